What follows belongs to an exercise in optimizing a design on an open flow for small area; a production flow would make more cautious choices.
In this exercise RTL edits were held to simulation tests only and were not proved equivalent to the original.
Order is by start time. A run may have started before the one above it ended, and the first run may already hold edits.
Some runs may be left out. An edit can pass the tests and still lose a function that they never use.

File: flow/config.mk
export PLATFORM = sky130hd
export DESIGN_NAME = top
export DESIGN_NICKNAME = top
export VERILOG_FILES = /design/flow/design.v
export SDC_FILE = /design/flow/constraint.sdc
export NUM_CORES = 4
export LEC_CHECK = 0
export CAP_MARGIN = 20
export CORE_MARGIN = 2
export CORE_UTILIZATION = 40
export SLEW_MARGIN = 20
File: flow/constraint.sdc
create_clock -name core_clock -period 10.0 [get_ports {clk}]
set_input_delay 2.0000 -clock core_clock [delete_from_list [all_inputs] [get_ports {clk}]]
set_output_delay 2.0000 -clock core_clock [all_outputs]
set_load 0.01 [all_outputs]
File: flow/design.v
module my74LS161(input wire clk,
                 input wire rst,
                 input wire ce,
                 input wire C_R,
                 input wire clear,
                 input wire L_D,
                 input wire CT_P,
                 input wire CT_T,
                 input wire [3:0] D,
                 output reg [3:0] Q,
                 output reg Co
	);
	always @(posedge clk)
	begin
		if (rst)
		begin
			Q <= 4'b0;
			Co <= 1'b0;
		end
		else if (ce)
		begin
			if (C_R==1&&CT_P==1&&CT_T==1&&L_D==1)
			begin
				Q[3:0] <= Q[3:0]+4'b0001;    
				if (Q[3:0]==4'b1000)
					Co <= 1'b1;              
				else
					Co <= 1'b0;
			end
			if (C_R==0)                      
			begin
				Q <= 0;
				Co <= 1'b0;
			end
			if (clear==1)                    
			begin
				Q <= 0;
				Co <= 1'b0;
			end
		end
	end
endmodule
module Score(
	input wire clk,
	input wire rst,
	input wire ce,           
	input wire L_D,          
	input wire clear,        
	output wire [15:0] Q     
	);
	wire [3:0] Co;
	wire INV1_OUT = ~Co[0];
	wire AND1_IN = ~(Co[0] & Co[1]);
	wire AND2_IN = ~(Co[1] & Co[2] & Co[0]);
	wire AND3_IN = ~(Co[0] & Co[3] & Co[1] & Co[2]);
	wire AND4_IN = Co[0] & Co[1];
	wire AND5_IN = Co[2] & AND4_IN;
	my74LS161 m1(.clk(clk),.rst(rst),.ce(ce),.clear(clear),.C_R(INV1_OUT),.L_D(1'b1),.CT_T(1'b1),.CT_P(L_D),.D(4'b0000),.Q(Q[3:0]),.Co(Co[0]));
	my74LS161 m2(.clk(clk),.rst(rst),.ce(ce),.clear(clear),.C_R(AND1_IN),.L_D(1'b1),.CT_T(Co[0]),.CT_P(L_D),.D(4'b0000),.Q(Q[7:4]),.Co(Co[1]));
	my74LS161 m3(.clk(clk),.rst(rst),.ce(ce),.clear(clear),.C_R(AND2_IN),.L_D(1'b1),.CT_T(AND4_IN),.CT_P(L_D),.D(4'b0000),.Q(Q[11:8]),.Co(Co[2]));
	my74LS161 m4(.clk(clk),.rst(rst),.ce(ce),.clear(clear),.C_R(AND3_IN),.L_D(1'b1),.CT_T(AND5_IN),.CT_P(L_D),.D(4'b0000),.Q(Q[15:12]),.Co(Co[3]));
endmodule
module Game(
    input wire clk,
    input wire rst,                                  
    input wire ce,                                   
    input wire jump,                                 
    input wire start,                                
    output reg night,                                
    output reg [11:0] dino_y,                        
    output reg signed [11:0] obstacle_x,             
    output reg game_over,                            
    output reg [1:0] dino_state                      
);
    localparam DINO_SCREEN_X = 12'd20;
    localparam DINO_HEAD_OFFSET_X = 12'd12;
    localparam DINO_HEAD_OFFSET_Y = -12'd20;
    localparam GROUND_SCREEN_Y = 12'd100;
    localparam OBSTACLE_BITMAP_SIZE_X = 12'd17;
    localparam OBSTACLE_BITMAP_SIZE_Y = 12'd28;
    localparam OBSTACLE_BITMAP_CENTER_X = 12'd9;
    localparam OBSTACLE_BITMAP_CENTER_Y = 12'd28;
    localparam
        DINO_STATE_RUNNING_1 = 2'b00,
        DINO_STATE_RUNNING_2 = 2'b01,
        DINO_STATE_JUMP = 2'b10,
        DINO_STATE_COLLIDED = 2'b11;
    localparam DINO_INIT_V = 12'd10;                 
    localparam DINO_G = 12'd1;                       
    localparam OBSTACLE_INIT_X = 12'd400;            
    reg signed [11:0] speed;
    reg is_going;                                    
    reg [1:0] state_counter;                         
    reg running_img;                                 
    reg [11:0] obs_speed;                            
    reg [11:0] frame_count;                          
    always @ (posedge clk)
    if (rst)
    begin
        is_going <= 0;
        dino_state <= DINO_STATE_RUNNING_1;
        state_counter <= 2'b0;
        running_img <= 1'b0;
        night <= 0;
        dino_y <= 0;
        obstacle_x <= 0;
        game_over <= 0;
        speed <= 0;
        obs_speed <= 0;
        frame_count <= 0;
    end
    else if (ce)
    begin
        if (is_going == 0 && start == 1)
        begin
            dino_y <= GROUND_SCREEN_Y;
            obstacle_x <= OBSTACLE_INIT_X;
            game_over <= 0;
            speed <= 0;
            is_going <= 1;
            frame_count <= 11'b0;
            obs_speed <= 3'd3;
            night <= 0;
        end
        if ((
                DINO_SCREEN_X >= obstacle_x - OBSTACLE_BITMAP_CENTER_X
                && DINO_SCREEN_X <= obstacle_x - OBSTACLE_BITMAP_CENTER_X + OBSTACLE_BITMAP_SIZE_X
                && dino_y >= GROUND_SCREEN_Y - OBSTACLE_BITMAP_CENTER_Y
                && dino_y <= GROUND_SCREEN_Y - OBSTACLE_BITMAP_CENTER_Y + OBSTACLE_BITMAP_SIZE_Y
            )
            ||(
                DINO_SCREEN_X + DINO_HEAD_OFFSET_X >= obstacle_x - OBSTACLE_BITMAP_CENTER_X
                && DINO_SCREEN_X + DINO_HEAD_OFFSET_X <= obstacle_x - OBSTACLE_BITMAP_CENTER_X + OBSTACLE_BITMAP_SIZE_X
                && dino_y + DINO_HEAD_OFFSET_Y >= GROUND_SCREEN_Y - OBSTACLE_BITMAP_CENTER_Y
                && dino_y + DINO_HEAD_OFFSET_Y <= GROUND_SCREEN_Y - OBSTACLE_BITMAP_CENTER_Y + OBSTACLE_BITMAP_SIZE_Y
            ))
        begin
            is_going <= 1'b0;
            game_over <= 1'b1;
            dino_state <= DINO_STATE_COLLIDED;
        end
        if (is_going == 1'b1)
        begin
            if (jump == 1'b1 && speed == 1'b0 && dino_y == GROUND_SCREEN_Y)
            begin
                speed <= DINO_INIT_V;
                dino_state <= DINO_STATE_JUMP;
            end
            else
            begin
                if (dino_y - speed >= GROUND_SCREEN_Y)
                begin
                    dino_y <= GROUND_SCREEN_Y;
                    speed <= 1'b0;
                    dino_state <= {1'b0, running_img};
                end
                else
                begin
                    dino_y <= dino_y - speed;
                    speed <= speed - DINO_G;
                end
            end
            if (obstacle_x > 0)
            begin
                obstacle_x <= obstacle_x - obs_speed;
            end
            else
            begin
                obstacle_x <= OBSTACLE_INIT_X;
            end
            state_counter <= state_counter + 1'b1;
            if (state_counter == 2'b11)
            begin
                running_img <= !running_img;
                state_counter <= 2'b00;
            end
            frame_count <= frame_count + 11'b1;
            if (frame_count == 11'b1_0_000_000) begin
                frame_count <= 11'b0;
                if (obs_speed < 12'd20)
                begin
                    obs_speed <= obs_speed + 3'd2;
                end
                night <= ~night;
            end
        end
    end
endmodule
module Renderer(
    input wire clk,
    input wire rst,
    input wire [11:0] dino_y,
    input wire [1:0] dino_state,
    input wire [11:0] obstacle_x,
    input wire night,
    input [11:0] vga_x,      
    input [11:0] vga_y,      
    output reg pixel         
);
    localparam DINO_SCREEN_X = 12'd20;
    localparam DINO_BITMAP_SIZE_X = 12'd28;
    localparam DINO_BITMAP_SIZE_Y = 12'd28;
    localparam DINO_BITMAP_CENTER_X = 12'd12;
    localparam DINO_BITMAP_CENTER_Y = 12'd28;
    localparam GROUND_SCREEN_Y = 12'd100;
    localparam OBSTACLE_BITMAP_SIZE_X = 12'd17;
    localparam OBSTACLE_BITMAP_SIZE_Y = 12'd28;
    localparam OBSTACLE_BITMAP_CENTER_X = 12'd9;
    localparam OBSTACLE_BITMAP_CENTER_Y = 12'd28;
    localparam [0:DINO_BITMAP_SIZE_X*DINO_BITMAP_SIZE_Y*4-1] DINO_IMG = {
    28'b0000000000000000000000000000,
    28'b0000000000000000000000000000,
    28'b0000000000000000000000000000,
    28'b0000000000000111111111000000,
    28'b0000000000001111111111100000,
    28'b0000000000001101111111100000,
    28'b0000000000001111111111100000,
    28'b0000000000001111111111100000,
    28'b0000000000001111111111100000,
    28'b0000000000001111100000000000,
    28'b0000000000001111111110000000,
    28'b0000000000001111111110000000,
    28'b1000000000011111000000000000,
    28'b1000000001111111000000000000,
    28'b1110000111111111111000000000,
    28'b1111001111111111001000000000,
    28'b1111111111111111000000000000,
    28'b1111111111111111000000000000,
    28'b0111111111111111000000000000,
    28'b0111111111111110000000000000,
    28'b0001111111111110000000000000,
    28'b0000111111111100000000000000,
    28'b0000011111111000000000000000,
    28'b0000001111001110000000000000,
    28'b0000001100000000000000000000,
    28'b0000001000000000000000000000,
    28'b0000001000000000000000000000,
    28'b0000001100000000000000000000,
    28'b0000000000000000000000000000,
    28'b0000000000000000000000000000,
    28'b0000000000000000000000000000,
    28'b0000000000000111111111000000,
    28'b0000000000001111111111100000,
    28'b0000000000001101111111100000,
    28'b0000000000001111111111100000,
    28'b0000000000001111111111100000,
    28'b0000000000001111111111100000,
    28'b0000000000001111100000000000,
    28'b0000000000001111111110000000,
    28'b0000000000001111111110000000,
    28'b1000000000011111000000000000,
    28'b1000000001111111000000000000,
    28'b1110000111111111111000000000,
    28'b1111001111111111001000000000,
    28'b1111111111111111000000000000,
    28'b1111111111111111000000000000,
    28'b0111111111111111000000000000,
    28'b0111111111111110000000000000,
    28'b0001111111111110000000000000,
    28'b0000111111111100000000000000,
    28'b0000011111111000000000000000,
    28'b0000001100011000000000000000,
    28'b0000000111001000000000000000,
    28'b0000000000001000000000000000,
    28'b0000000000001000000000000000,
    28'b0000000000001100000000000000,
    28'b0000000000000000000000000000,
    28'b0000000000000000000000000000,
    28'b0000000000000000000000000000,
    28'b0000000000000111111111000000,
    28'b0000000000001111111111100000,
    28'b0000000000001101111111100000,
    28'b0000000000001111111111100000,
    28'b0000000000001111111111100000,
    28'b0000000000001111111111100000,
    28'b0000000000001111100000000000,
    28'b0000000000001111111110000000,
    28'b0000000000001111111110000000,
    28'b1000000000011111000000000000,
    28'b1000000001111111000000000000,
    28'b1110000111111111111000000000,
    28'b1111001111111111001000000000,
    28'b1111111111111111000000000000,
    28'b1111111111111111000000000000,
    28'b0111111111111111000000000000,
    28'b0111111111111110000000000000,
    28'b0001111111111110000000000000,
    28'b0000111111111100000000000000,
    28'b0000011111111000000000000000,
    28'b0000001111011000000000000000,
    28'b0000001100001000000000000000,
    28'b0000001000001000000000000000,
    28'b0000001000001000000000000000,
    28'b0000001100001100000000000000,
    28'b0000000000000000000000000000,
    28'b0000000000000000000000000000,
    28'b0000000000000000000000000000,
    28'b0000000000000111111111000000,
    28'b0000000000001111111111100000,
    28'b0000000000001100011111100000,
    28'b0000000000001101011111100000,
    28'b0000000000001100011111100000,
    28'b0000000000001111111111100000,
    28'b0000000000001111111111000000,
    28'b0000000000001111111111000000,
    28'b0000000000001111111110000000,
    28'b1000000000011111000000000000,
    28'b1000000001111111000000000000,
    28'b1110000111111111111000000000,
    28'b1111001111111111001000000000,
    28'b1111111111111111000000000000,
    28'b1111111111111111000000000000,
    28'b0111111111111111000000000000,
    28'b0111111111111110000000000000,
    28'b0001111111111110000000000000,
    28'b0000111111111100000000000000,
    28'b0000011111111000000000000000,
    28'b0000001111011000000000000000,
    28'b0000001100001000000000000000,
    28'b0000001000001000000000000000,
    28'b0000001000001000000000000000,
    28'b0000001100001100000000000000
    };
    localparam [0:OBSTACLE_BITMAP_SIZE_X*OBSTACLE_BITMAP_SIZE_Y-1] OBSTACLE_IMG = {
    17'b00000001110000000,
    17'b00000011111000000,
    17'b00000011111000000,
    17'b00000011111000000,
    17'b01100011111000000,
    17'b11110011111000000,
    17'b11110011111000000,
    17'b11110011111000110,
    17'b11110011111001111,
    17'b11110011111001111,
    17'b11110011111001111,
    17'b11110011111001111,
    17'b11110011111001111,
    17'b11110011111001111,
    17'b11111111111001111,
    17'b01111111111001111,
    17'b00111111111001111,
    17'b00011111111001111,
    17'b00000011111001111,
    17'b00000011111111100,
    17'b00000011111111100,
    17'b00000011111000000,
    17'b00000011111000000,
    17'b00000011111000000,
    17'b00000011111000000,
    17'b00000011111000000,
    17'b00000011111000000,
    17'b00000011111000000
    };
    wire [11:0] screen_x = vga_x >> 1;
    wire [11:0] screen_y = vga_y >> 1;
    wire dino_in_rect;
    wire [11:0] dino_rel_x;
    wire [11:0] dino_rel_y;
    wire [11:0] dino_pixel_pos;
    wire is_dino;
    wire obs_in_rect;
    wire [11:0] obs_rel_x;
    wire [11:0] obs_rel_y;
    wire [11:0] obs_pixel_pos;
    wire is_obstacle;
    InRect obs_rect(
        .cur_x(screen_x),
        .cur_y(screen_y),
        .rect_pos_x(obstacle_x - OBSTACLE_BITMAP_CENTER_X),
        .rect_pos_y(GROUND_SCREEN_Y - OBSTACLE_BITMAP_CENTER_Y),
        .rect_size_x(OBSTACLE_BITMAP_SIZE_X),
        .rect_size_y(OBSTACLE_BITMAP_SIZE_Y),
        .in_rect(obs_in_rect),
        .rel_x(obs_rel_x),
        .rel_y(obs_rel_y)
    );
    InRect dino_rect(
        .cur_x(screen_x),
        .cur_y(screen_y),
        .rect_pos_x(DINO_SCREEN_X - DINO_BITMAP_CENTER_X),
        .rect_pos_y(dino_y - DINO_BITMAP_CENTER_Y),
        .rect_size_x(DINO_BITMAP_SIZE_X),
        .rect_size_y(DINO_BITMAP_SIZE_Y),
        .in_rect(dino_in_rect),
        .rel_x(dino_rel_x),
        .rel_y(dino_rel_y)
    );
    assign dino_pixel_pos =
        dino_state * DINO_BITMAP_SIZE_X * DINO_BITMAP_CENTER_Y +
        dino_rel_y * DINO_BITMAP_SIZE_X +
        dino_rel_x;
    assign is_dino = dino_in_rect ? DINO_IMG[dino_pixel_pos] : 1'b0;
    assign obs_pixel_pos =
        obs_rel_y * OBSTACLE_BITMAP_SIZE_X +
        obs_rel_x;
    assign is_obstacle = obs_in_rect ? OBSTACLE_IMG[obs_pixel_pos] : 1'b0;
    wire is_ground = screen_y == GROUND_SCREEN_Y;
    always @(posedge clk) begin
        if (rst)
            pixel <= 1'b0;
        else
            pixel <= night != (is_dino || is_obstacle || is_ground);  
    end
endmodule
module InRect(
    input wire [11:0] cur_x, cur_y,
    input wire [11:0] rect_pos_x, rect_pos_y,
    input wire [11:0] rect_size_x, rect_size_y,
    output wire in_rect,
    output wire [11:0] rel_x, rel_y  
);
    assign in_rect =
        cur_x >= rect_pos_x &&
        cur_y >= rect_pos_y &&
        cur_x < rect_pos_x + rect_size_x &&
        cur_y < rect_pos_y + rect_size_y;
    assign rel_x = cur_x - rect_pos_x;
    assign rel_y = cur_y - rect_pos_y;
endmodule
module vgac (vga_clk,clrn,d_in,row_addr,col_addr,rdn,r,g,b,hs,vs);
   input     [11:0] d_in;      
   input            vga_clk;   
   input            clrn;      
   output reg [8:0] row_addr;  
   output reg [9:0] col_addr;  
   output reg [3:0] r,g,b;     
   output reg       rdn;       
   output reg       hs,vs;     
   reg [9:0] h_count;
   always @ (posedge vga_clk) begin
       if (!clrn) begin
           h_count <= 10'h0;
       end else if (h_count == 10'd799) begin
           h_count <= 10'h0;
       end else begin
           h_count <= h_count + 10'h1;
       end
   end
   reg [9:0] v_count;
   always @ (posedge vga_clk) begin
       if (!clrn) begin
           v_count <= 10'h0;
       end else if (h_count == 10'd799) begin
           if (v_count == 10'd524) begin
               v_count <= 10'h0;
           end else begin
               v_count <= v_count + 10'h1;
           end
       end
   end
    wire  [9:0] row    =  v_count - 10'd35;      
    wire  [9:0] col    =  h_count - 10'd143;     
    wire        h_sync = (h_count > 10'd95);     
    wire        v_sync = (v_count > 10'd1);      
    wire        read   = (h_count > 10'd142) &&  
                         (h_count < 10'd783) &&  
                         (v_count > 10'd34)  &&  
                         (v_count < 10'd515);    
    always @ (posedge vga_clk) begin
        if (!clrn) begin
            row_addr <= 9'b0;
            col_addr <= 10'b0;
            rdn      <= 1'b0;
            hs       <= 1'b0;
            vs       <= 1'b0;
            r        <= 4'h0;
            g        <= 4'h0;
            b        <= 4'h0;
        end else begin
            row_addr <=  row[8:0];
            col_addr <=  col;
            rdn      <= ~read;
            hs       <=  h_sync;
            vs       <=  v_sync;
            r        <=  rdn ? 4'h0 : d_in[3:0];
            g        <=  rdn ? 4'h0 : d_in[7:4];
            b        <=  rdn ? 4'h0 : d_in[11:8];
        end
    end
endmodule
module top(
	input clk,                   
	input rst,                   
	input tick,                  
	input start,                 
	input BTN,                   
	output [7:0] LED,            
	output hs,                   
	output vs,                   
	output [3:0] r,              
	output [3:0] g,              
	output [3:0] b,              
	output [15:0] score          
	);
	reg [1:0] tick_div;
	always @(posedge clk) begin
		if (rst)
			tick_div <= 2'b0;
		else if (tick)
			tick_div <= tick_div + 1'b1;
	end
	wire score_tick = tick && (tick_div == 2'd2);
	wire [11:0] dino_y;
	wire [11:0] obstacle_x;
	wire night;
	wire game_over;
	wire [1:0] dino_state;
	wire [9:0] col_addr;
	wire [8:0] row_addr;
	wire [11:0] vga_x = {2'b0, col_addr};
	wire [11:0] vga_y = {3'b0, row_addr};
	wire pixel;
	assign LED = {8{game_over}};
	Score score0(
		.clk(clk),
		.rst(rst),
		.ce(score_tick),
		.clear(start),
		.L_D(!game_over),
		.Q(score));
	Game game0(
		.clk(clk),
		.rst(rst),
		.ce(tick),
		.jump(~BTN),
		.start(start),
		.dino_y(dino_y),
		.night(night),
		.obstacle_x(obstacle_x),
		.game_over(game_over),
		.dino_state(dino_state));
	Renderer renderer0(
		.clk(clk),
		.rst(rst),
		.dino_y(dino_y),
		.dino_state(dino_state),
		.obstacle_x(obstacle_x),
		.night(night),
		.vga_x(vga_x),
		.vga_y(vga_y),
		.pixel(pixel));
	vgac v0 (
		.vga_clk(clk),
		.clrn(!rst),
		.d_in(pixel ? 12'hFFF : 12'h000),
		.row_addr(row_addr),
		.col_addr(col_addr),
		.rdn(),
		.r(r),
		.g(g),
		.b(b),
		.hs(hs),
		.vs(vs)
	);
endmodule
File: flow/run.sh
#!/bin/bash
# synth_recipe.tcl (not shown) runs the flow's synth.tcl, then flattens the netlist and writes it again
# the make line also repeats each setting of config.mk as NAME=value (left out here)
make -C /OpenROAD-flow-scripts/flow DESIGN_CONFIG=/design/flow/config.mk WORK_HOME=/design/flow/orfs CLKGATE_MAP_FILE= SYNTH_SCRIPT=/design/flow/synth_recipe.tcl finish
==> run notes, run 1 <==
| Stage | Item | Reported |
|---|---|---|
| sta | Relative slew slack | 0.354 |
| routing | Residual DRC count | 0 |
| sta | Clock period minus worst slack | 7.90 ns |
| logic synthesis | Number of register bits inferred by synthesis | 132 |
| grt | Number of global-route vias before repair | 12700 |
| worst setup path | Worst Path Class, Setup | register to register |
| floorplan | Area of the core region | 34500 µm² |
| worst setup path | Maximum single-stage delay on the critical path | 0.87 ns |
| clock tree | Clk sinks | 132 |
| sta | Number of pins exceeding their max-slew limit in the final report | 0 |
| routing | Wire length per cell | 16.8 µm |
| grt | Antenna violations before repair | 0 |
| grt | Met1 track demand over resource | 0.256 |
| placed design | Port buffer count | 42 |
| clock tree | Clk Tree Root Cell | sky130_fd_sc_hd__clkbuf_16 |
| logic synthesis | Cell area after technology mapping | 14000 µm² |
| worst setup path | Critical path data required time | 10.32 ns |
| sta | Tightest Pin Transition | 0.964 ns |
| finish | Final-stage net count | 2027 |
| routing | First-pass iteration count of the detailed router | 9 |
| sta | Final period utilization | 0.790 |
| routing | Post-DR vias/cell | 5.81 |
| clock tree | Post-CTS setup-driven buffer insertion count | 0 |
| worst setup path | Crit-path leading delay family | adder cells |
| clock tree | Clk pin slew, worst setup/hold paths | 0.07 ns |
| floorplan | IO Count | 43 |
| sta | Final setup fails | 0 |
| worst setup path | Crit start category | register |
| grt | GR peak layer | met2 |
| logic synthesis | Average cell area after synthesis | 7.39 µm² |
| logic synthesis | Number of distinct standard cells referenced by the synthesized netlist | 94 |
| grt | Wire length of the first global-routing pass | 63400 µm |
| run status | Run status | finished clean |
| clock tree | Max Root-Sink Buffers | 2 |
| logic synthesis | Post-Syn Instances | 1898 |
| clock tree | TritonCTS clock tree | yes |
| floorplan | Number of placement rows | 68 |
| grt | Global Route met2 Usage | 0.378 |
| routing | Wire length reported by the detailed router | 38900 µm |
| finish | Share of cells above drive strength 1 | 0.0420 |
| logic synthesis | Number of flops mapped to enable cells by yosys | 0 |
| routing | Vias | 13400 |
| worst setup path | CP bufs+invs | 4 |
| sta | Setup repair after global routing missed its margin | false |
| placed design | Post-detailed-placement half-perimeter wirelength | 29100 µm |
| grt | All-layer global routing usage | 0.213 |
| logic synthesis | Main flop type after synthesis | sky130_fd_sc_hd__dfxtp_1 |
| logic synthesis | Number of warnings reported in the yosys synthesis log | 5 |
| logic synthesis | Portion of the post-synthesis area used by sequential elements | 0.188 |
| sta | Setup slack of the critical path after layout | 2.10 ns |
| placed design | GPL Wtd Cong | 0.941 |
| placed design | Setup slack at placement | 2.29 ns |
| floorplan | Effective utilization at floorplan | 0.406 |
| hold path | Hold Crit Class | register to register |
| sta | Setup skew after layout | 0.0146 ns |
| worst setup path | Type of destination of the critical path | register |
| finish | Synth-to-Final Area Change | 8.09% |
| finish | Filler cell count | 3518 |
| logic synthesis | Proportion of register bits with asynchronous set or reset after synthesis | 0 |
| clock tree | Post-cts resize count | 0 |
| clock tree | Clock H-tree levels | 4 |
| routing | Detailed Route Iter0 Violations | 1097 |
| routing | Number of nets with antenna violations after detailed routing | 0 |
| worst setup path | CP Max Fanout | 26 |
| worst setup path | Most common cell type on the critical path | sky130_fd_sc_hd__ha_1 |
| sta | Maximum operating frequency | 127 MHz |
| flow run | Max-cap violation count | 0 |
| clock tree | Number of buffers added to fix hold violations after cts | 0 |
| clock tree | Number of buffers created by CTS | 17 |
| sta | Post-route worst hold slack | 0.463 ns |
| floorplan | Die H | 191 µm |
| logic synthesis | Syn_nets | 2078 |
| floorplan | Full die area | 36600 µm² |
| clock tree | Insertion delay of the later-clocked pin in the worst-skew pair | 0.43 ns |
| worst setup path | Arr. time, crit path | 8.22 ns |
| worst setup path | Max stage delay cell, worst path | sky130_fd_sc_hd__ha_1 |
| finish | Register cell area after layout | 2640 µm² |
| floorplan | Die span in x | 191 µm |
| sta | Sum of negative setup slack | 0 ns |
| grt | Met3 track demand over resource | 0.0228 |
| grt | Pin count of the biggest net entering global routing | 75 |
| grt | Global route overflow | 0 |
| finish | Multi-input gate area | 10300 µm² |
| finish | Diode count | 0 |
| sta | Number of hold violations in the final report | 0 |
==> metal layers <==
layer / wire [µm] / vias to the layer above
met5: 0 / -
met2: 18900 / 405
li1: - / 6608
met1: 16800 / 6324
met3: 1630 / 99
met4: 1500 / 0
==> tightest hold or removal path, delay by kind of cell (launching register included) <==
| family | cells | cell delay (ns) |
|---|---|---|
| flops | 1 | 0.31 |
| buf+inv | 1 | 0.07 |
| simple gates | 1 | 0.04 |
==> area by class of cell <==
class | instances | share of cell area
sequential | 132 | 0.174
timing repair buffer | 56 | 0.0343
clock inverter | 9 | 0.00850
tap | 455 | 0.0375
multi-input combinational | 1487 | 0.677
inverter | 153 | 0.0379
clock buffer | 22 | 0.0306
==> cell families after synthesis <==
| logic type | count (synthesis) | synth area share |
|---|---|---|
| AOI/OAI and AO/OA | 516 | 0.238 |
| xor gates and xnor gates | 145 | 0.0941 |
| adders and majority gates | 176 | 0.173 |
| buffers and inverters | 279 | 0.0820 |
| DFF | 132 | 0.188 |
| muxes | 12 | 0.00874 |
| and+or+nand+nor | 638 | 0.215 |
==> worst paths after layout <==
path / end / from / slack [ns] / cells past startpoint
worst max-delay path: renderer0.pixel / game0.dino_y[2] / 2.10 / 25
worst min-delay path: game0.obs_speed[6] / game0.obs_speed[6] / 0.46 / 2
worst max register to register: renderer0.pixel / game0.dino_y[2] / 2.10 / 25
worst min register to register: game0.obs_speed[6] / game0.obs_speed[6] / 0.46 / 2
==> stage by stage <==
step | util | cells | instance area, µm²
after floorplan | - | 1898 | 14000
after global placement | 0.422 | 2283 | 14600
after detailed placement | 0.422 | 2283 | 14600
after CTS | 0.439 | 2314 | 15200
after global routing | 0.439 | 2314 | 15200
final | 0.439 | 2314 | 15200
==> synthesized netlist by cell type (24+ instances only) <==
cell / n / area (µm²)
sky130_fd_sc_hd__a21oi_1: 143 / 716
sky130_fd_sc_hd__o21ai_0: 97 / 485
sky130_fd_sc_hd__a211oi_1: 24 / 180
sky130_fd_sc_hd__fa_1: 31 / 621
sky130_fd_sc_hd__ha_1: 144 / 1800
sky130_fd_sc_hd__xnor2_1: 83 / 727
sky130_fd_sc_hd__nand3_1: 54 / 270
sky130_fd_sc_hd__dfxtp_1: 132 / 2640
sky130_fd_sc_hd__nor3_1: 59 / 295
sky130_fd_sc_hd__nand2_1: 156 / 586
sky130_fd_sc_hd__a31oi_1: 28 / 175
sky130_fd_sc_hd__inv_1: 150 / 563
sky130_fd_sc_hd__clkbuf_1: 89 / 334
sky130_fd_sc_hd__nor2_1: 209 / 785
sky130_fd_sc_hd__xor2_1: 57 / 499
==> flip-flops by register name, indices dropped and copies added, names as in the netlist, 2 cells and up <==
signal / cells
game0.dino_state: 2
game0.dino_y: 12
game0.frame_count: 12
game0.obs_speed: 12
game0.obstacle_x: 12
game0.speed: 12
game0.state_counter: 2
score0.m1.Q: 4
score0.m2.Q: 4
score0.m3.Q: 4
score0.m4.Q: 4
tick_div: 2
v0.col_addr: 9
v0.h_count: 10
v0.row_addr: 8
v0.v_count: 10
==> placed cells by master (no fill, tap or decap), types with 10 or more instances in the layout <==
cell                                n
sky130_fd_sc_hd__inv_1            150
sky130_fd_sc_hd__mux2i_1           10
sky130_fd_sc_hd__o21ai_1           15
sky130_fd_sc_hd__clkdlybuf4s50_1   41
sky130_fd_sc_hd__a31oi_1           28
sky130_fd_sc_hd__o21a_1            20
sky130_fd_sc_hd__nand2b_1          12
sky130_fd_sc_hd__clkbuf_16         17
sky130_fd_sc_hd__dfxtp_1          132
sky130_fd_sc_hd__nor2_1           209
sky130_fd_sc_hd__nand2_1          156
sky130_fd_sc_hd__xnor2_1           81
sky130_fd_sc_hd__o211ai_1          13
sky130_fd_sc_hd__buf_4             14
sky130_fd_sc_hd__a21o_1            21
sky130_fd_sc_hd__o31ai_1           13
sky130_fd_sc_hd__nor3_1            59
sky130_fd_sc_hd__a211oi_1          24
sky130_fd_sc_hd__nor2b_1           14
sky130_fd_sc_hd__or3_1             15
sky130_fd_sc_hd__a21oi_1          143
sky130_fd_sc_hd__nor4_1            18
sky130_fd_sc_hd__ha_1             144
sky130_fd_sc_hd__nand3_1           54
sky130_fd_sc_hd__fa_1              31
sky130_fd_sc_hd__and3_1            18
sky130_fd_sc_hd__a311oi_1          18
sky130_fd_sc_hd__a22oi_1           20
sky130_fd_sc_hd__or2_2             10
sky130_fd_sc_hd__o22ai_1           12
sky130_fd_sc_hd__xor2_1            56
sky130_fd_sc_hd__nand4_1           22
sky130_fd_sc_hd__o21ai_0           96
Power of run 1 is not shown: the default activity estimate is doubtful for this run.
==> inputs of run 2 (changes only) <==
==> flow/design.v (replaced) <==
module Score(
	input wire clk,
	input wire rst,
	input wire ce,           
	input wire run,          
	input wire clear,        
	output reg [15:0] Q      
	);
	wire n0 = Q[3] & Q[0];
	wire n1 = Q[7] & Q[4];
	wire n2 = Q[11] & Q[8];
	wire n3 = Q[15] & Q[12];
	wire c1 = n0;
	wire c2 = n0 & n1;
	wire c3 = c2 & n2;
	always @(posedge clk) begin
		if (rst || (ce && clear))
			Q <= 16'b0;
		else if (ce) begin
			Q[3:0]   <= n0 ? 4'd0 : Q[3:0] + run;
			Q[7:4]   <= c2 ? 4'd0 : Q[7:4] + (run & c1);
			Q[11:8]  <= c3 ? 4'd0 : Q[11:8] + (run & c2);
			Q[15:12] <= (c3 & n3) ? 4'd0 : Q[15:12] + (run & c3);
		end
	end
endmodule
module Game(
    input wire clk,
    input wire rst,
    input wire ce,
    input wire jump,
    input wire start,
    output wire idle,
    output reg night,
    output reg [3:0] dino_h,
    output reg [8:0] obstacle_x,
    output reg game_over,
    output reg [1:0] dino_state
);
    reg is_going;
    reg up;
    reg [2:0] anim;              
    reg [3:0] spd;
    reg [7:0] frame_count;
    assign idle = !is_going && !game_over;
    wire foot_x = obstacle_x >= 9'd12 && obstacle_x <= 9'd29;
    wire head_x = obstacle_x >= 9'd24 && obstacle_x <= 9'd41;
    wire collide = !idle && ((dino_h <= 4'd3 && foot_x) || (dino_h == 4'd0 && head_x));
    wire [9:0] ox_sub = {1'b0, obstacle_x} - {5'b0, spd, 1'b1};
    wire on_ground = !up && dino_h == 4'd0;
    always @(posedge clk)
    if (rst)
    begin
        is_going <= 1'b0;
        game_over <= 1'b0;
        dino_state <= 2'b00;
        anim <= 3'b0;
        night <= 1'b0;
    end
    else if (ce)
    begin
        if (!is_going && start)
        begin
            dino_h <= 4'd0;
            up <= 1'b0;
            obstacle_x <= 9'd400;
            game_over <= 1'b0;
            is_going <= 1'b1;
            frame_count <= 8'd0;
            spd <= 4'd1;
            night <= 1'b0;
        end
        if (collide)
        begin
            is_going <= 1'b0;
            game_over <= 1'b1;
            dino_state <= 2'b11;
        end
        if (is_going)
        begin
            if (on_ground && jump)
            begin
                up <= 1'b1;
                dino_state <= 2'b10;
            end
            else if (up)
            begin
                if (dino_h == 4'd10)
                    up <= 1'b0;
                else
                    dino_h <= dino_h + 4'd1;
            end
            else
            begin
                if (dino_h <= 4'd1)
                    dino_state <= {1'b0, anim[2]};      
                if (dino_h != 4'd0)
                    dino_h <= dino_h - 4'd1;
            end
            if (obstacle_x == 9'd0)
                obstacle_x <= 9'd400;
            else if (ox_sub[9] || ox_sub == 10'd0)
                obstacle_x <= 9'd0;
            else
                obstacle_x <= ox_sub[8:0];
            anim <= anim + 3'd1;
            if (frame_count[7])
            begin
                frame_count <= 8'd0;
                if (spd != 4'd10)
                    spd <= spd + 4'd1;
                night <= ~night;
            end
            else
                frame_count <= frame_count + 8'd1;
        end
    end
endmodule
module Renderer(
    input wire clk,
    input wire rst,
    input wire idle,
    input wire [3:0] dino_h,
    input wire [1:0] dino_state,
    input wire [8:0] obstacle_x,
    input wire night,
    input wire [9:0] col,
    input wire [9:0] row,
    input wire read,
    output reg rgb
);
    wire [8:0] sx = col[9:1];
    wire [7:0] sy = row[8:1];
    reg [6:0] ytop;
    always @(*) case (dino_h)
        4'd0: ytop = 7'd72;
        4'd1: ytop = 7'd62;
        4'd2: ytop = 7'd53;
        4'd3: ytop = 7'd45;
        4'd4: ytop = 7'd38;
        4'd5: ytop = 7'd32;
        4'd6: ytop = 7'd27;
        4'd7: ytop = 7'd23;
        4'd8: ytop = 7'd20;
        4'd9: ytop = 7'd18;
        4'd10: ytop = 7'd17;
        default: ytop = 7'd0;
    endcase
    wire [8:0] dy = {1'b0, sy} - {2'b0, ytop};
    wire [4:0] dx = sx[4:0] - 5'd8;
    wire dino_in = !idle && dy <= 9'd27 && sx >= 9'd8 && sx <= 9'd35;
    reg dino_bit;
    always @(*) case ({dino_state, dy[4:0], dx})
        12'd109: dino_bit = 1'b1;
        12'd110: dino_bit = 1'b1;
        12'd111: dino_bit = 1'b1;
        12'd112: dino_bit = 1'b1;
        12'd113: dino_bit = 1'b1;
        12'd114: dino_bit = 1'b1;
        12'd115: dino_bit = 1'b1;
        12'd116: dino_bit = 1'b1;
        12'd117: dino_bit = 1'b1;
        12'd140: dino_bit = 1'b1;
        12'd141: dino_bit = 1'b1;
        12'd142: dino_bit = 1'b1;
        12'd143: dino_bit = 1'b1;
        12'd144: dino_bit = 1'b1;
        12'd145: dino_bit = 1'b1;
        12'd146: dino_bit = 1'b1;
        12'd147: dino_bit = 1'b1;
        12'd148: dino_bit = 1'b1;
        12'd149: dino_bit = 1'b1;
        12'd150: dino_bit = 1'b1;
        12'd172: dino_bit = 1'b1;
        12'd173: dino_bit = 1'b1;
        12'd175: dino_bit = 1'b1;
        12'd176: dino_bit = 1'b1;
        12'd177: dino_bit = 1'b1;
        12'd178: dino_bit = 1'b1;
        12'd179: dino_bit = 1'b1;
        12'd180: dino_bit = 1'b1;
        12'd181: dino_bit = 1'b1;
        12'd182: dino_bit = 1'b1;
        12'd204: dino_bit = 1'b1;
        12'd205: dino_bit = 1'b1;
        12'd206: dino_bit = 1'b1;
        12'd207: dino_bit = 1'b1;
        12'd208: dino_bit = 1'b1;
        12'd209: dino_bit = 1'b1;
        12'd210: dino_bit = 1'b1;
        12'd211: dino_bit = 1'b1;
        12'd212: dino_bit = 1'b1;
        12'd213: dino_bit = 1'b1;
        12'd214: dino_bit = 1'b1;
        12'd236: dino_bit = 1'b1;
        12'd237: dino_bit = 1'b1;
        12'd238: dino_bit = 1'b1;
        12'd239: dino_bit = 1'b1;
        12'd240: dino_bit = 1'b1;
        12'd241: dino_bit = 1'b1;
        12'd242: dino_bit = 1'b1;
        12'd243: dino_bit = 1'b1;
        12'd244: dino_bit = 1'b1;
        12'd245: dino_bit = 1'b1;
        12'd246: dino_bit = 1'b1;
        12'd268: dino_bit = 1'b1;
        12'd269: dino_bit = 1'b1;
        12'd270: dino_bit = 1'b1;
        12'd271: dino_bit = 1'b1;
        12'd272: dino_bit = 1'b1;
        12'd273: dino_bit = 1'b1;
        12'd274: dino_bit = 1'b1;
        12'd275: dino_bit = 1'b1;
        12'd276: dino_bit = 1'b1;
        12'd277: dino_bit = 1'b1;
        12'd278: dino_bit = 1'b1;
        12'd300: dino_bit = 1'b1;
        12'd301: dino_bit = 1'b1;
        12'd302: dino_bit = 1'b1;
        12'd303: dino_bit = 1'b1;
        12'd304: dino_bit = 1'b1;
        12'd332: dino_bit = 1'b1;
        12'd333: dino_bit = 1'b1;
        12'd334: dino_bit = 1'b1;
        12'd335: dino_bit = 1'b1;
        12'd336: dino_bit = 1'b1;
        12'd337: dino_bit = 1'b1;
        12'd338: dino_bit = 1'b1;
        12'd339: dino_bit = 1'b1;
        12'd340: dino_bit = 1'b1;
        12'd364: dino_bit = 1'b1;
        12'd365: dino_bit = 1'b1;
        12'd366: dino_bit = 1'b1;
        12'd367: dino_bit = 1'b1;
        12'd368: dino_bit = 1'b1;
        12'd369: dino_bit = 1'b1;
        12'd370: dino_bit = 1'b1;
        12'd371: dino_bit = 1'b1;
        12'd372: dino_bit = 1'b1;
        12'd384: dino_bit = 1'b1;
        12'd395: dino_bit = 1'b1;
        12'd396: dino_bit = 1'b1;
        12'd397: dino_bit = 1'b1;
        12'd398: dino_bit = 1'b1;
        12'd399: dino_bit = 1'b1;
        12'd416: dino_bit = 1'b1;
        12'd425: dino_bit = 1'b1;
        12'd426: dino_bit = 1'b1;
        12'd427: dino_bit = 1'b1;
        12'd428: dino_bit = 1'b1;
        12'd429: dino_bit = 1'b1;
        12'd430: dino_bit = 1'b1;
        12'd431: dino_bit = 1'b1;
        12'd448: dino_bit = 1'b1;
        12'd449: dino_bit = 1'b1;
        12'd450: dino_bit = 1'b1;
        12'd455: dino_bit = 1'b1;
        12'd456: dino_bit = 1'b1;
        12'd457: dino_bit = 1'b1;
        12'd458: dino_bit = 1'b1;
        12'd459: dino_bit = 1'b1;
        12'd460: dino_bit = 1'b1;
        12'd461: dino_bit = 1'b1;
        12'd462: dino_bit = 1'b1;
        12'd463: dino_bit = 1'b1;
        12'd464: dino_bit = 1'b1;
        12'd465: dino_bit = 1'b1;
        12'd466: dino_bit = 1'b1;
        12'd480: dino_bit = 1'b1;
        12'd481: dino_bit = 1'b1;
        12'd482: dino_bit = 1'b1;
        12'd483: dino_bit = 1'b1;
        12'd486: dino_bit = 1'b1;
        12'd487: dino_bit = 1'b1;
        12'd488: dino_bit = 1'b1;
        12'd489: dino_bit = 1'b1;
        12'd490: dino_bit = 1'b1;
        12'd491: dino_bit = 1'b1;
        12'd492: dino_bit = 1'b1;
        12'd493: dino_bit = 1'b1;
        12'd494: dino_bit = 1'b1;
        12'd495: dino_bit = 1'b1;
        12'd498: dino_bit = 1'b1;
        12'd512: dino_bit = 1'b1;
        12'd513: dino_bit = 1'b1;
        12'd514: dino_bit = 1'b1;
        12'd515: dino_bit = 1'b1;
        12'd516: dino_bit = 1'b1;
        12'd517: dino_bit = 1'b1;
        12'd518: dino_bit = 1'b1;
        12'd519: dino_bit = 1'b1;
        12'd520: dino_bit = 1'b1;
        12'd521: dino_bit = 1'b1;
        12'd522: dino_bit = 1'b1;
        12'd523: dino_bit = 1'b1;
        12'd524: dino_bit = 1'b1;
        12'd525: dino_bit = 1'b1;
        12'd526: dino_bit = 1'b1;
        12'd527: dino_bit = 1'b1;
        12'd544: dino_bit = 1'b1;
        12'd545: dino_bit = 1'b1;
        12'd546: dino_bit = 1'b1;
        12'd547: dino_bit = 1'b1;
        12'd548: dino_bit = 1'b1;
        12'd549: dino_bit = 1'b1;
        12'd550: dino_bit = 1'b1;
        12'd551: dino_bit = 1'b1;
        12'd552: dino_bit = 1'b1;
        12'd553: dino_bit = 1'b1;
        12'd554: dino_bit = 1'b1;
        12'd555: dino_bit = 1'b1;
        12'd556: dino_bit = 1'b1;
        12'd557: dino_bit = 1'b1;
        12'd558: dino_bit = 1'b1;
        12'd559: dino_bit = 1'b1;
        12'd577: dino_bit = 1'b1;
        12'd578: dino_bit = 1'b1;
        12'd579: dino_bit = 1'b1;
        12'd580: dino_bit = 1'b1;
        12'd581: dino_bit = 1'b1;
        12'd582: dino_bit = 1'b1;
        12'd583: dino_bit = 1'b1;
        12'd584: dino_bit = 1'b1;
        12'd585: dino_bit = 1'b1;
        12'd586: dino_bit = 1'b1;
        12'd587: dino_bit = 1'b1;
        12'd588: dino_bit = 1'b1;
        12'd589: dino_bit = 1'b1;
        12'd590: dino_bit = 1'b1;
        12'd591: dino_bit = 1'b1;
        12'd609: dino_bit = 1'b1;
        12'd610: dino_bit = 1'b1;
        12'd611: dino_bit = 1'b1;
        12'd612: dino_bit = 1'b1;
        12'd613: dino_bit = 1'b1;
        12'd614: dino_bit = 1'b1;
        12'd615: dino_bit = 1'b1;
        12'd616: dino_bit = 1'b1;
        12'd617: dino_bit = 1'b1;
        12'd618: dino_bit = 1'b1;
        12'd619: dino_bit = 1'b1;
        12'd620: dino_bit = 1'b1;
        12'd621: dino_bit = 1'b1;
        12'd622: dino_bit = 1'b1;
        12'd643: dino_bit = 1'b1;
        12'd644: dino_bit = 1'b1;
        12'd645: dino_bit = 1'b1;
        12'd646: dino_bit = 1'b1;
        12'd647: dino_bit = 1'b1;
        12'd648: dino_bit = 1'b1;
        12'd649: dino_bit = 1'b1;
        12'd650: dino_bit = 1'b1;
        12'd651: dino_bit = 1'b1;
        12'd652: dino_bit = 1'b1;
        12'd653: dino_bit = 1'b1;
        12'd654: dino_bit = 1'b1;
        12'd676: dino_bit = 1'b1;
        12'd677: dino_bit = 1'b1;
        12'd678: dino_bit = 1'b1;
        12'd679: dino_bit = 1'b1;
        12'd680: dino_bit = 1'b1;
        12'd681: dino_bit = 1'b1;
        12'd682: dino_bit = 1'b1;
        12'd683: dino_bit = 1'b1;
        12'd684: dino_bit = 1'b1;
        12'd685: dino_bit = 1'b1;
        12'd709: dino_bit = 1'b1;
        12'd710: dino_bit = 1'b1;
        12'd711: dino_bit = 1'b1;
        12'd712: dino_bit = 1'b1;
        12'd713: dino_bit = 1'b1;
        12'd714: dino_bit = 1'b1;
        12'd715: dino_bit = 1'b1;
        12'd716: dino_bit = 1'b1;
        12'd742: dino_bit = 1'b1;
        12'd743: dino_bit = 1'b1;
        12'd744: dino_bit = 1'b1;
        12'd745: dino_bit = 1'b1;
        12'd748: dino_bit = 1'b1;
        12'd749: dino_bit = 1'b1;
        12'd750: dino_bit = 1'b1;
        12'd774: dino_bit = 1'b1;
        12'd775: dino_bit = 1'b1;
        12'd806: dino_bit = 1'b1;
        12'd838: dino_bit = 1'b1;
        12'd870: dino_bit = 1'b1;
        12'd871: dino_bit = 1'b1;
        12'd1133: dino_bit = 1'b1;
        12'd1134: dino_bit = 1'b1;
        12'd1135: dino_bit = 1'b1;
        12'd1136: dino_bit = 1'b1;
        12'd1137: dino_bit = 1'b1;
        12'd1138: dino_bit = 1'b1;
        12'd1139: dino_bit = 1'b1;
        12'd1140: dino_bit = 1'b1;
        12'd1141: dino_bit = 1'b1;
        12'd1164: dino_bit = 1'b1;
        12'd1165: dino_bit = 1'b1;
        12'd1166: dino_bit = 1'b1;
        12'd1167: dino_bit = 1'b1;
        12'd1168: dino_bit = 1'b1;
        12'd1169: dino_bit = 1'b1;
        12'd1170: dino_bit = 1'b1;
        12'd1171: dino_bit = 1'b1;
        12'd1172: dino_bit = 1'b1;
        12'd1173: dino_bit = 1'b1;
        12'd1174: dino_bit = 1'b1;
        12'd1196: dino_bit = 1'b1;
        12'd1197: dino_bit = 1'b1;
        12'd1199: dino_bit = 1'b1;
        12'd1200: dino_bit = 1'b1;
        12'd1201: dino_bit = 1'b1;
        12'd1202: dino_bit = 1'b1;
        12'd1203: dino_bit = 1'b1;
        12'd1204: dino_bit = 1'b1;
        12'd1205: dino_bit = 1'b1;
        12'd1206: dino_bit = 1'b1;
        12'd1228: dino_bit = 1'b1;
        12'd1229: dino_bit = 1'b1;
        12'd1230: dino_bit = 1'b1;
        12'd1231: dino_bit = 1'b1;
        12'd1232: dino_bit = 1'b1;
        12'd1233: dino_bit = 1'b1;
        12'd1234: dino_bit = 1'b1;
        12'd1235: dino_bit = 1'b1;
        12'd1236: dino_bit = 1'b1;
        12'd1237: dino_bit = 1'b1;
        12'd1238: dino_bit = 1'b1;
        12'd1260: dino_bit = 1'b1;
        12'd1261: dino_bit = 1'b1;
        12'd1262: dino_bit = 1'b1;
        12'd1263: dino_bit = 1'b1;
        12'd1264: dino_bit = 1'b1;
        12'd1265: dino_bit = 1'b1;
        12'd1266: dino_bit = 1'b1;
        12'd1267: dino_bit = 1'b1;
        12'd1268: dino_bit = 1'b1;
        12'd1269: dino_bit = 1'b1;
        12'd1270: dino_bit = 1'b1;
        12'd1292: dino_bit = 1'b1;
        12'd1293: dino_bit = 1'b1;
        12'd1294: dino_bit = 1'b1;
        12'd1295: dino_bit = 1'b1;
        12'd1296: dino_bit = 1'b1;
        12'd1297: dino_bit = 1'b1;
        12'd1298: dino_bit = 1'b1;
        12'd1299: dino_bit = 1'b1;
        12'd1300: dino_bit = 1'b1;
        12'd1301: dino_bit = 1'b1;
        12'd1302: dino_bit = 1'b1;
        12'd1324: dino_bit = 1'b1;
        12'd1325: dino_bit = 1'b1;
        12'd1326: dino_bit = 1'b1;
        12'd1327: dino_bit = 1'b1;
        12'd1328: dino_bit = 1'b1;
        12'd1356: dino_bit = 1'b1;
        12'd1357: dino_bit = 1'b1;
        12'd1358: dino_bit = 1'b1;
        12'd1359: dino_bit = 1'b1;
        12'd1360: dino_bit = 1'b1;
        12'd1361: dino_bit = 1'b1;
        12'd1362: dino_bit = 1'b1;
        12'd1363: dino_bit = 1'b1;
        12'd1364: dino_bit = 1'b1;
        12'd1388: dino_bit = 1'b1;
        12'd1389: dino_bit = 1'b1;
        12'd1390: dino_bit = 1'b1;
        12'd1391: dino_bit = 1'b1;
        12'd1392: dino_bit = 1'b1;
        12'd1393: dino_bit = 1'b1;
        12'd1394: dino_bit = 1'b1;
        12'd1395: dino_bit = 1'b1;
        12'd1396: dino_bit = 1'b1;
        12'd1408: dino_bit = 1'b1;
        12'd1419: dino_bit = 1'b1;
        12'd1420: dino_bit = 1'b1;
        12'd1421: dino_bit = 1'b1;
        12'd1422: dino_bit = 1'b1;
        12'd1423: dino_bit = 1'b1;
        12'd1440: dino_bit = 1'b1;
        12'd1449: dino_bit = 1'b1;
        12'd1450: dino_bit = 1'b1;
        12'd1451: dino_bit = 1'b1;
        12'd1452: dino_bit = 1'b1;
        12'd1453: dino_bit = 1'b1;
        12'd1454: dino_bit = 1'b1;
        12'd1455: dino_bit = 1'b1;
        12'd1472: dino_bit = 1'b1;
        12'd1473: dino_bit = 1'b1;
        12'd1474: dino_bit = 1'b1;
        12'd1479: dino_bit = 1'b1;
        12'd1480: dino_bit = 1'b1;
        12'd1481: dino_bit = 1'b1;
        12'd1482: dino_bit = 1'b1;
        12'd1483: dino_bit = 1'b1;
        12'd1484: dino_bit = 1'b1;
        12'd1485: dino_bit = 1'b1;
        12'd1486: dino_bit = 1'b1;
        12'd1487: dino_bit = 1'b1;
        12'd1488: dino_bit = 1'b1;
        12'd1489: dino_bit = 1'b1;
        12'd1490: dino_bit = 1'b1;
        12'd1504: dino_bit = 1'b1;
        12'd1505: dino_bit = 1'b1;
        12'd1506: dino_bit = 1'b1;
        12'd1507: dino_bit = 1'b1;
        12'd1510: dino_bit = 1'b1;
        12'd1511: dino_bit = 1'b1;
        12'd1512: dino_bit = 1'b1;
        12'd1513: dino_bit = 1'b1;
        12'd1514: dino_bit = 1'b1;
        12'd1515: dino_bit = 1'b1;
        12'd1516: dino_bit = 1'b1;
        12'd1517: dino_bit = 1'b1;
        12'd1518: dino_bit = 1'b1;
        12'd1519: dino_bit = 1'b1;
        12'd1522: dino_bit = 1'b1;
        12'd1536: dino_bit = 1'b1;
        12'd1537: dino_bit = 1'b1;
        12'd1538: dino_bit = 1'b1;
        12'd1539: dino_bit = 1'b1;
        12'd1540: dino_bit = 1'b1;
        12'd1541: dino_bit = 1'b1;
        12'd1542: dino_bit = 1'b1;
        12'd1543: dino_bit = 1'b1;
        12'd1544: dino_bit = 1'b1;
        12'd1545: dino_bit = 1'b1;
        12'd1546: dino_bit = 1'b1;
        12'd1547: dino_bit = 1'b1;
        12'd1548: dino_bit = 1'b1;
        12'd1549: dino_bit = 1'b1;
        12'd1550: dino_bit = 1'b1;
        12'd1551: dino_bit = 1'b1;
        12'd1568: dino_bit = 1'b1;
        12'd1569: dino_bit = 1'b1;
        12'd1570: dino_bit = 1'b1;
        12'd1571: dino_bit = 1'b1;
        12'd1572: dino_bit = 1'b1;
        12'd1573: dino_bit = 1'b1;
        12'd1574: dino_bit = 1'b1;
        12'd1575: dino_bit = 1'b1;
        12'd1576: dino_bit = 1'b1;
        12'd1577: dino_bit = 1'b1;
        12'd1578: dino_bit = 1'b1;
        12'd1579: dino_bit = 1'b1;
        12'd1580: dino_bit = 1'b1;
        12'd1581: dino_bit = 1'b1;
        12'd1582: dino_bit = 1'b1;
        12'd1583: dino_bit = 1'b1;
        12'd1601: dino_bit = 1'b1;
        12'd1602: dino_bit = 1'b1;
        12'd1603: dino_bit = 1'b1;
        12'd1604: dino_bit = 1'b1;
        12'd1605: dino_bit = 1'b1;
        12'd1606: dino_bit = 1'b1;
        12'd1607: dino_bit = 1'b1;
        12'd1608: dino_bit = 1'b1;
        12'd1609: dino_bit = 1'b1;
        12'd1610: dino_bit = 1'b1;
        12'd1611: dino_bit = 1'b1;
        12'd1612: dino_bit = 1'b1;
        12'd1613: dino_bit = 1'b1;
        12'd1614: dino_bit = 1'b1;
        12'd1615: dino_bit = 1'b1;
        12'd1633: dino_bit = 1'b1;
        12'd1634: dino_bit = 1'b1;
        12'd1635: dino_bit = 1'b1;
        12'd1636: dino_bit = 1'b1;
        12'd1637: dino_bit = 1'b1;
        12'd1638: dino_bit = 1'b1;
        12'd1639: dino_bit = 1'b1;
        12'd1640: dino_bit = 1'b1;
        12'd1641: dino_bit = 1'b1;
        12'd1642: dino_bit = 1'b1;
        12'd1643: dino_bit = 1'b1;
        12'd1644: dino_bit = 1'b1;
        12'd1645: dino_bit = 1'b1;
        12'd1646: dino_bit = 1'b1;
        12'd1667: dino_bit = 1'b1;
        12'd1668: dino_bit = 1'b1;
        12'd1669: dino_bit = 1'b1;
        12'd1670: dino_bit = 1'b1;
        12'd1671: dino_bit = 1'b1;
        12'd1672: dino_bit = 1'b1;
        12'd1673: dino_bit = 1'b1;
        12'd1674: dino_bit = 1'b1;
        12'd1675: dino_bit = 1'b1;
        12'd1676: dino_bit = 1'b1;
        12'd1677: dino_bit = 1'b1;
        12'd1678: dino_bit = 1'b1;
        12'd1700: dino_bit = 1'b1;
        12'd1701: dino_bit = 1'b1;
        12'd1702: dino_bit = 1'b1;
        12'd1703: dino_bit = 1'b1;
        12'd1704: dino_bit = 1'b1;
        12'd1705: dino_bit = 1'b1;
        12'd1706: dino_bit = 1'b1;
        12'd1707: dino_bit = 1'b1;
        12'd1708: dino_bit = 1'b1;
        12'd1709: dino_bit = 1'b1;
        12'd1733: dino_bit = 1'b1;
        12'd1734: dino_bit = 1'b1;
        12'd1735: dino_bit = 1'b1;
        12'd1736: dino_bit = 1'b1;
        12'd1737: dino_bit = 1'b1;
        12'd1738: dino_bit = 1'b1;
        12'd1739: dino_bit = 1'b1;
        12'd1740: dino_bit = 1'b1;
        12'd1766: dino_bit = 1'b1;
        12'd1767: dino_bit = 1'b1;
        12'd1771: dino_bit = 1'b1;
        12'd1772: dino_bit = 1'b1;
        12'd1799: dino_bit = 1'b1;
        12'd1800: dino_bit = 1'b1;
        12'd1801: dino_bit = 1'b1;
        12'd1804: dino_bit = 1'b1;
        12'd1836: dino_bit = 1'b1;
        12'd1868: dino_bit = 1'b1;
        12'd1900: dino_bit = 1'b1;
        12'd1901: dino_bit = 1'b1;
        12'd2157: dino_bit = 1'b1;
        12'd2158: dino_bit = 1'b1;
        12'd2159: dino_bit = 1'b1;
        12'd2160: dino_bit = 1'b1;
        12'd2161: dino_bit = 1'b1;
        12'd2162: dino_bit = 1'b1;
        12'd2163: dino_bit = 1'b1;
        12'd2164: dino_bit = 1'b1;
        12'd2165: dino_bit = 1'b1;
        12'd2188: dino_bit = 1'b1;
        12'd2189: dino_bit = 1'b1;
        12'd2190: dino_bit = 1'b1;
        12'd2191: dino_bit = 1'b1;
        12'd2192: dino_bit = 1'b1;
        12'd2193: dino_bit = 1'b1;
        12'd2194: dino_bit = 1'b1;
        12'd2195: dino_bit = 1'b1;
        12'd2196: dino_bit = 1'b1;
        12'd2197: dino_bit = 1'b1;
        12'd2198: dino_bit = 1'b1;
        12'd2220: dino_bit = 1'b1;
        12'd2221: dino_bit = 1'b1;
        12'd2223: dino_bit = 1'b1;
        12'd2224: dino_bit = 1'b1;
        12'd2225: dino_bit = 1'b1;
        12'd2226: dino_bit = 1'b1;
        12'd2227: dino_bit = 1'b1;
        12'd2228: dino_bit = 1'b1;
        12'd2229: dino_bit = 1'b1;
        12'd2230: dino_bit = 1'b1;
        12'd2252: dino_bit = 1'b1;
        12'd2253: dino_bit = 1'b1;
        12'd2254: dino_bit = 1'b1;
        12'd2255: dino_bit = 1'b1;
        12'd2256: dino_bit = 1'b1;
        12'd2257: dino_bit = 1'b1;
        12'd2258: dino_bit = 1'b1;
        12'd2259: dino_bit = 1'b1;
        12'd2260: dino_bit = 1'b1;
        12'd2261: dino_bit = 1'b1;
        12'd2262: dino_bit = 1'b1;
        12'd2284: dino_bit = 1'b1;
        12'd2285: dino_bit = 1'b1;
        12'd2286: dino_bit = 1'b1;
        12'd2287: dino_bit = 1'b1;
        12'd2288: dino_bit = 1'b1;
        12'd2289: dino_bit = 1'b1;
        12'd2290: dino_bit = 1'b1;
        12'd2291: dino_bit = 1'b1;
        12'd2292: dino_bit = 1'b1;
        12'd2293: dino_bit = 1'b1;
        12'd2294: dino_bit = 1'b1;
        12'd2316: dino_bit = 1'b1;
        12'd2317: dino_bit = 1'b1;
        12'd2318: dino_bit = 1'b1;
        12'd2319: dino_bit = 1'b1;
        12'd2320: dino_bit = 1'b1;
        12'd2321: dino_bit = 1'b1;
        12'd2322: dino_bit = 1'b1;
        12'd2323: dino_bit = 1'b1;
        12'd2324: dino_bit = 1'b1;
        12'd2325: dino_bit = 1'b1;
        12'd2326: dino_bit = 1'b1;
        12'd2348: dino_bit = 1'b1;
        12'd2349: dino_bit = 1'b1;
        12'd2350: dino_bit = 1'b1;
        12'd2351: dino_bit = 1'b1;
        12'd2352: dino_bit = 1'b1;
        12'd2380: dino_bit = 1'b1;
        12'd2381: dino_bit = 1'b1;
        12'd2382: dino_bit = 1'b1;
        12'd2383: dino_bit = 1'b1;
        12'd2384: dino_bit = 1'b1;
        12'd2385: dino_bit = 1'b1;
        12'd2386: dino_bit = 1'b1;
        12'd2387: dino_bit = 1'b1;
        12'd2388: dino_bit = 1'b1;
        12'd2412: dino_bit = 1'b1;
        12'd2413: dino_bit = 1'b1;
        12'd2414: dino_bit = 1'b1;
        12'd2415: dino_bit = 1'b1;
        12'd2416: dino_bit = 1'b1;
        12'd2417: dino_bit = 1'b1;
        12'd2418: dino_bit = 1'b1;
        12'd2419: dino_bit = 1'b1;
        12'd2420: dino_bit = 1'b1;
        12'd2432: dino_bit = 1'b1;
        12'd2443: dino_bit = 1'b1;
        12'd2444: dino_bit = 1'b1;
        12'd2445: dino_bit = 1'b1;
        12'd2446: dino_bit = 1'b1;
        12'd2447: dino_bit = 1'b1;
        12'd2464: dino_bit = 1'b1;
        12'd2473: dino_bit = 1'b1;
        12'd2474: dino_bit = 1'b1;
        12'd2475: dino_bit = 1'b1;
        12'd2476: dino_bit = 1'b1;
        12'd2477: dino_bit = 1'b1;
        12'd2478: dino_bit = 1'b1;
        12'd2479: dino_bit = 1'b1;
        12'd2496: dino_bit = 1'b1;
        12'd2497: dino_bit = 1'b1;
        12'd2498: dino_bit = 1'b1;
        12'd2503: dino_bit = 1'b1;
        12'd2504: dino_bit = 1'b1;
        12'd2505: dino_bit = 1'b1;
        12'd2506: dino_bit = 1'b1;
        12'd2507: dino_bit = 1'b1;
        12'd2508: dino_bit = 1'b1;
        12'd2509: dino_bit = 1'b1;
        12'd2510: dino_bit = 1'b1;
        12'd2511: dino_bit = 1'b1;
        12'd2512: dino_bit = 1'b1;
        12'd2513: dino_bit = 1'b1;
        12'd2514: dino_bit = 1'b1;
        12'd2528: dino_bit = 1'b1;
        12'd2529: dino_bit = 1'b1;
        12'd2530: dino_bit = 1'b1;
        12'd2531: dino_bit = 1'b1;
        12'd2534: dino_bit = 1'b1;
        12'd2535: dino_bit = 1'b1;
        12'd2536: dino_bit = 1'b1;
        12'd2537: dino_bit = 1'b1;
        12'd2538: dino_bit = 1'b1;
        12'd2539: dino_bit = 1'b1;
        12'd2540: dino_bit = 1'b1;
        12'd2541: dino_bit = 1'b1;
        12'd2542: dino_bit = 1'b1;
        12'd2543: dino_bit = 1'b1;
        12'd2546: dino_bit = 1'b1;
        12'd2560: dino_bit = 1'b1;
        12'd2561: dino_bit = 1'b1;
        12'd2562: dino_bit = 1'b1;
        12'd2563: dino_bit = 1'b1;
        12'd2564: dino_bit = 1'b1;
        12'd2565: dino_bit = 1'b1;
        12'd2566: dino_bit = 1'b1;
        12'd2567: dino_bit = 1'b1;
        12'd2568: dino_bit = 1'b1;
        12'd2569: dino_bit = 1'b1;
        12'd2570: dino_bit = 1'b1;
        12'd2571: dino_bit = 1'b1;
        12'd2572: dino_bit = 1'b1;
        12'd2573: dino_bit = 1'b1;
        12'd2574: dino_bit = 1'b1;
        12'd2575: dino_bit = 1'b1;
        12'd2592: dino_bit = 1'b1;
        12'd2593: dino_bit = 1'b1;
        12'd2594: dino_bit = 1'b1;
        12'd2595: dino_bit = 1'b1;
        12'd2596: dino_bit = 1'b1;
        12'd2597: dino_bit = 1'b1;
        12'd2598: dino_bit = 1'b1;
        12'd2599: dino_bit = 1'b1;
        12'd2600: dino_bit = 1'b1;
        12'd2601: dino_bit = 1'b1;
        12'd2602: dino_bit = 1'b1;
        12'd2603: dino_bit = 1'b1;
        12'd2604: dino_bit = 1'b1;
        12'd2605: dino_bit = 1'b1;
        12'd2606: dino_bit = 1'b1;
        12'd2607: dino_bit = 1'b1;
        12'd2625: dino_bit = 1'b1;
        12'd2626: dino_bit = 1'b1;
        12'd2627: dino_bit = 1'b1;
        12'd2628: dino_bit = 1'b1;
        12'd2629: dino_bit = 1'b1;
        12'd2630: dino_bit = 1'b1;
        12'd2631: dino_bit = 1'b1;
        12'd2632: dino_bit = 1'b1;
        12'd2633: dino_bit = 1'b1;
        12'd2634: dino_bit = 1'b1;
        12'd2635: dino_bit = 1'b1;
        12'd2636: dino_bit = 1'b1;
        12'd2637: dino_bit = 1'b1;
        12'd2638: dino_bit = 1'b1;
        12'd2639: dino_bit = 1'b1;
        12'd2657: dino_bit = 1'b1;
        12'd2658: dino_bit = 1'b1;
        12'd2659: dino_bit = 1'b1;
        12'd2660: dino_bit = 1'b1;
        12'd2661: dino_bit = 1'b1;
        12'd2662: dino_bit = 1'b1;
        12'd2663: dino_bit = 1'b1;
        12'd2664: dino_bit = 1'b1;
        12'd2665: dino_bit = 1'b1;
        12'd2666: dino_bit = 1'b1;
        12'd2667: dino_bit = 1'b1;
        12'd2668: dino_bit = 1'b1;
        12'd2669: dino_bit = 1'b1;
        12'd2670: dino_bit = 1'b1;
        12'd2691: dino_bit = 1'b1;
        12'd2692: dino_bit = 1'b1;
        12'd2693: dino_bit = 1'b1;
        12'd2694: dino_bit = 1'b1;
        12'd2695: dino_bit = 1'b1;
        12'd2696: dino_bit = 1'b1;
        12'd2697: dino_bit = 1'b1;
        12'd2698: dino_bit = 1'b1;
        12'd2699: dino_bit = 1'b1;
        12'd2700: dino_bit = 1'b1;
        12'd2701: dino_bit = 1'b1;
        12'd2702: dino_bit = 1'b1;
        12'd2724: dino_bit = 1'b1;
        12'd2725: dino_bit = 1'b1;
        12'd2726: dino_bit = 1'b1;
        12'd2727: dino_bit = 1'b1;
        12'd2728: dino_bit = 1'b1;
        12'd2729: dino_bit = 1'b1;
        12'd2730: dino_bit = 1'b1;
        12'd2731: dino_bit = 1'b1;
        12'd2732: dino_bit = 1'b1;
        12'd2733: dino_bit = 1'b1;
        12'd2757: dino_bit = 1'b1;
        12'd2758: dino_bit = 1'b1;
        12'd2759: dino_bit = 1'b1;
        12'd2760: dino_bit = 1'b1;
        12'd2761: dino_bit = 1'b1;
        12'd2762: dino_bit = 1'b1;
        12'd2763: dino_bit = 1'b1;
        12'd2764: dino_bit = 1'b1;
        12'd2790: dino_bit = 1'b1;
        12'd2791: dino_bit = 1'b1;
        12'd2792: dino_bit = 1'b1;
        12'd2793: dino_bit = 1'b1;
        12'd2795: dino_bit = 1'b1;
        12'd2796: dino_bit = 1'b1;
        12'd2822: dino_bit = 1'b1;
        12'd2823: dino_bit = 1'b1;
        12'd2828: dino_bit = 1'b1;
        12'd2854: dino_bit = 1'b1;
        12'd2860: dino_bit = 1'b1;
        12'd2886: dino_bit = 1'b1;
        12'd2892: dino_bit = 1'b1;
        12'd2918: dino_bit = 1'b1;
        12'd2919: dino_bit = 1'b1;
        12'd2924: dino_bit = 1'b1;
        12'd2925: dino_bit = 1'b1;
        12'd3181: dino_bit = 1'b1;
        12'd3182: dino_bit = 1'b1;
        12'd3183: dino_bit = 1'b1;
        12'd3184: dino_bit = 1'b1;
        12'd3185: dino_bit = 1'b1;
        12'd3186: dino_bit = 1'b1;
        12'd3187: dino_bit = 1'b1;
        12'd3188: dino_bit = 1'b1;
        12'd3189: dino_bit = 1'b1;
        12'd3212: dino_bit = 1'b1;
        12'd3213: dino_bit = 1'b1;
        12'd3214: dino_bit = 1'b1;
        12'd3215: dino_bit = 1'b1;
        12'd3216: dino_bit = 1'b1;
        12'd3217: dino_bit = 1'b1;
        12'd3218: dino_bit = 1'b1;
        12'd3219: dino_bit = 1'b1;
        12'd3220: dino_bit = 1'b1;
        12'd3221: dino_bit = 1'b1;
        12'd3222: dino_bit = 1'b1;
        12'd3244: dino_bit = 1'b1;
        12'd3245: dino_bit = 1'b1;
        12'd3249: dino_bit = 1'b1;
        12'd3250: dino_bit = 1'b1;
        12'd3251: dino_bit = 1'b1;
        12'd3252: dino_bit = 1'b1;
        12'd3253: dino_bit = 1'b1;
        12'd3254: dino_bit = 1'b1;
        12'd3276: dino_bit = 1'b1;
        12'd3277: dino_bit = 1'b1;
        12'd3279: dino_bit = 1'b1;
        12'd3281: dino_bit = 1'b1;
        12'd3282: dino_bit = 1'b1;
        12'd3283: dino_bit = 1'b1;
        12'd3284: dino_bit = 1'b1;
        12'd3285: dino_bit = 1'b1;
        12'd3286: dino_bit = 1'b1;
        12'd3308: dino_bit = 1'b1;
        12'd3309: dino_bit = 1'b1;
        12'd3313: dino_bit = 1'b1;
        12'd3314: dino_bit = 1'b1;
        12'd3315: dino_bit = 1'b1;
        12'd3316: dino_bit = 1'b1;
        12'd3317: dino_bit = 1'b1;
        12'd3318: dino_bit = 1'b1;
        12'd3340: dino_bit = 1'b1;
        12'd3341: dino_bit = 1'b1;
        12'd3342: dino_bit = 1'b1;
        12'd3343: dino_bit = 1'b1;
        12'd3344: dino_bit = 1'b1;
        12'd3345: dino_bit = 1'b1;
        12'd3346: dino_bit = 1'b1;
        12'd3347: dino_bit = 1'b1;
        12'd3348: dino_bit = 1'b1;
        12'd3349: dino_bit = 1'b1;
        12'd3350: dino_bit = 1'b1;
        12'd3372: dino_bit = 1'b1;
        12'd3373: dino_bit = 1'b1;
        12'd3374: dino_bit = 1'b1;
        12'd3375: dino_bit = 1'b1;
        12'd3376: dino_bit = 1'b1;
        12'd3377: dino_bit = 1'b1;
        12'd3378: dino_bit = 1'b1;
        12'd3379: dino_bit = 1'b1;
        12'd3380: dino_bit = 1'b1;
        12'd3381: dino_bit = 1'b1;
        12'd3404: dino_bit = 1'b1;
        12'd3405: dino_bit = 1'b1;
        12'd3406: dino_bit = 1'b1;
        12'd3407: dino_bit = 1'b1;
        12'd3408: dino_bit = 1'b1;
        12'd3409: dino_bit = 1'b1;
        12'd3410: dino_bit = 1'b1;
        12'd3411: dino_bit = 1'b1;
        12'd3412: dino_bit = 1'b1;
        12'd3413: dino_bit = 1'b1;
        12'd3436: dino_bit = 1'b1;
        12'd3437: dino_bit = 1'b1;
        12'd3438: dino_bit = 1'b1;
        12'd3439: dino_bit = 1'b1;
        12'd3440: dino_bit = 1'b1;
        12'd3441: dino_bit = 1'b1;
        12'd3442: dino_bit = 1'b1;
        12'd3443: dino_bit = 1'b1;
        12'd3444: dino_bit = 1'b1;
        12'd3456: dino_bit = 1'b1;
        12'd3467: dino_bit = 1'b1;
        12'd3468: dino_bit = 1'b1;
        12'd3469: dino_bit = 1'b1;
        12'd3470: dino_bit = 1'b1;
        12'd3471: dino_bit = 1'b1;
        12'd3488: dino_bit = 1'b1;
        12'd3497: dino_bit = 1'b1;
        12'd3498: dino_bit = 1'b1;
        12'd3499: dino_bit = 1'b1;
        12'd3500: dino_bit = 1'b1;
        12'd3501: dino_bit = 1'b1;
        12'd3502: dino_bit = 1'b1;
        12'd3503: dino_bit = 1'b1;
        12'd3520: dino_bit = 1'b1;
        12'd3521: dino_bit = 1'b1;
        12'd3522: dino_bit = 1'b1;
        12'd3527: dino_bit = 1'b1;
        12'd3528: dino_bit = 1'b1;
        12'd3529: dino_bit = 1'b1;
        12'd3530: dino_bit = 1'b1;
        12'd3531: dino_bit = 1'b1;
        12'd3532: dino_bit = 1'b1;
        12'd3533: dino_bit = 1'b1;
        12'd3534: dino_bit = 1'b1;
        12'd3535: dino_bit = 1'b1;
        12'd3536: dino_bit = 1'b1;
        12'd3537: dino_bit = 1'b1;
        12'd3538: dino_bit = 1'b1;
        12'd3552: dino_bit = 1'b1;
        12'd3553: dino_bit = 1'b1;
        12'd3554: dino_bit = 1'b1;
        12'd3555: dino_bit = 1'b1;
        12'd3558: dino_bit = 1'b1;
        12'd3559: dino_bit = 1'b1;
        12'd3560: dino_bit = 1'b1;
        12'd3561: dino_bit = 1'b1;
        12'd3562: dino_bit = 1'b1;
        12'd3563: dino_bit = 1'b1;
        12'd3564: dino_bit = 1'b1;
        12'd3565: dino_bit = 1'b1;
        12'd3566: dino_bit = 1'b1;
        12'd3567: dino_bit = 1'b1;
        12'd3570: dino_bit = 1'b1;
        12'd3584: dino_bit = 1'b1;
        12'd3585: dino_bit = 1'b1;
        12'd3586: dino_bit = 1'b1;
        12'd3587: dino_bit = 1'b1;
        12'd3588: dino_bit = 1'b1;
        12'd3589: dino_bit = 1'b1;
        12'd3590: dino_bit = 1'b1;
        12'd3591: dino_bit = 1'b1;
        12'd3592: dino_bit = 1'b1;
        12'd3593: dino_bit = 1'b1;
        12'd3594: dino_bit = 1'b1;
        12'd3595: dino_bit = 1'b1;
        12'd3596: dino_bit = 1'b1;
        12'd3597: dino_bit = 1'b1;
        12'd3598: dino_bit = 1'b1;
        12'd3599: dino_bit = 1'b1;
        12'd3616: dino_bit = 1'b1;
        12'd3617: dino_bit = 1'b1;
        12'd3618: dino_bit = 1'b1;
        12'd3619: dino_bit = 1'b1;
        12'd3620: dino_bit = 1'b1;
        12'd3621: dino_bit = 1'b1;
        12'd3622: dino_bit = 1'b1;
        12'd3623: dino_bit = 1'b1;
        12'd3624: dino_bit = 1'b1;
        12'd3625: dino_bit = 1'b1;
        12'd3626: dino_bit = 1'b1;
        12'd3627: dino_bit = 1'b1;
        12'd3628: dino_bit = 1'b1;
        12'd3629: dino_bit = 1'b1;
        12'd3630: dino_bit = 1'b1;
        12'd3631: dino_bit = 1'b1;
        12'd3649: dino_bit = 1'b1;
        12'd3650: dino_bit = 1'b1;
        12'd3651: dino_bit = 1'b1;
        12'd3652: dino_bit = 1'b1;
        12'd3653: dino_bit = 1'b1;
        12'd3654: dino_bit = 1'b1;
        12'd3655: dino_bit = 1'b1;
        12'd3656: dino_bit = 1'b1;
        12'd3657: dino_bit = 1'b1;
        12'd3658: dino_bit = 1'b1;
        12'd3659: dino_bit = 1'b1;
        12'd3660: dino_bit = 1'b1;
        12'd3661: dino_bit = 1'b1;
        12'd3662: dino_bit = 1'b1;
        12'd3663: dino_bit = 1'b1;
        12'd3681: dino_bit = 1'b1;
        12'd3682: dino_bit = 1'b1;
        12'd3683: dino_bit = 1'b1;
        12'd3684: dino_bit = 1'b1;
        12'd3685: dino_bit = 1'b1;
        12'd3686: dino_bit = 1'b1;
        12'd3687: dino_bit = 1'b1;
        12'd3688: dino_bit = 1'b1;
        12'd3689: dino_bit = 1'b1;
        12'd3690: dino_bit = 1'b1;
        12'd3691: dino_bit = 1'b1;
        12'd3692: dino_bit = 1'b1;
        12'd3693: dino_bit = 1'b1;
        12'd3694: dino_bit = 1'b1;
        12'd3715: dino_bit = 1'b1;
        12'd3716: dino_bit = 1'b1;
        12'd3717: dino_bit = 1'b1;
        12'd3718: dino_bit = 1'b1;
        12'd3719: dino_bit = 1'b1;
        12'd3720: dino_bit = 1'b1;
        12'd3721: dino_bit = 1'b1;
        12'd3722: dino_bit = 1'b1;
        12'd3723: dino_bit = 1'b1;
        12'd3724: dino_bit = 1'b1;
        12'd3725: dino_bit = 1'b1;
        12'd3726: dino_bit = 1'b1;
        12'd3748: dino_bit = 1'b1;
        12'd3749: dino_bit = 1'b1;
        12'd3750: dino_bit = 1'b1;
        12'd3751: dino_bit = 1'b1;
        12'd3752: dino_bit = 1'b1;
        12'd3753: dino_bit = 1'b1;
        12'd3754: dino_bit = 1'b1;
        12'd3755: dino_bit = 1'b1;
        12'd3756: dino_bit = 1'b1;
        12'd3757: dino_bit = 1'b1;
        12'd3781: dino_bit = 1'b1;
        12'd3782: dino_bit = 1'b1;
        12'd3783: dino_bit = 1'b1;
        12'd3784: dino_bit = 1'b1;
        12'd3785: dino_bit = 1'b1;
        12'd3786: dino_bit = 1'b1;
        12'd3787: dino_bit = 1'b1;
        12'd3788: dino_bit = 1'b1;
        12'd3814: dino_bit = 1'b1;
        12'd3815: dino_bit = 1'b1;
        12'd3816: dino_bit = 1'b1;
        12'd3817: dino_bit = 1'b1;
        12'd3819: dino_bit = 1'b1;
        12'd3820: dino_bit = 1'b1;
        12'd3846: dino_bit = 1'b1;
        12'd3847: dino_bit = 1'b1;
        12'd3852: dino_bit = 1'b1;
        12'd3878: dino_bit = 1'b1;
        12'd3884: dino_bit = 1'b1;
        12'd3910: dino_bit = 1'b1;
        12'd3916: dino_bit = 1'b1;
        12'd3942: dino_bit = 1'b1;
        12'd3943: dino_bit = 1'b1;
        12'd3948: dino_bit = 1'b1;
        12'd3949: dino_bit = 1'b1;
        default: dino_bit = 1'b0;
    endcase
    wire [9:0] ex = {1'b0, sx} + 10'd9 - {1'b0, obstacle_x};
    wire [7:0] oy = sy - 8'd72;
    wire obs_in = !idle && obstacle_x >= 9'd9 && ex <= 10'd16 && sy >= 8'd72 && sy <= 8'd99;
    reg obs_bit;
    always @(*) case ({oy[4:0], ex[4:0]})
        10'd7: obs_bit = 1'b1;
        10'd8: obs_bit = 1'b1;
        10'd9: obs_bit = 1'b1;
        10'd38: obs_bit = 1'b1;
        10'd39: obs_bit = 1'b1;
        10'd40: obs_bit = 1'b1;
        10'd41: obs_bit = 1'b1;
        10'd42: obs_bit = 1'b1;
        10'd70: obs_bit = 1'b1;
        10'd71: obs_bit = 1'b1;
        10'd72: obs_bit = 1'b1;
        10'd73: obs_bit = 1'b1;
        10'd74: obs_bit = 1'b1;
        10'd102: obs_bit = 1'b1;
        10'd103: obs_bit = 1'b1;
        10'd104: obs_bit = 1'b1;
        10'd105: obs_bit = 1'b1;
        10'd106: obs_bit = 1'b1;
        10'd129: obs_bit = 1'b1;
        10'd130: obs_bit = 1'b1;
        10'd134: obs_bit = 1'b1;
        10'd135: obs_bit = 1'b1;
        10'd136: obs_bit = 1'b1;
        10'd137: obs_bit = 1'b1;
        10'd138: obs_bit = 1'b1;
        10'd160: obs_bit = 1'b1;
        10'd161: obs_bit = 1'b1;
        10'd162: obs_bit = 1'b1;
        10'd163: obs_bit = 1'b1;
        10'd166: obs_bit = 1'b1;
        10'd167: obs_bit = 1'b1;
        10'd168: obs_bit = 1'b1;
        10'd169: obs_bit = 1'b1;
        10'd170: obs_bit = 1'b1;
        10'd192: obs_bit = 1'b1;
        10'd193: obs_bit = 1'b1;
        10'd194: obs_bit = 1'b1;
        10'd195: obs_bit = 1'b1;
        10'd198: obs_bit = 1'b1;
        10'd199: obs_bit = 1'b1;
        10'd200: obs_bit = 1'b1;
        10'd201: obs_bit = 1'b1;
        10'd202: obs_bit = 1'b1;
        10'd224: obs_bit = 1'b1;
        10'd225: obs_bit = 1'b1;
        10'd226: obs_bit = 1'b1;
        10'd227: obs_bit = 1'b1;
        10'd230: obs_bit = 1'b1;
        10'd231: obs_bit = 1'b1;
        10'd232: obs_bit = 1'b1;
        10'd233: obs_bit = 1'b1;
        10'd234: obs_bit = 1'b1;
        10'd238: obs_bit = 1'b1;
        10'd239: obs_bit = 1'b1;
        10'd256: obs_bit = 1'b1;
        10'd257: obs_bit = 1'b1;
        10'd258: obs_bit = 1'b1;
        10'd259: obs_bit = 1'b1;
        10'd262: obs_bit = 1'b1;
        10'd263: obs_bit = 1'b1;
        10'd264: obs_bit = 1'b1;
        10'd265: obs_bit = 1'b1;
        10'd266: obs_bit = 1'b1;
        10'd269: obs_bit = 1'b1;
        10'd270: obs_bit = 1'b1;
        10'd271: obs_bit = 1'b1;
        10'd272: obs_bit = 1'b1;
        10'd288: obs_bit = 1'b1;
        10'd289: obs_bit = 1'b1;
        10'd290: obs_bit = 1'b1;
        10'd291: obs_bit = 1'b1;
        10'd294: obs_bit = 1'b1;
        10'd295: obs_bit = 1'b1;
        10'd296: obs_bit = 1'b1;
        10'd297: obs_bit = 1'b1;
        10'd298: obs_bit = 1'b1;
        10'd301: obs_bit = 1'b1;
        10'd302: obs_bit = 1'b1;
        10'd303: obs_bit = 1'b1;
        10'd304: obs_bit = 1'b1;
        10'd320: obs_bit = 1'b1;
        10'd321: obs_bit = 1'b1;
        10'd322: obs_bit = 1'b1;
        10'd323: obs_bit = 1'b1;
        10'd326: obs_bit = 1'b1;
        10'd327: obs_bit = 1'b1;
        10'd328: obs_bit = 1'b1;
        10'd329: obs_bit = 1'b1;
        10'd330: obs_bit = 1'b1;
        10'd333: obs_bit = 1'b1;
        10'd334: obs_bit = 1'b1;
        10'd335: obs_bit = 1'b1;
        10'd336: obs_bit = 1'b1;
        10'd352: obs_bit = 1'b1;
        10'd353: obs_bit = 1'b1;
        10'd354: obs_bit = 1'b1;
        10'd355: obs_bit = 1'b1;
        10'd358: obs_bit = 1'b1;
        10'd359: obs_bit = 1'b1;
        10'd360: obs_bit = 1'b1;
        10'd361: obs_bit = 1'b1;
        10'd362: obs_bit = 1'b1;
        10'd365: obs_bit = 1'b1;
        10'd366: obs_bit = 1'b1;
        10'd367: obs_bit = 1'b1;
        10'd368: obs_bit = 1'b1;
        10'd384: obs_bit = 1'b1;
        10'd385: obs_bit = 1'b1;
        10'd386: obs_bit = 1'b1;
        10'd387: obs_bit = 1'b1;
        10'd390: obs_bit = 1'b1;
        10'd391: obs_bit = 1'b1;
        10'd392: obs_bit = 1'b1;
        10'd393: obs_bit = 1'b1;
        10'd394: obs_bit = 1'b1;
        10'd397: obs_bit = 1'b1;
        10'd398: obs_bit = 1'b1;
        10'd399: obs_bit = 1'b1;
        10'd400: obs_bit = 1'b1;
        10'd416: obs_bit = 1'b1;
        10'd417: obs_bit = 1'b1;
        10'd418: obs_bit = 1'b1;
        10'd419: obs_bit = 1'b1;
        10'd422: obs_bit = 1'b1;
        10'd423: obs_bit = 1'b1;
        10'd424: obs_bit = 1'b1;
        10'd425: obs_bit = 1'b1;
        10'd426: obs_bit = 1'b1;
        10'd429: obs_bit = 1'b1;
        10'd430: obs_bit = 1'b1;
        10'd431: obs_bit = 1'b1;
        10'd432: obs_bit = 1'b1;
        10'd448: obs_bit = 1'b1;
        10'd449: obs_bit = 1'b1;
        10'd450: obs_bit = 1'b1;
        10'd451: obs_bit = 1'b1;
        10'd452: obs_bit = 1'b1;
        10'd453: obs_bit = 1'b1;
        10'd454: obs_bit = 1'b1;
        10'd455: obs_bit = 1'b1;
        10'd456: obs_bit = 1'b1;
        10'd457: obs_bit = 1'b1;
        10'd458: obs_bit = 1'b1;
        10'd461: obs_bit = 1'b1;
        10'd462: obs_bit = 1'b1;
        10'd463: obs_bit = 1'b1;
        10'd464: obs_bit = 1'b1;
        10'd481: obs_bit = 1'b1;
        10'd482: obs_bit = 1'b1;
        10'd483: obs_bit = 1'b1;
        10'd484: obs_bit = 1'b1;
        10'd485: obs_bit = 1'b1;
        10'd486: obs_bit = 1'b1;
        10'd487: obs_bit = 1'b1;
        10'd488: obs_bit = 1'b1;
        10'd489: obs_bit = 1'b1;
        10'd490: obs_bit = 1'b1;
        10'd493: obs_bit = 1'b1;
        10'd494: obs_bit = 1'b1;
        10'd495: obs_bit = 1'b1;
        10'd496: obs_bit = 1'b1;
        10'd514: obs_bit = 1'b1;
        10'd515: obs_bit = 1'b1;
        10'd516: obs_bit = 1'b1;
        10'd517: obs_bit = 1'b1;
        10'd518: obs_bit = 1'b1;
        10'd519: obs_bit = 1'b1;
        10'd520: obs_bit = 1'b1;
        10'd521: obs_bit = 1'b1;
        10'd522: obs_bit = 1'b1;
        10'd525: obs_bit = 1'b1;
        10'd526: obs_bit = 1'b1;
        10'd527: obs_bit = 1'b1;
        10'd528: obs_bit = 1'b1;
        10'd547: obs_bit = 1'b1;
        10'd548: obs_bit = 1'b1;
        10'd549: obs_bit = 1'b1;
        10'd550: obs_bit = 1'b1;
        10'd551: obs_bit = 1'b1;
        10'd552: obs_bit = 1'b1;
        10'd553: obs_bit = 1'b1;
        10'd554: obs_bit = 1'b1;
        10'd557: obs_bit = 1'b1;
        10'd558: obs_bit = 1'b1;
        10'd559: obs_bit = 1'b1;
        10'd560: obs_bit = 1'b1;
        10'd582: obs_bit = 1'b1;
        10'd583: obs_bit = 1'b1;
        10'd584: obs_bit = 1'b1;
        10'd585: obs_bit = 1'b1;
        10'd586: obs_bit = 1'b1;
        10'd589: obs_bit = 1'b1;
        10'd590: obs_bit = 1'b1;
        10'd591: obs_bit = 1'b1;
        10'd592: obs_bit = 1'b1;
        10'd614: obs_bit = 1'b1;
        10'd615: obs_bit = 1'b1;
        10'd616: obs_bit = 1'b1;
        10'd617: obs_bit = 1'b1;
        10'd618: obs_bit = 1'b1;
        10'd619: obs_bit = 1'b1;
        10'd620: obs_bit = 1'b1;
        10'd621: obs_bit = 1'b1;
        10'd622: obs_bit = 1'b1;
        10'd646: obs_bit = 1'b1;
        10'd647: obs_bit = 1'b1;
        10'd648: obs_bit = 1'b1;
        10'd649: obs_bit = 1'b1;
        10'd650: obs_bit = 1'b1;
        10'd651: obs_bit = 1'b1;
        10'd652: obs_bit = 1'b1;
        10'd653: obs_bit = 1'b1;
        10'd654: obs_bit = 1'b1;
        10'd678: obs_bit = 1'b1;
        10'd679: obs_bit = 1'b1;
        10'd680: obs_bit = 1'b1;
        10'd681: obs_bit = 1'b1;
        10'd682: obs_bit = 1'b1;
        10'd710: obs_bit = 1'b1;
        10'd711: obs_bit = 1'b1;
        10'd712: obs_bit = 1'b1;
        10'd713: obs_bit = 1'b1;
        10'd714: obs_bit = 1'b1;
        10'd742: obs_bit = 1'b1;
        10'd743: obs_bit = 1'b1;
        10'd744: obs_bit = 1'b1;
        10'd745: obs_bit = 1'b1;
        10'd746: obs_bit = 1'b1;
        10'd774: obs_bit = 1'b1;
        10'd775: obs_bit = 1'b1;
        10'd776: obs_bit = 1'b1;
        10'd777: obs_bit = 1'b1;
        10'd778: obs_bit = 1'b1;
        10'd806: obs_bit = 1'b1;
        10'd807: obs_bit = 1'b1;
        10'd808: obs_bit = 1'b1;
        10'd809: obs_bit = 1'b1;
        10'd810: obs_bit = 1'b1;
        10'd838: obs_bit = 1'b1;
        10'd839: obs_bit = 1'b1;
        10'd840: obs_bit = 1'b1;
        10'd841: obs_bit = 1'b1;
        10'd842: obs_bit = 1'b1;
        10'd870: obs_bit = 1'b1;
        10'd871: obs_bit = 1'b1;
        10'd872: obs_bit = 1'b1;
        10'd873: obs_bit = 1'b1;
        10'd874: obs_bit = 1'b1;
        default: obs_bit = 1'b0;
    endcase
    wire is_ground = sy == 8'd100;
    wire pixel_d = read && (night != ((dino_in && dino_bit) || (obs_in && obs_bit) || is_ground));
    reg pixel;
    always @(posedge clk) begin
        if (rst) begin
            pixel <= 1'b0;
            rgb <= 1'b0;
        end else begin
            pixel <= pixel_d;
            rgb <= pixel;
        end
    end
endmodule
module vgac(
	input clk,
	input rst,
	output reg [9:0] col,
	output reg [9:0] row,
	output read,               
	output reg hs,
	output reg vs
	);
	wire h_end = col == 10'd655;             
	always @(posedge clk) begin
		if (rst) begin
			col <= 10'd880;                  
			row <= 10'd989;                  
			hs  <= 1'b0;
			vs  <= 1'b0;
		end else begin
			col <= h_end ? 10'd880 : col + 10'd1;
			if (h_end)
				row <= (row == 10'd489) ? 10'd989 : row + 10'd1;
			hs <= !(col >= 10'd656 && col <= 10'd975);    
			vs <= !(row == 10'd989 || row == 10'd990);    
		end
	end
	assign read = (col == 10'd1023 || col <= 10'd638) && row <= 10'd479;
endmodule
module top(
	input clk,                   
	input rst,                   
	input tick,                  
	input start,                 
	input BTN,                   
	output [7:0] LED,            
	output hs,                   
	output vs,                   
	output [3:0] r,              
	output [3:0] g,              
	output [3:0] b,              
	output [15:0] score          
	);
	reg [1:0] tick_div;
	always @(posedge clk) begin
		if (rst)
			tick_div <= 2'b0;
		else if (tick)
			tick_div <= tick_div + 1'b1;
	end
	wire score_tick = tick && (tick_div == 2'd2);
	wire game_over;
	wire idle;
	wire night;
	wire [1:0] dino_state;
	wire [3:0] dino_h;
	wire [8:0] obstacle_x;
	wire [9:0] col;
	wire [9:0] row;
	wire read;
	wire pix;
	assign LED = {8{game_over}};
	Score score0(
		.clk(clk),
		.rst(rst),
		.ce(score_tick),
		.clear(start),
		.run(!game_over),
		.Q(score));
	Game game0(
		.clk(clk),
		.rst(rst),
		.ce(tick),
		.jump(~BTN),
		.start(start),
		.idle(idle),
		.night(night),
		.dino_h(dino_h),
		.obstacle_x(obstacle_x),
		.game_over(game_over),
		.dino_state(dino_state));
	Renderer renderer0(
		.clk(clk),
		.rst(rst),
		.idle(idle),
		.dino_h(dino_h),
		.dino_state(dino_state),
		.obstacle_x(obstacle_x),
		.night(night),
		.col(col),
		.row(row),
		.read(read),
		.rgb(pix));
	vgac v0(
		.clk(clk),
		.rst(rst),
		.col(col),
		.row(row),
		.read(read),
		.hs(hs),
		.vs(vs));
	assign r = {4{pix}};
	assign g = {4{pix}};
	assign b = {4{pix}};
endmodule
==> run notes, run 2 <==
| Stage | Item | Reported |
|---|---|---|
| hold path | Number of cells on the worst hold path | 1 |
| placed design | GPL Wtd Cong | 0.872 |
| logic synthesis | Proportion of register bits with asynchronous set or reset after synthesis | 0 |
| clock tree | Clk pin slew, worst setup/hold paths | 0.06 ns |
| finish | Synth-to-Final Area Change | 10.7% |
| finish | Most flops, register | score0.Q |
| worst setup path | Critical path data required time | 10.26 ns |
| routing | Detailed Route Iter0 Violations | 425 |
| sta | Tightest Pin Transition | 1.05 ns |
| logic synthesis | Number of distinct standard cells referenced by the synthesized netlist | 80 |
| clock tree | TritonCTS clock tree | yes |
| worst setup path | Worst Path Class, Setup | input pin to register |
| routing | Vias | 5782 |
| logic synthesis | Dominant cell type by area after synthesis | sky130_fd_sc_hd__dfxtp_1 |
| logic synthesis | Post-Syn Instances | 821 |
| routing | Met2 routed WL | 7090 µm |
| clock tree | Clock H-tree levels | 3 |
| sta | Clock period minus worst slack | 4.57 ns |
| placed design | Port buffer count | 42 |
| routing | Post-DR vias/cell | 5.53 |
| clock tree | Clk Tree Root Cell | sky130_fd_sc_hd__clkbuf_16 |
| grt | All-layer global routing usage | 0.177 |
| grt | Wire length of the first global-routing pass | 25800 µm |
| clock tree | Number of buffers added to fix hold violations after cts | 0 |
| routing | Wire length per cell | 14.9 µm |
| routing | Wire length the detailed router placed on met1 | 7740 µm |
| sta | Maximum operating frequency | 219 MHz |
| worst setup path | Crit-path leading delay family | buffers and inverters |
| logic synthesis | Post-synthesis mux area share | 0.00898 |
| logic synthesis | Cell area after technology mapping | 6690 µm² |
| finish | Commonest non-fill, non-tap cell in the layout | sky130_fd_sc_hd__nand2_1 |
| finish | Share of cells above drive strength 1 | 0.0484 |
| logic synthesis | Largest cells by area after synthesis | sky130_fd_sc_hd__dfxtp_1 (17%), sky130_fd_sc_hd__ha_1 (13%), sky130_fd_sc_hd__edfxtp_1 (12%), sky130_fd_sc_hd__a21oi_1 (4.6%), sky130_fd_sc_hd__nand2_1 (4.2%) |
| flow run | Max-cap violation count | 0 |
| finish | Registers with the most flip-flops | score0.Q: 16 flops, v0.col: 10 flops, v0.row: 10 flops |
| logic synthesis | Synthesized-area fraction occupied by and/or/nand/nor cells | 0.220 |
| sta | Final setup fails | 0 |
| logic synthesis | Main flop type after synthesis | sky130_fd_sc_hd__dfxtp_1 |
| clock tree | Post-cts resize count | 0 |
| floorplan | Die H | 133 µm |
| floorplan | Die span in x | 133 µm |
| worst setup path | Flop-to-flop setup slack | 5.80 ns |
| worst setup path | Crit start category | input pin |
| worst setup path | Capturing element of the worst setup path | renderer0.ytop[2] |
| finish | Multi-input gate area | 4230 µm² |
| logic synthesis | List of most frequent post-synthesis cells | sky130_fd_sc_hd__nand2_1 (75), sky130_fd_sc_hd__ha_1 (69), sky130_fd_sc_hd__nor2_1 (63), sky130_fd_sc_hd__a21oi_1 (61), sky130_fd_sc_hd__inv_1 (59) |
| logic synthesis | Most frequent cell after synthesis | sky130_fd_sc_hd__nand2_1 |
| logic synthesis | Syn_nets | 898 |
| floorplan | Number of placement rows | 47 |
| grt | Pin count of the biggest net entering global routing | 30 |
| finish | Register cell area after layout | 1920 µm² |
| worst setup path | CP Max Fanout | 19 |
| logic synthesis | Compound-gate portion of the synthesized area | 0.200 |
| finish | Final-stage net count | 898 |
| grt | Global route overflow | 0 |
| routing | Top routing layer in use | met4 |
| sta | Sum of negative setup slack | 0 ns |
| sta | Number of hold violations in the final report | 0 |
| finish | Filler cell count | 1682 |
| logic synthesis | Adder-Cell Fraction of Synth Area | 0.141 |
| routing | Residual DRC count | 0 |
| run status | Run status | finished clean |
| logic synthesis | Number of warnings reported in the yosys synthesis log | 5 |
| clock tree | Max Root-Sink Buffers | 2 |
| logic synthesis | Number of flops mapped to enable cells by yosys | 26 |
| hold path | Hold Crit Class | register to register |
| logic synthesis | Post-synthesis share of cell area spent on xor and xnor gates | 0.0623 |
| finish | Diode count | 0 |
| sta | Number of pins exceeding their max-slew limit in the final report | 0 |
| grt | Antenna violations before repair | 0 |
| worst setup path | Worst r2r src | v0.col[4] |
| worst setup path | Cells traversed along the worst timing path | clkdlybuf4s50_1 > nand2b_1 > inv_1 > o21ai_0 > inv_1 > ha_1 > nand2b_1 > o21a_1 > o21ai_0 |
| placed design | Post-detailed-placement half-perimeter wirelength | 11300 µm |
| logic synthesis | Portion of the post-synthesis area used by sequential elements | 0.287 |
| worst setup path | Type of destination of the critical path | register |
| sta | Relative slew slack | 0.300 |
| floorplan | Area of the core region | 16500 µm² |
| worst setup path | CP bufs+invs | 3 |
| logic synthesis | Average cell area after synthesis | 8.14 µm² |
| routing | Number of nets with antenna violations after detailed routing | 0 |
| worst setup path | Max stage delay cell, worst path | sky130_fd_sc_hd__clkdlybuf4s50_1 |
| worst setup path | Instance count on the critical path | 9 |
| clock tree | Insertion delay of the later-clocked pin in the worst-skew pair | 0.35 ns |
| routing | Wire length reported by the detailed router | 15600 µm |
| worst setup path | Arr. time, crit path | 4.83 ns |
| floorplan | Full die area | 17800 µm² |
| finish | Flip-flop count of the largest register, all copies and words added | 16 |
| routing | Met3 wire length | 535 µm |
| clock tree | Post-CTS setup-driven buffer insertion count | 0 |
| worst setup path | Crit Reg-Reg Endpoint | renderer0.pixel |
| clock tree | Number of buffers created by CTS | 9 |
| floorplan | Effective utilization at floorplan | 0.406 |
| logic synthesis | Dominant combinational cell family by area after synthesis | simple AND/OR/NAND/NOR gates |
| sta | Post-route worst hold slack | 0.457 ns |
| logic synthesis | Area share of the largest cell type after synthesis | 0.171 |
| routing | First-pass iteration count of the detailed router | 6 |
| sta | Setup skew after layout | 0.00981 ns |
| clock tree | Clk sinks | 83 |
| worst setup path | Maximum single-stage delay on the critical path | 0.72 ns |
| sta | Final period utilization | 0.457 |
| grt | Number of global-route vias before repair | 5215 |
| worst setup path | Cell depth of the worst flop-to-flop path | 13 |
| logic synthesis | Number of register bits inferred by synthesis | 83 |
| floorplan | IO Count | 43 |
| finish | Most used cells in the layout excluding fill and tap cells | sky130_fd_sc_hd__nand2_1 (75), sky130_fd_sc_hd__ha_1 (69), sky130_fd_sc_hd__nor2_1 (63) |
| sta | Setup repair after global routing missed its margin | false |
| worst setup path | Worst setup path startpoint | tick |
[run 2: through the flow]
| step | util | std cells | setup slack [ns] | area (µm²) |
|---|---|---|---|---|
| 2_1_floorplan | - | 821 | 6.08 | 6690 |
| 3_3_place_gp | 0.431 | 1030 | 5.25 | 7100 |
| 3_5_place_dp | 0.431 | 1030 | 5.10 | 7100 |
| 4_1_cts | 0.449 | 1046 | 5.46 | 7400 |
| 5_1_grt | 0.449 | 1046 | 5.14 | 7400 |
| 6_report | 0.449 | 1046 | 5.43 | 7400 |
[run 2: area by class of cell]
type / count / share of cell area
clock buffer: 12 / 0.0335
clock inverter: 4 / 0.00676
multi-input combinational: 620 / 0.571
timing repair buffer: 46 / 0.0609
tap: 220 / 0.0372
sequential: 83 / 0.260
inverter: 61 / 0.0309
[run 2: worst min path at each step]
stage                          from            end
floorplan           renderer0.pixel  renderer0.rgb
global placement    renderer0.pixel  renderer0.rgb
detailed placement  renderer0.pixel  renderer0.rgb
CTS                 renderer0.pixel  renderer0.rgb
global route        renderer0.pixel  renderer0.rgb
finish              renderer0.pixel  renderer0.rgb
[run 2: worst reg2reg max path: stages (launching register included)]
cell and delay, ns:
sky130_fd_sc_hd__dfxtp_1 1.01, sky130_fd_sc_hd__inv_2 0.31, sky130_fd_sc_hd__ha_1 0.38, sky130_fd_sc_hd__inv_1 0.04
sky130_fd_sc_hd__ha_1 0.39, sky130_fd_sc_hd__a21oi_1 0.17, sky130_fd_sc_hd__nand2_1 0.13, sky130_fd_sc_hd__xnor2_1 0.54
sky130_fd_sc_hd__nor3b_1 0.25, sky130_fd_sc_hd__o211ai_1 0.11, sky130_fd_sc_hd__a31oi_1 0.25, sky130_fd_sc_hd__a31oi_1 0.17
sky130_fd_sc_hd__a21oi_1 0.14, sky130_fd_sc_hd__and3b_1 0.21
[run 2: kinds of logic after synthesis]
family	after synthesis
simple gates	287
mux	6
buf+inv	118
flops	83
xor+xnor	45
fa+ha+maj	74
compound gates	208
[run 2: routing by layer]
layer | GRT usage | vias to the layer above
li1 | - | 2940
met2 | 0.284 | 108
met4 | 0.0520 | 0
met5 | 0 | -
met3 | 0.0331 | 18
met1 | 0.244 | 2716
Power of run 2 is not shown: the default activity estimate is doubtful for this run.

-- afterwards: timing with drivers on the ports --
The flow's constraints put no driver on any port. The routed layouts listed below were extracted and timed again, unchanged, in two steps. Step 1 (the two cells are an assumption about what drives the block):
set clk [get_ports {clk}]
set_driving_cell -lib_cell sky130_fd_sc_hd__clkbuf_16 $clk
set_driving_cell -lib_cell sky130_fd_sc_hd__buf_2 [delete_from_list [all_inputs] $clk]
Step 2 adds t to the input delays and takes it off the output delays; t is the mean of the earliest and latest rising clock arrival at the registers after step 1. Input paths then give back, and output paths get back, about the clock's delay inside the block. a / b / c = ideal / step 1 / step 2; a / b = the first two.
run | t, ns | setup WS [ns] | hold slack, ns | worst setup path after step 2 | pins driven straight from the clock port
run 1 | 0.467 | 2.095 / 2.095 / 2.095 | 0.463 / 0.463 / 0.463 | register to register | 1
run 2 | 0.387 | 5.428 / 5.447 / 5.060 | 0.457 / 0.457 / 0.457 | input to register | 1
After both steps setup and hold are still met in every run listed. For run 2, which loses most, drivers alone change the setup slack by +0.019 ns; drivers and shift together by -0.368 ns.
